Background: an optimization exercise with open tools, aiming at a short achievable clock period and few clock cycles. Do not read the settings as production practice. RTL that was checked went through simulation tests only; none was proved equivalent to the original. Runs are listed by start time; runs that overlapped did not see each other's results, and the first one shown may already differ from the original design. Some runs may be left out. An edit can pass the tests and still lose a function that they never use. The RTL of run 2 was laid out without a check of its function.

**flow/design.v**
```verilog
`timescale 1ns / 1ps
module ALU(A,B,OP,R,V,Z,N,C);
	parameter WORDSIZE = 32;
	parameter OPSIZE = 4;
	parameter IMMSIZE = 20;
	parameter UI = WORDSIZE - IMMSIZE;
	parameter ADD = 1;
	parameter SUB = 2;
	parameter SLL = 3;
	parameter SRL = 4;
	parameter SRA = 5;
	parameter SLU = 6;	 
	parameter SLT = 7;	 
	parameter OR = 8;
	parameter AND = 9;
	parameter XOR = 10;
	parameter SIU = 11;  
	parameter AIU = 12;  
	parameter JLX = 13;  
	input [WORDSIZE-1:0] A,B;
	input [OPSIZE-1:0]	OP;
	output reg signed [WORDSIZE-1:0]	R;
	output V,N,Z;
	output reg C;
	wire signed [WORDSIZE-1:0] AA, BB;
	wire signA, signB, signR;
	assign AA = A;
	assign BB = B;
	assign signA = A[WORDSIZE-1];
	assign signB = B[WORDSIZE-1];
	assign signR = R[WORDSIZE-1];
	always @(*)
	begin
		case (OP)
			ADD: {C,R} = A + B;
			SUB: {C,R} = A - B;
			SLL: {C,R} = A << B;
			SRL: {C,R} = A >> B;
			SRA: {C,R} = A >>> B;
			SLU: {C,R} = A < B;
			SLT: {C,R} = AA < BB;
			OR : {C,R} = A | B;
			AND: {C,R} = A & B;
			XOR: {C,R} = A ^ B;
			SIU: {C,R} = B << UI;
			AIU: {C,R} = A + (B << UI);
			JLX: {C,R} = A + 4;
			default: {C,R} = 0;
		endcase
	end
	assign V = (OP == ADD) & (signA == signB) & (signR != signA);
	assign N = R[WORDSIZE-1];
	assign Z = !(|R);  
endmodule
`timescale 1ns / 1ps
module BranchLogic(IMM,RS1,PC,HOLD,D,Z,RST,OPCODE,INCR,MSL);
	parameter ZER = 1;
	parameter NZR = 2;
	parameter DAT = 3;
	parameter NDT = 4;
	parameter JLI = 5;
	parameter JLR = 6;
	input [31:0] IMM, PC, D, RS1;
   input [2:0] OPCODE;
   input Z, RST, HOLD;
   output reg [31:0] INCR;
	output MSL;  
	reg ADD_IMMEDIATE;
	wire DATA_NULL, ADD_REGISTER;
	assign DATA_NULL = |D;
	assign ADD_REGISTER = (OPCODE == JLR);
	assign MSL = |INCR[1:0];  
	always @(*)
	begin
		case(OPCODE)
			ZER: ADD_IMMEDIATE = Z;
			NZR: ADD_IMMEDIATE = !Z;
			DAT: ADD_IMMEDIATE = DATA_NULL;
			NDT: ADD_IMMEDIATE = !DATA_NULL;
			JLI: ADD_IMMEDIATE = 1'b1;
			JLR: ADD_IMMEDIATE = 1'b0;
			default: ADD_IMMEDIATE = 1'b0;
		endcase
		if (HOLD) begin
			INCR = PC;
		end else if (ADD_IMMEDIATE) begin
			INCR = PC + IMM;
		end else if (ADD_REGISTER) begin
			INCR = IMM + RS1 + 4;  
		end else begin
			INCR = PC + 4;
		end
	end	
endmodule
`timescale 1ns / 1ps
module BusMux2(
    input [31:0] IN1,
    input [31:0] IN2,
    input SEL,
    output reg [31:0] R
    );
	always @(*)
	begin
		if (SEL) begin
			R = IN1;
		end else begin
			R = IN2;
		end
	end
endmodule
`timescale 1ns / 1ps
module BusMux3(
    input [31:0] IN1,
    input [31:0] IN2,
	 input [31:0] IN3,
    input [1:0] SEL,
    output reg [31:0] R
    );
	always @(*)
	begin
		case (SEL)
			0: R = IN1;
			1: R = IN2;
			2: R = IN3;
			default: R = IN1;
		endcase
	end
endmodule
`timescale 1ns / 1ps
module PC(INCR, CLK, RST, PC);
	input [31:0] INCR;
   input CLK, RST;
   output reg [31:0] PC;
	always @(posedge CLK)
	begin
		if (RST) begin
			PC <= 0;
		end else	begin
			PC <= INCR;
		end
	end
endmodule
`timescale 1ns / 1ps
module RegFile(AW,AR,BR,WE,CLK,D,RST,A,B);
	input WE, CLK, RST;
	reg AWW;
	input [4:0] AW, AR, BR;
	input [31:0] D;
	output [31:0] A, B;
	reg [31:0] memory [31:0];
	integer i;
	always @(posedge CLK)
	begin
		memory[0] <= 0;
		if (RST) begin
			for (i=1;i<=31;i=i+1) begin
				memory[i] <= 0;
			end
		end else if (WE & (AW != 0)) begin
			memory[AW] <= D;
		end		
	end
	assign A = memory[AR];
	assign B = memory[BR];
endmodule
`timescale 1ns / 1ps
module InstrDecode(INSTR,FUNCT7,FUNCT3,OPCODE,IMM,RS1,RS2_SHAMT,RD);
	parameter LUI = 7'b0110111;
	parameter AUIPC = 7'b0010111;
	parameter JAL = 7'b1101111;
	parameter JALR = 7'b1100111;
	parameter BTYPE = 7'b1100011;
	parameter LOADS = 7'b0000011;
	parameter STORES = 7'b0100011;
	parameter ARITHM_I = 7'b0010011;
	parameter ARITHM_R = 7'b0110011;
	input [31:0] INSTR;
	output [6:0] FUNCT7;
	output [3:0] FUNCT3;
	output [6:0] OPCODE;
	output reg signed [31:0] IMM;
	output [4:0] RS1;
	output [4:0] RS2_SHAMT;
	output [4:0] RD;
	wire signed [11:0] IMM_I;
	wire signed [11:0] IMM_S;
	wire signed [12:0] IMM_B;
	wire signed [19:0] IMM_U;
	wire signed [20:0] IMM_J;
	assign OPCODE = INSTR[6:0];
	assign FUNCT7 = INSTR[31:25];
	assign FUNCT3 = INSTR[14:12];
	assign RD = INSTR[11:7];
	assign RS1 = INSTR[19:15];
	assign RS2_SHAMT = INSTR[24:20];
	assign IMM_I = INSTR[31:20];
	assign IMM_S = {INSTR[31:25],INSTR[11:7]};
	assign IMM_B = {INSTR[31],INSTR[7],INSTR[30:25],INSTR[11:8],1'b0};
	assign IMM_U = INSTR[31:12];
	assign IMM_J = {INSTR[31],INSTR[19:12],INSTR[20],INSTR[30:21],1'b0};  
	always @(*)
	begin
		case(OPCODE)
			LUI, AUIPC	: IMM = IMM_U;
			JAL 			: IMM = IMM_J;
			BTYPE			: IMM = IMM_B;
			STORES		: IMM = IMM_S;
			JALR, LOADS, ARITHM_I : IMM = IMM_I;
			default: IMM = 0;
		endcase
	end
endmodule
`timescale 1ns / 1ps
module InstrCache(PC,CLK,RST,IADDR,IDATA,INSTR);
	input [31:0] PC;
	input CLK, RST;
	output [31:0] IADDR;
	input [31:0] IDATA;
	output reg [31:0] INSTR;
	assign IADDR = PC;
	always @(posedge CLK)
	begin
		if (RST)
			INSTR <= {{12{1'b0}},{5{1'b0}},{3{1'b0}},{5{1'b0}},7'b0010011};
		else
			INSTR <= IDATA;
	end
endmodule
`timescale 1ns / 1ps
module Controller(FUNCT7,FUNCT3,OPCODE,RDY,RDY_IO,RST,CLK,HOLD,SELA,SELB,WE,CWE,RREQ,SIGNED,LIM,CMUXSEL,OP,OP_B);
	input [6:0] FUNCT7, OPCODE;
	input [3:0] FUNCT3;
	input RDY, RDY_IO, RST, CLK;
	output reg [2:0] LIM;
	output reg [1:0] CMUXSEL;
	output SELA, SELB, WE, SIGNED;
	output reg HOLD, RREQ, CWE;
	output reg [3:0] OP;
	output reg [2:0] OP_B;
	reg [2:0] state;
	reg restart;
	parameter LUI = 7'b0110111;
	parameter AUIPC = 7'b0010111;
	parameter JAL = 7'b1101111;
	parameter JALR = 7'b1100111;
	parameter BTYPE = 7'b1100011;
	parameter LOADS = 7'b0000011;
	parameter STORES = 7'b0100011;
	parameter ARITHM_I = 7'b0010011;
	parameter ARITHM_R = 7'b0110011;
	parameter ZER = 1;
	parameter NZR = 2;
	parameter DAT = 3;
	parameter NDT = 4;
	parameter JLI = 5;
	parameter JLR = 6;
	parameter ADD = 1;
	parameter SUB = 2;
	parameter SLL = 3;
	parameter SRL = 4;
	parameter SRA = 5;
	parameter SLU = 6;	 
	parameter SLT = 7;	 
	parameter OR = 8;
	parameter AND = 9;
	parameter XOR = 10;
	parameter SIU = 11;  
	parameter AIU = 12;  
	parameter JLX = 13;
	parameter FUNCT3_ADD_SUB = 3'b000;
	parameter FUNCT3_SLL = 3'b001;
	parameter FUNCT3_SLT = 3'b010;
	parameter FUNCT3_SLU = 3'b011;
	parameter FUNCT3_XOR = 3'b100;
	parameter FUNCT3_SRX = 3'b101;
	parameter FUNCT3_OR = 3'b110;
	parameter FUNCT3_AND = 3'b111;
	parameter FUNCT7_DEF = 7'b0000000;
	parameter FUNCT7_MOD = 7'b0100000;
	parameter BEQ = FUNCT3_ADD_SUB;
	parameter BNE = FUNCT3_SLL;
	parameter BLT = FUNCT3_XOR;
	parameter BGE = FUNCT3_SRX;
	parameter BLTU = FUNCT3_OR;
	parameter BGEU = FUNCT3_AND;
	parameter LB = FUNCT3_ADD_SUB;
	parameter LH = FUNCT3_SLL;
	parameter LW = FUNCT3_SLT;
	parameter LBU = FUNCT3_XOR;
	parameter LHU = FUNCT3_SRX;
	parameter SB = FUNCT3_ADD_SUB;
	parameter SH = FUNCT3_SLL;
	parameter SW = FUNCT3_SLT;
	parameter START = 1;
	parameter R_UNSET = 2;
	parameter W_UNSET = 3;
	parameter WAIT = 4;
	parameter CMUX_ALU = 0;
	parameter CMUX_CACHE = 1;
	parameter CMUX_IOCTL = 2;
	assign SELA = !((OPCODE == LUI) | (OPCODE == AUIPC) | (OPCODE == JALR) | (OPCODE == JAL));
	assign SELB = (OPCODE == BTYPE) | (OPCODE == ARITHM_R);
	assign WE = !((OPCODE == STORES) | (OPCODE == BTYPE)); 
	assign SIGNED = !((FUNCT3 == LBU) | (FUNCT3 == LHU) | (OPCODE == STORES)); 
	always @(negedge CLK)
	begin
		if (RST) begin
			state <= START;
			CMUXSEL <= CMUX_ALU;
			HOLD <= 0;
			RREQ <= 0;
			CWE <= 0;
		end else begin
			case (state)
				START: begin
						HOLD <= 0;
						RREQ <= 0;
						CWE <= 0;
						CMUXSEL <= CMUX_ALU;
						if (OPCODE == LOADS) begin
							HOLD <= 1;
							RREQ <= 1;
							state <= R_UNSET;
						end else if (OPCODE == STORES) begin
							HOLD <= 1;
							CWE <= 1;
							state <= W_UNSET;
						end
					end
				R_UNSET: begin
						RREQ <= 0;
						state <= WAIT;
					end
				W_UNSET: begin
						CWE <= 0;
						state <= WAIT;
					end
				WAIT: begin
						if (RDY | RDY_IO) begin
							CMUXSEL <= RDY ? CMUX_CACHE : CMUX_IOCTL;
							HOLD <= 0;
							state <= START;
						end
					end
				default: state <= START;			
			endcase
		end
	end
	always @(*)
	begin
		case (FUNCT3)
			LB,LBU,SB: LIM = 0;
			LH,LHU,SH: LIM = 1;
			default: LIM = 3;
		endcase
		if (OPCODE == BTYPE) begin
			case (FUNCT3)
				BEQ: OP_B = ZER;
				BNE: OP_B = NZR;
				BLT, BLTU: OP_B = DAT;
				BGE, BGEU: OP_B = NDT;
				default: OP_B = 0;
			endcase
		end else if (OPCODE == JAL) begin
			OP_B = JLI;
		end else if (OPCODE == JALR) begin
			OP_B = JLR;
		end else begin
			OP_B = 0;
		end
		if ((OPCODE == AUIPC)) begin
			OP = AIU;
		end else if ((OPCODE ==  JAL) | (OPCODE == JALR)) begin
			OP = JLX;
		end else if ((OPCODE == STORES) | (OPCODE == LOADS)) begin
			OP = ADD;
		end else if (OPCODE == LUI) begin
			OP = SIU;
		end else if (OPCODE == BTYPE) begin
			case (FUNCT3)
				BEQ, BNE: OP = SUB;
				BLT, BGE: OP = SLT;
				BLTU,BGEU:OP = SLU;
				default: OP = 0;
			endcase
		end else begin
			OP_B = 0;
			case(FUNCT3)
				FUNCT3_ADD_SUB: if ((OPCODE == ARITHM_R) & (FUNCT7 == FUNCT7_MOD)) begin
					OP = SUB;
				end else begin
					OP = ADD;
				end
				FUNCT3_SLL: OP = SLL;
				FUNCT3_SLT: OP = SLT;
				FUNCT3_SLU: OP = SLU;
				FUNCT3_XOR: OP = XOR;
				FUNCT3_SRX: if (FUNCT7 == FUNCT7_MOD) begin
					OP = SRA;
				end else begin
					OP = SRL;
				end
				FUNCT3_OR: OP = OR;
				FUNCT3_AND: OP = AND;
				default: OP = 0;
			endcase
		end
	end  
endmodule
`timescale 1ns / 1ps
module CacheController(WE,ADDR,DIN,FOUND,MD,MDO,RREQ,RST,CLK,MADDR,MWE,MRDY,CDOUT,CDIN,CWE,DOUT,RDY,LIM,SIGNED);
	parameter START = 1;
	parameter WAIT = 3;
	parameter CHECK_CACHE = 4;
	parameter WAIT_MREAD = 5;
	parameter CACHE_UPDATE = 6;
	parameter WAIT_MWRITE = 7;
	parameter MREAD_BUF = 8;
	parameter W_MASK_B = {{24{1'b0}},{8{1'b1}}};
	parameter W_MASK_H = {{16{1'b0}},{16{1'b1}}};
	parameter W_MASK_W = {32{1'b1}};
	input [31:0] ADDR, DIN, CDOUT;
	input [2:0] LIM;
	input [7:0] MD;   
	output [7:0] MDO;  
	output reg[31:0] MADDR, DOUT;
	output reg[31+3+1:0] CDIN;
	input WE, CLK, FOUND, RREQ, MRDY, RST, SIGNED;
	output reg MWE, CWE, RDY;
	reg [31:0] mask;  
	reg [3:0] state;
	reg [7:0] mdin [3:0];
	reg [7:0] rbuf [3:0];
	reg [2:0] incr;
	wire [31:0] flattened;
	wire io_flag;
	assign MDO = mdin[incr];
	assign flattened = {rbuf[3],rbuf[2],rbuf[1],rbuf[0]};
	assign io_flag = ADDR[31];
	always @(*)
	begin
		case(LIM)
			0: mask = W_MASK_B;
			1: mask = W_MASK_H;
			default: mask = W_MASK_W;
		endcase
	end
	always @(posedge CLK)
	begin
		if (RST) begin
			state <= START;
			MWE <= 0;
		end else begin
			case (state)
				START: begin
						RDY <= 1;
						CWE <= 0;
						MWE <= 0;
						incr <= 0;
						state <= WAIT;
					end
				WAIT: begin
						RDY <= 0;
						CDIN <= {SIGNED,LIM,(DIN & mask)};
						MADDR <= ADDR;
						if (WE & !io_flag) begin
							MWE <= 1;
							{mdin[3],mdin[2],mdin[1],mdin[0]} <= DIN;
							state <= WAIT_MWRITE;
						end else if (RREQ & !io_flag) begin
							{rbuf[3],rbuf[2],rbuf[1],rbuf[0]} <= {32{1'b0}};
							state <= CHECK_CACHE;
						end
					end
				CHECK_CACHE: begin
						if (FOUND) begin
							DOUT <= CDOUT;
							state <= START;
						end else begin
							state <= WAIT_MREAD;
						end
					end
				WAIT_MREAD: begin
						if (MRDY) begin
							state <= MREAD_BUF;
						end
					end
				MREAD_BUF: begin
						MADDR <= MADDR + 1;
						incr <= incr + 1;
						rbuf[incr] <= MD;
						if (incr >= LIM) begin						
							state <= CACHE_UPDATE;
						end else begin
							state <= WAIT_MREAD;
						end
					end
				CACHE_UPDATE: begin
						case (LIM)
							0: {CDIN,DOUT} <= {SIGNED,LIM,{2{{24{(SIGNED & flattened[7])}},flattened[7:0]}}};
							1: {CDIN,DOUT} <= {SIGNED,LIM,{2{{16{(SIGNED & flattened[15])}},flattened[15:0]}}};
							default: {CDIN,DOUT} <= {SIGNED,LIM,{2{flattened}}};
						endcase
						state <= START;
					end
				WAIT_MWRITE: begin
						if (MRDY) begin
							if (incr >= LIM) begin
								state <= START;
							end else begin
								MADDR <= MADDR + 1;
								incr <= incr + 1;
							end
						end
					end
				default: state <= START;
			endcase
		end  
	end  
endmodule
`timescale 1ns / 1ps
module CacheTop(ADDR,DIN,WE,RREQ,LIM,SIGNED,RST,CLK,DOUT,RDY,MADDR,MDI,MDO,MWE);
	input [31:0] ADDR, DIN;
	input [2:0] LIM;  
	input WE, CLK, RREQ, RST, SIGNED;
	output [31:0] DOUT;
	output RDY;
	output [31:0] MADDR;
	input [7:0] MDI;
	output [7:0] MDO;
	output MWE;
	wire [31:0] CDOUT;
	wire [31+3+1:0] CDIN;
	wire FOUND, CWE, MRDY;
   CacheController controller (
    .WE(WE), 
    .ADDR(ADDR), 
    .DIN(DIN), 
    .FOUND(FOUND), 
    .MD(MDI), 
    .MDO(MDO), 
	 .RREQ(RREQ),
    .RST(RST), 
    .CLK(CLK), 
    .MADDR(MADDR), 
    .MWE(MWE), 
    .MRDY(MRDY), 
    .CDOUT(CDOUT), 
    .CDIN(CDIN), 
    .CWE(CWE), 
    .DOUT(DOUT), 
    .RDY(RDY),
	 .LIM(LIM),
	 .SIGNED(SIGNED)
    );
	assign CDOUT = 0;
	assign FOUND = 0;
	assign MRDY = 1'b1;
endmodule
`timescale 1ns / 1ps
module riscv_cpu(clk, 
           rst, 
           imem_addr, 
           imem_data, 
           mem_addr, 
           mem_wdata, 
           mem_we, 
           mem_rdata);
    input clk;
    input rst;
   output [31:0] imem_addr;
    input [31:0] imem_data;
   output [31:0] mem_addr;
   output [7:0] mem_wdata;
   output mem_we;
    input [7:0] mem_rdata;
   wire [31:0] A;
   wire [31:0] B;
   wire C;
   wire N;
   wire V;
   wire MSL;
   wire [31:0] XLXN_9;
   wire [3:0] XLXN_12;
   wire [6:0] XLXN_25;
   wire [3:0] XLXN_26;
   wire [6:0] XLXN_27;
   wire [31:0] XLXN_42;
   wire XLXN_64;
   wire XLXN_65;
   wire [31:0] XLXN_108;
   wire [31:0] XLXN_118;
   wire [31:0] XLXN_232;
   wire [31:0] XLXN_233;
   wire [31:0] XLXN_243;
   wire [31:0] XLXN_245;
   wire [4:0] XLXN_257;
   wire [4:0] XLXN_258;
   wire [4:0] XLXN_259;
   wire XLXN_261;
   wire [31:0] XLXN_263;
   wire [2:0] XLXN_266;
   wire XLXN_269;
   wire XLXN_271;
   wire [2:0] XLXN_272;
   wire [31:0] XLXN_319;
   wire XLXN_320;
   wire XLXN_321;
   wire [1:0] XLXN_326;
   wire XLXN_327;
   wire XLXN_328;
   wire Z;
   wire DCLK;
   wire RST;
   assign DCLK = clk;
   assign RST = rst;
   assign XLXN_319 = 32'd0;
   assign XLXN_327 = 1'b0;
   InstrDecode  XLXI_2 (.INSTR(XLXN_108[31:0]), 
                       .FUNCT3(XLXN_26[3:0]), 
                       .FUNCT7(XLXN_25[6:0]), 
                       .IMM(XLXN_118[31:0]), 
                       .OPCODE(XLXN_27[6:0]), 
                       .RD(XLXN_257[4:0]), 
                       .RS1(XLXN_259[4:0]), 
                       .RS2_SHAMT(XLXN_258[4:0]));
   RegFile  XLXI_5 (.AR(XLXN_259[4:0]), 
                   .AW(XLXN_257[4:0]), 
                   .BR(XLXN_258[4:0]), 
                   .CLK(DCLK), 
                   .D(XLXN_263[31:0]), 
                   .RST(RST), 
                   .WE(XLXN_261), 
                   .A(A[31:0]), 
                   .B(B[31:0]));
   ALU  XLXI_10 (.A(XLXN_9[31:0]), 
                .B(XLXN_42[31:0]), 
                .OP(XLXN_12[3:0]), 
                .C(C), 
                .N(N), 
                .R(XLXN_232[31:0]), 
                .V(V), 
                .Z(Z));
   BusMux2  XLXI_17 (.IN1(B[31:0]), 
                    .IN2(XLXN_118[31:0]), 
                    .SEL(XLXN_64), 
                    .R(XLXN_42[31:0]));
   BusMux2  XLXI_18 (.IN1(A[31:0]), 
                    .IN2(XLXN_245[31:0]), 
                    .SEL(XLXN_65), 
                    .R(XLXN_9[31:0]));
   PC  XLXI_19 (.CLK(DCLK), 
               .INCR(XLXN_243[31:0]), 
               .RST(RST), 
               .PC(XLXN_245[31:0]));
   BranchLogic  XLXI_20 (.D(XLXN_263[31:0]), 
                        .HOLD(XLXN_269), 
                        .IMM(XLXN_118[31:0]), 
                        .OPCODE(XLXN_266[2:0]), 
                        .PC(XLXN_245[31:0]), 
                        .RST(RST), 
                        .RS1(A[31:0]), 
                        .Z(Z), 
                        .INCR(XLXN_243[31:0]), 
                        .MSL(MSL));
   InstrCache  XLXI_21 (.CLK(DCLK), 
                       .RST(RST), 
                       .PC(XLXN_243[31:0]), 
                       .IADDR(imem_addr[31:0]), 
                       .IDATA(imem_data[31:0]), 
                       .INSTR(XLXN_108[31:0]));
   CacheTop  XLXI_22 (.ADDR(XLXN_232[31:0]), 
                     .CLK(DCLK), 
                     .DIN(B[31:0]), 
                     .LIM(XLXN_272[2:0]), 
                     .RREQ(XLXN_321), 
                     .RST(RST), 
                     .SIGNED(XLXN_271), 
                     .WE(XLXN_320), 
                     .DOUT(XLXN_233[31:0]), 
                     .RDY(XLXN_328), 
                     .MADDR(mem_addr[31:0]), 
                     .MDI(mem_rdata[7:0]), 
                     .MDO(mem_wdata[7:0]), 
                     .MWE(mem_we));
   BusMux3  XLXI_56 (.IN1(XLXN_232[31:0]), 
                    .IN2(XLXN_233[31:0]), 
                    .IN3(XLXN_319[31:0]), 
                    .SEL(XLXN_326[1:0]), 
                    .R(XLXN_263[31:0]));
   Controller  XLXI_57 (.CLK(DCLK), 
                       .FUNCT3(XLXN_26[3:0]), 
                       .FUNCT7(XLXN_25[6:0]), 
                       .OPCODE(XLXN_27[6:0]), 
                       .RDY(XLXN_328), 
                       .RDY_IO(XLXN_327), 
                       .RST(RST), 
                       .CMUXSEL(XLXN_326[1:0]), 
                       .CWE(XLXN_320), 
                       .HOLD(XLXN_269), 
                       .LIM(XLXN_272[2:0]), 
                       .OP(XLXN_12[3:0]), 
                       .OP_B(XLXN_266[2:0]), 
                       .RREQ(XLXN_321), 
                       .SELA(XLXN_65), 
                       .SELB(XLXN_64), 
                       .SIGNED(XLXN_271), 
                       .WE(XLXN_261));
endmodule
```
**flow/run.sh**
```bash
#!/bin/bash
# synth_recipe.tcl (not shown) runs the flow's synth.tcl, then flattens the netlist and writes it again
# the make line also repeats each setting of config.mk as NAME=value (left out here)
make -C /OpenROAD-flow-scripts/flow DESIGN_CONFIG=/design/flow/config.mk WORK_HOME=/design/flow/orfs CLKGATE_MAP_FILE= SYNTH_SCRIPT=/design/flow/synth_recipe.tcl finish
```
**flow/config.mk**
```make
export PLATFORM = sky130hd
export DESIGN_NAME = riscv_cpu
export DESIGN_NICKNAME = riscv_cpu
export VERILOG_FILES = /design/flow/design.v
export SDC_FILE = /design/flow/constraint.sdc
export NUM_CORES = 4
export LEC_CHECK = 0
export CAP_MARGIN = 20
export CORE_MARGIN = 2
export CORE_UTILIZATION = 30
export PLACE_DENSITY = 0.5
export SLEW_MARGIN = 20
```
**flow/constraint.sdc**
```tcl
create_clock -name core_clock -period 22.0 [get_ports {clk}]
set_input_delay 4.4000 -clock core_clock [delete_from_list [all_inputs] [get_ports {clk}]]
set_output_delay 4.4000 -clock core_clock [all_outputs]
set_load 0.01 [all_outputs]
```
==> results of run 1 <==
-- critical path: stages (launching register included) --
cell and delay, ns:
sky130_fd_sc_hd__dfxtp_1 0.63, sky130_fd_sc_hd__inv_2 0.42, sky130_fd_sc_hd__buf_16 0.29, sky130_fd_sc_hd__o21bai_2 0.16, sky130_fd_sc_hd__buf_4 0.40, sky130_fd_sc_hd__and4b_1 0.29, sky130_fd_sc_hd__nand4_1 0.12, sky130_fd_sc_hd__nor4_1 0.36
sky130_fd_sc_hd__nand4_1 0.64, sky130_fd_sc_hd__o211a_4 0.59, sky130_fd_sc_hd__nor2_8 0.42, sky130_fd_sc_hd__a2111oi_1 0.13, sky130_fd_sc_hd__buf_4 0.17, sky130_fd_sc_hd__a211oi_1 0.33, sky130_fd_sc_hd__clkdlybuf4s50_1 0.62
-- cells in the mapped netlist, types with 68 or more instances --
| cell type | instances |
|---|---|
| sky130_fd_sc_hd__a21o_1 | 68 |
| sky130_fd_sc_hd__a21oi_1 | 308 |
| sky130_fd_sc_hd__a22oi_1 | 273 |
| sky130_fd_sc_hd__buf_2 | 70 |
| sky130_fd_sc_hd__clkbuf_1 | 406 |
| sky130_fd_sc_hd__dfxtp_1 | 108 |
| sky130_fd_sc_hd__edfxtp_1 | 1124 |
| sky130_fd_sc_hd__ha_1 | 214 |
| sky130_fd_sc_hd__inv_1 | 154 |
| sky130_fd_sc_hd__mux2i_1 | 673 |
| sky130_fd_sc_hd__mux4_2 | 271 |
| sky130_fd_sc_hd__nand2_1 | 382 |
| sky130_fd_sc_hd__nand3_1 | 184 |
| sky130_fd_sc_hd__nor2_1 | 1296 |
| sky130_fd_sc_hd__nor3_1 | 103 |
| sky130_fd_sc_hd__o21ai_0 | 183 |
| sky130_fd_sc_hd__xnor2_1 | 103 |
-- sequential cells by signal, indices dropped and copies added, names as in the netlist, 3 cells and up --
| name | count |
|---|---|
| XLXI_57.state | 3 |
| XLXI_19.PC | 32 |
| XLXI_22.controller.MADDR | 32 |
| XLXI_5.memory | 1024 |
| XLXI_21.INSTR | 32 |
| XLXI_22.controller.incr | 3 |
| XLXI_22.controller.mdin | 32 |
| XLXI_22.controller.DOUT | 32 |
| XLXI_22.controller.state | 4 |
| XLXI_22.controller.rbuf | 32 |
-- cells by family (layout without fill, tap and decap cells) --
group,after synthesis,count (layout),synth area share
buf+inv,775,847,0.04484
simple gates,2425,2426,0.1400
fa+ha+maj,221,221,0.03587
xor+xnor,155,155,0.01741
compound gates,1450,1450,0.1289
flops,1232,1232,0.4605
mux,997,997,0.1725
other cells,1,43,0.00004808
-- through the flow --
step	std cells	area, um2	setup slack [ns]	hold slack (ns)	util
2_1_floorplan	7287	78110	3.080	0.4003	-
3_3_place_gp	10480	83450	0.9044	0.4025	0.3222
3_5_place_dp	10480	83510	0.9106	0.4215	0.3224
4_1_cts	10760	88160	0.07306	0.4348	0.3404
5_1_grt	10770	88270	0.08266	0.4404	0.3408
6_report	10770	88280	0.1910	0.4295	0.3409
-- cell type report --
| type | count | area, um2 |
|---|---|---|
| multi-input cells | 5281 | 39390 |
| fillers | 25880 | 170700 |
| repair buffers | 397 | 3358 |
| inverters | 175 | 658.1 |
| flip-flops and latches | 1232 | 35940 |
| well taps | 3402 | 4257 |
| clock buffers | 191 | 3905 |
| clock inverters | 84 | 749.5 |
| diodes | 11 | 27.53 |
-- worst max-delay path by stage --
| stage | start | end | slack [ns] | depth (start not counted) |
|---|---|---|---|---|
| finish | XLXI_57.CMUXSEL[0] | imem_addr[21] | 0.19 | 14 |
| global route | XLXI_57.CMUXSEL[0] | imem_addr[21] | 0.08 | 14 |
| CTS | XLXI_57.CMUXSEL[0] | imem_addr[21] | 0.07 | 13 |
| detailed placement | XLXI_57.CMUXSEL[0] | imem_addr[21] | 0.91 | 13 |
| global placement | XLXI_57.CMUXSEL[0] | imem_addr[21] | 0.90 | 14 |
| floorplan | XLXI_57.CMUXSEL[0] | imem_addr[16] | 3.08 | 13 |
-- routing by layer --
layer | GRT usage | wire length, um
met4 | 0.1707 | 26930
met3 | 0.07352 | 39180
met5 | 0 | 175
met1 | 0.3390 | 141100
met2 | 0.4338 | 168600
==> qor.yml, run 1 <==
synth.area.top_cells: "sky130_fd_sc_hd__edfxtp_1, sky130_fd_sc_hd__mux2i_1, sky130_fd_sc_hd__mux4_2"
ant_nets: 0
drive_gt1_frac: 0.1395
avgSynthCellArea_um2: 10.75
cts_stage_hold_buffer_count: 0
launch_point_of_the_worst_hold_path: "XLXI_22.controller.rbuf[0][4]"
finalHoldViolCount: 0
max_cap_violations: 0
sort_of_element_at_the_end_of_the_critical_path: "output port"
clkLatencyLatePin_ns: 0.85
path_clk_slew_ns: 0.06
post_synth_instance_area_um2: 77990
routed_via_density: 6.049
floorplan.io_pins: 115
grt_pass1_wl_um: 514600
wl_per_cell_um: 34.90
grt_setup_unrepaired: "false"
cp_max_fo: 32
critical_path.startpoint_type: "register"
io_port_bufs: 114
finalWirelength_um: 375900
yosysSeqAreaShare: 0.4605
pre_antenna_drt_iters: 6
syn-instance-count: 7256
fp.dieW_um: 513.9
ys_dominant_reg_cell: "sky130_fd_sc_hd__edfxtp_1"
layout_commonest_cell: "sky130_fd_sc_hd__nor2_1"
clkSinkCount: 1232
cts_setup_buffers: 0
skew_ns: 0.06630
timing.critical_path.required_ns: 17.60
first_global_vias: 63270
slew-limit-headroom: 0.1687
worst_slew_pin_slew_ns: 1.238
dr_total_vias: 65170
yosys_register_bits: 1232
timing.setup.tns_ns: 0
cell_type_with_the_highest_aggregate_area_in_the_netlist: "sky130_fd_sc_hd__edfxtp_1"
synth_top_area_share: 0.4328
report.final.setup_viol: 0
synthToLayoutAreaGrowth_pct: 13.20
critPathKind: "register to output port"
crit_arrival_ns: 17.41
cts.root.buffer_cell: "sky130_fd_sc_hd__clkbuf_16"
initial_cell_density_of_the_core: 0.3011
grtUsageTotal: 0.2769
antenna_found_initial: 27
resize_count_post_cts: 0
drcViolationCount: 0
grt_start_max_net_pins: 111
mostFrequentLayoutCells: "sky130_fd_sc_hd__nor2_1, sky130_fd_sc_hd__edfxtp_1, sky130_fd_sc_hd__mux2i_1"
cts_tree: "done"
min_delay_path_depth: 0
reg2reg_from: "XLXI_57.CMUXSEL[0]"
yosysWarnings: 11
edff_count_synth: 1124
run_status: "timing/DRC/antenna clean"
min_path_type: "register to register"
async_reset_ff_frac: 0
ys_types: 116
globalRouteOverflowTotal: 0
timing.rr.end: "XLXI_19.PC[21]"
rrSetupSlack_ns: 5.87
numCtsBuffers: 146
cts_htree_levels: 4
final_max_slew_viol_count: 0
hpwl_um: 262300
buffer_depth_of_the_longest_clock_path: 3
die-height_um: 513.9
layout.nets: 7501
die-area_um2: 264100
reg2regPathDepth: 13
coreArea_um2: 259000
num_rows: 187
detailedRoute.firstIterationViolations: 8989
hold-path-endpoint: "XLXI_22.controller.DOUT[4]"
globalplace.congestion: 1.001
Testbench counts, summed over its fixed seeds: cycles 99,251.
Power of run 1 is not shown: the default activity estimate is doubtful for this run.
==> run 2, diff against run 1 <==
==> flow/design.v (replaced) <==
`timescale 1ns / 1ps
module riscv_cpu(clk, rst, imem_addr, imem_data, mem_addr, mem_wdata, mem_we, mem_rdata);
   input clk;
   input rst;
   output [31:0] imem_addr;
   input [31:0] imem_data;
   output [31:0] mem_addr;
   output [7:0] mem_wdata;
   output mem_we;
   input [7:0] mem_rdata;
   localparam QD = 4;    
   localparam QW = 2;    
   reg [31:0] pc_f;
   reg [31:0] ir;
   reg [31:0] pc_e;
   reg v_e;
   assign imem_addr = pc_f;
   wire [6:0] opc = ir[6:0];
   wire [2:0] f3 = ir[14:12];
   wire [6:0] f7 = ir[31:25];
   wire [4:0] rd = ir[11:7];
   wire [4:0] rs1 = ir[19:15];
   wire [4:0] rs2 = ir[24:20];
   wire is_lui   = (opc == 7'b0110111);
   wire is_auipc = (opc == 7'b0010111);
   wire is_jal   = (opc == 7'b1101111);
   wire is_jalr  = (opc == 7'b1100111);
   wire is_br    = (opc == 7'b1100011);
   wire is_ld    = (opc == 7'b0000011);
   wire is_st    = (opc == 7'b0100011);
   wire is_opi   = (opc == 7'b0010011);
   wire is_op    = (opc == 7'b0110011);
   wire [31:0] imm_i = {{20{ir[31]}}, ir[31:20]};
   wire [31:0] imm_s = {{20{ir[31]}}, ir[31:25], ir[11:7]};
   wire [31:0] imm_b = {{19{ir[31]}}, ir[31], ir[7], ir[30:25], ir[11:8], 1'b0};
   wire [31:0] imm_u = {ir[31:12], 12'b0};
   wire [31:0] imm_j = {{11{ir[31]}}, ir[31], ir[19:12], ir[20], ir[30:21], 1'b0};
   wire uses_rs1 = !(is_lui | is_auipc | is_jal);
   wire uses_rs2 = is_op | is_br | is_st;
   wire wr_alu   = is_lui | is_auipc | is_jal | is_jalr | is_opi | is_op;
   wire wr_rd    = (wr_alu | is_ld) & (rd != 5'd0);
   wire is_mem   = is_ld | is_st;
   wire [1023:0] rff;
   wire        we1, we2;
   wire [4:0]  wa1, wa2;
   wire [31:0] wd1, wd2;
   assign rff[31:0] = 32'd0;
   genvar g;
   generate
      for (g = 1; g < 32; g = g + 1) begin : R
         reg [31:0] q;
         always @(posedge clk) begin
            if (rst)
               q <= 32'd0;
            else if (we1 && wa1 == g)
               q <= wd1;
            else if (we2 && wa2 == g)
               q <= wd2;
         end
         assign rff[g*32 +: 32] = q;
      end
   endgenerate
   wire [31:0] a = rff[rs1*32 +: 32];
   wire [31:0] b = rff[rs2*32 +: 32];
   reg [31:1] busy;
   wire [31:0] busy0 = {busy, 1'b0};
   reg [QW:0] q_cnt;
   wire q_full = (q_cnt == QD);
   wire stall = v_e & ((uses_rs1 & busy0[rs1]) | (uses_rs2 & busy0[rs2]) |
                       (wr_rd & busy0[rd]) | (is_mem & q_full));
   wire go = v_e & !stall;
   wire [31:0] opb = is_op ? b : imm_i;
   wire sub = is_op & (f7 == 7'b0100000);
   wire [31:0] sum = sub ? (a - opb) : (a + opb);
   wire lt  = ($signed(a) < $signed(opb));
   wire ltu = (a < opb);
   wire big = |opb[31:5];
   wire [31:0] shl = big ? 32'd0 : (a << opb[4:0]);
   wire [31:0] shr = big ? 32'd0 : (a >> opb[4:0]);
   reg [31:0] alu;
   always @(*) begin
      case (f3)
         3'b000: alu = sum;
         3'b001: alu = shl;
         3'b010: alu = {31'd0, lt};
         3'b011: alu = {31'd0, ltu};
         3'b100: alu = a ^ opb;
         3'b101: alu = shr;
         3'b110: alu = a | opb;
         default: alu = a & opb;
      endcase
   end
   wire [31:0] pc4 = pc_e + 32'd4;
   reg [31:0] res;
   always @(*) begin
      if (is_lui)
         res = imm_u;
      else if (is_auipc)
         res = pc_e + imm_u;
      else if (is_jal | is_jalr)
         res = pc4;
      else
         res = alu;
   end
   assign we1 = go & wr_alu & (rd != 5'd0);
   assign wa1 = rd;
   assign wd1 = res;
   wire beq  = (a == b);
   wire blt  = ($signed(a) < $signed(b));
   wire bltu = (a < b);
   reg cond;
   always @(*) begin
      case (f3)
         3'b000: cond = beq;
         3'b001: cond = !beq;
         3'b100: cond = blt;
         3'b101: cond = !blt;
         3'b110: cond = bltu;
         3'b111: cond = !bltu;
         default: cond = 1'b0;
      endcase
   end
   wire taken = go & (is_jal | is_jalr | (is_br & cond));
   wire [31:0] jalr_off = imm_i + 32'd4;
   wire [31:0] target = is_jalr ? (a + jalr_off) : (pc_e + (is_jal ? imm_j : imm_b));
   always @(posedge clk) begin
      if (rst) begin
         pc_f <= 32'd4;
         v_e <= 1'b0;
      end else if (!stall) begin
         ir <= imem_data;
         pc_e <= pc_f;
         v_e <= !taken;
         pc_f <= taken ? target : (pc_f + 32'd4);
      end
   end
   wire [1:0] m_cnt = (f3[1:0] == 2'b00) ? 2'd0 : (f3[1:0] == 2'b01) ? 2'd1 : 2'd3;
   wire m_sg = !((f3 == 3'b100) | (f3 == 3'b101));
   wire [31:0] m_addr = a + (is_st ? imm_s : imm_i);
   wire mem_go = go & is_mem;
   reg        q_st   [0:QD-1];
   reg [1:0]  q_cn   [0:QD-1];
   reg        q_sg   [0:QD-1];
   reg [4:0]  q_rd   [0:QD-1];
   reg [31:0] q_ad   [0:QD-1];
   reg [31:0] q_da   [0:QD-1];
   reg [QW-1:0] q_hd, q_tl;
   reg        eb;         
   reg        e_st;
   reg [1:0]  e_cnt;      
   reg [1:0]  e_sz;
   reg [1:0]  e_idx;
   reg        e_sg;
   reg [4:0]  e_rd;
   reg [31:0] maddr;
   reg [31:0] wsh;
   reg        mwe;
   assign mem_addr = maddr;
   assign mem_wdata = wsh[7:0];
   assign mem_we = mwe;
   wire e_free = !eb | (e_cnt == 2'd0);
   wire take_q = e_free & (q_cnt != 0);
   wire take_d = e_free & (q_cnt == 0) & mem_go;
   wire push = mem_go & !take_d;
   always @(posedge clk) begin
      if (push) begin
         q_st[q_tl] <= is_st;
         q_cn[q_tl] <= m_cnt;
         q_sg[q_tl] <= m_sg;
         q_rd[q_tl] <= rd;
         q_ad[q_tl] <= m_addr;
         q_da[q_tl] <= b;
      end
   end
   always @(posedge clk) begin
      if (rst) begin
         q_cnt <= 0;
         q_hd <= 0;
         q_tl <= 0;
      end else begin
         if (push) q_tl <= q_tl + 1'b1;
         if (take_q) q_hd <= q_hd + 1'b1;
         q_cnt <= q_cnt + push - take_q;
      end
   end
   always @(posedge clk) begin
      if (rst) begin
         eb <= 1'b0;
         mwe <= 1'b0;
      end else if (take_q) begin
         eb <= 1'b1;
         e_st <= q_st[q_hd];
         mwe <= q_st[q_hd];
         e_cnt <= q_cn[q_hd];
         e_sz <= q_cn[q_hd];
         e_idx <= 2'd0;
         e_sg <= q_sg[q_hd];
         e_rd <= q_rd[q_hd];
         maddr <= q_ad[q_hd];
         wsh <= q_da[q_hd];
      end else if (take_d) begin
         eb <= 1'b1;
         e_st <= is_st;
         mwe <= is_st;
         e_cnt <= m_cnt;
         e_sz <= m_cnt;
         e_idx <= 2'd0;
         e_sg <= m_sg;
         e_rd <= rd;
         maddr <= m_addr;
         wsh <= b;
      end else if (eb & (e_cnt != 2'd0)) begin
         e_cnt <= e_cnt - 1'b1;
         e_idx <= e_idx + 1'b1;
         maddr <= maddr + 32'd1;
         wsh <= {8'd0, wsh[31:8]};
      end else begin
         eb <= 1'b0;
         mwe <= 1'b0;
      end
   end
   reg       rcv_v, rcv_last, rcv_sg;
   reg [1:0] rcv_idx, rcv_sz;
   reg [4:0] rcv_rd;
   reg [7:0] lb0, lb1, lb2, lb3;
   reg       wb_v, wb_sg;
   reg [1:0] wb_sz;
   reg [4:0] wb_rd;
   always @(posedge clk) begin
      if (rst) begin
         rcv_v <= 1'b0;
         wb_v <= 1'b0;
      end else begin
         rcv_v <= eb & !e_st;
         rcv_last <= (e_cnt == 2'd0);
         rcv_idx <= e_idx;
         rcv_sz <= e_sz;
         rcv_sg <= e_sg;
         rcv_rd <= e_rd;
         wb_v <= rcv_v & rcv_last;
         wb_sz <= rcv_sz;
         wb_sg <= rcv_sg;
         wb_rd <= rcv_rd;
      end
      if (rcv_v) begin
         case (rcv_idx)
            2'd0: lb0 <= mem_rdata;
            2'd1: lb1 <= mem_rdata;
            2'd2: lb2 <= mem_rdata;
            default: lb3 <= mem_rdata;
         endcase
      end
   end
   assign we2 = wb_v & (wb_rd != 5'd0);
   assign wa2 = wb_rd;
   assign wd2 = (wb_sz == 2'd0) ? {{24{wb_sg & lb0[7]}}, lb0} :
                (wb_sz == 2'd1) ? {{16{wb_sg & lb1[7]}}, lb1, lb0} :
                {lb3, lb2, lb1, lb0};
   integer k;
   always @(posedge clk) begin
      if (rst)
         busy <= 31'd0;
      else begin
         for (k = 1; k < 32; k = k + 1) begin
            if (mem_go & is_ld & (rd == k))
               busy[k] <= 1'b1;
            else if (wb_v & (wb_rd == k))
               busy[k] <= 1'b0;
         end
      end
   end
endmodule
==> qor.yml, run 2 <==
run_status: "timing/DRC/antenna clean"
largest_register_ffs: 992
resize_count_post_cts: 0
detailedRoute.firstIterationViolations: 14210
biggestRegsByFlops: "R.q x992, q_ad x128, q_da x128"
hpwl_um: 354700
timing.critical_path.required_ns: 22.72
yosys.cell_count.top_type: "sky130_fd_sc_hd__nand2_1"
drive_gt1_frac: 0.1355
coreArea_um2: 333200
layout.nets: 11120
synth_area_in_compound_gates: 0.2358
synthToLayoutAreaGrowth_pct: 11.58
avgSynthCellArea_um2: 8.907
launch_point_of_the_worst_hold_path: "e_sz[0]"
num_rows: 212
synthAdderAreaFrac: 0.03205
dominant_combinational_cell_family_by_area_after_synthesis: "compound AO/OA/AOI/OAI gates"
report.final.setup_viol: 0
sort_of_element_at_the_end_of_the_critical_path: "register"
final_util: 0.3361
max_cap_violations: 0
grt_start_max_net_pins: 170
dp.cells: 15010
grt_setup_unrepaired: "false"
final_max_slew_viol_count: 0
pre_antenna_drt_iters: 6
multi_input_gate_area_in_the_final_layout_um2: 59220
path_common_cell: "sky130_fd_sc_hd__buf_4"
finalWirelength_um: 525300
min_path_type: "register to register"
buffer_depth_of_the_longest_clock_path: 4
cts_htree_levels: 4
synth.area.top_cells: "sky130_fd_sc_hd__dfxtp_1, sky130_fd_sc_hd__edfxtp_1, sky130_fd_sc_hd__mux4_2"
critical_path.startpoint_type: "register"
timing.rr.end: "R[25].q[30]"
floorplan.io_pins: 115
yosysWarnings: 1
synth_top_area_share: 0.2133
edff_count_synth: 484
synthSimpleGateAreaFrac: 0.1583
timing.final.crit_share: 0.4687
cts_tree: "done"
dr_total_vias: 98920
cts_stage_hold_buffer_count: 0
drcViolationCount: 0
min_delay_path_depth: 0
post_synth_instance_area_um2: 100300
syn-instance-count: 11270
clkLatencyLatePin_ns: 0.92
finalHoldViolCount: 0
path_clk_slew_ns: 0.07
critPathKind: "register to register"
cts_setup_buffers: 0
wl_per_cell_um: 34.18
timing.setup.tns_ns: 0
clock.fmax_mhz: 96.99
grtUsageTotal: 0.2965
post_layout_nonfiller_instances: 15370
routed_via_density: 6.436
crit_arrival_ns: 11.03
register_area_um2: 35940
ant_nets: 0
critical_path.top_delay_family: "buffers and inverters"
layout_commonest_cell: "sky130_fd_sc_hd__nand2_1"
clkSinkCount: 1553
timing.critical_path.cells: "buf_12, buf_12, buf_4, buf_4, mux4_2, a22oi_1, o31ai_1, nor2_2, inv_1, ha_1, nor2_1, a221o_1, a41oi_2, o21ai_0, o22ai_1, o21ai_0, a311oi_1, mux2i_1, nand4_1, nor3b_2, buf_4, o32ai_1"
die-height_um: 582.3
fillCellCount: 34050
globalRouteOverflowTotal: 0
yosys_register_bits: 1553
worst_slew_pin_slew_ns: 1.412
first_global_vias: 92320
placed_area_um2: 105700
cts.root.buffer_cell: "sky130_fd_sc_hd__clkbuf_16"
cell_type_with_the_highest_aggregate_area_in_the_netlist: "sky130_fd_sc_hd__dfxtp_1"
io_port_bufs: 114
timing.critical_path.slowest_cell_delay_ns: 0.79
fp.dieW_um: 582.3
async_reset_ff_frac: 0
synth_mux_area_frac: 0.1394
cpMaxStageDelayCell: "sky130_fd_sc_hd__buf_4"
hold-path-endpoint: "rcv_sz[0]"
reg2reg_from: "ir[15]"
slew-limit-headroom: 0.05559
skew_ns: 0.09914
min_period_ns: 10.31
synthTopCellsByCount: "sky130_fd_sc_hd__nand2_1, sky130_fd_sc_hd__nor2_1, sky130_fd_sc_hd__dfxtp_1, sky130_fd_sc_hd__clkbuf_1, sky130_fd_sc_hd__a21oi_1"
yosysSeqAreaShare: 0.3581
ys_types: 106
finalInstanceArea_um2: 112000
ys_dominant_reg_cell: "sky130_fd_sc_hd__dfxtp_1"
reg2regPathDepth: 22
die-area_um2: 339100
rrSetupSlack_ns: 11.69
initial_cell_density_of_the_core: 0.3012
synth_xor_area_frac: 0.01545
globalplace.congestion: 1.017
cp_max_fo: 77
largest_register: "R.q"
antenna_found_initial: 33
mostFrequentLayoutCells: "sky130_fd_sc_hd__nand2_1, sky130_fd_sc_hd__dfxtp_1, sky130_fd_sc_hd__nor2_1"
numCtsBuffers: 190
grt_pass1_wl_um: 726700
worstPathBufferInverterCount: 6
[run 2: cell types whose count changed after synthesis, sizes merged, moves of 153 or more]
cell     change
buf        +204
mux2i      -381
dfxtp      +961
clkbuf     +363
a211oi     +276
mux4       +160
o211ai     +268
edfxtp     -640
nand2     +1138
nor2       -214
o22ai      +153
o2111ai    +156
o21ai      +354
a21oi      +403
[run 2: worst max path at each step]
| stage | from | endpoint | slack [ns] | depth (start not counted) |
|---|---|---|---|---|
| floorplan | rst | e_cnt[0] | 13.24 | 6 |
| global placement | ir[15] | R[13].q[30] | 11.82 | 22 |
| detailed placement | ir[15] | R[13].q[30] | 12.23 | 22 |
| CTS | ir[15] | R[17].q[30] | 12.20 | 22 |
| global route | ir[15] | R[26].q[30] | 11.69 | 22 |
| finish | ir[15] | R[25].q[30] | 11.69 | 22 |
[run 2: routing by layer]
layer | vias to the layer above | global-route usage | wire (um)
met5 | - | 0 | 150
met4 | 22 | 0.1917 | 39290
met3 | 1565 | 0.07892 | 58560
met2 | 6719 | 0.4477 | 226700
met1 | 48980 | 0.3727 | 200600
li1 | 41630 | - | -
[run 2: layout make-up]
cell class                      instances  share of cell area
Sequential cell                      1553              0.3210
Tap cell                             4387             0.04903
Inverter                              192            0.006504
Clock inverter                         78            0.006951
Antenna cell                           18           0.0004023
Multi-Input combinational cell       8355              0.5289
Clock buffer                          258             0.04745
Timing Repair Buffer                  528             0.03972
[run 2: cell families (layout without fill, tap and decap cells)]
kind of cell               after synthesis  after routing
other                                    0             18
buffers and inverters                 1358           1056
xor gates and xnor gates               177            177
AOI/OAI and AO/OA                     3474           3474
DFF                                   1553           1553
muxes                                  844            844
adders and majority gates              254            254
and+or+nand+nor                       3606           3606
[run 2: through the flow]
step | hold WS, ns | worst slack (ns)
4_1_cts | 0.4064 | 12.20
6_report | 0.4093 | 11.69
5_1_grt | 0.3977 | 11.69
3_3_place_gp | 0.4108 | 11.82
2_1_floorplan | 0.3891 | 13.24
3_5_place_dp | 0.4059 | 12.23
Power of run 2 is not shown: the default activity estimate is doubtful for this run.
==> run 3, diff against run 2 <==
==> flow/design.v (replaced) <==
`timescale 1ns / 1ps
module riscv_cpu(clk, rst, imem_addr, imem_data, mem_addr, mem_wdata, mem_we, mem_rdata);
   input clk;
   input rst;
   output [31:0] imem_addr;
   input [31:0] imem_data;
   output [31:0] mem_addr;
   output [7:0] mem_wdata;
   output mem_we;
   input [7:0] mem_rdata;
   localparam QD = 4;    
   localparam QW = 2;    
   localparam NB = 4;    
   reg rst_q;
   always @(posedge clk) rst_q <= rst;
   integer j, m;
   reg [31:0] pc_f;
   reg [31:0] ia_q;      
   assign imem_addr = ia_q;
   reg        btb_v  [0:NB-1];
   reg [9:0]  btb_pc [0:NB-1];
   reg [9:0]  btb_tg [0:NB-1];
   reg [1:0]  btb_rr;
   reg [NB-1:0] hit;
   reg [31:0] ptg;
   always @(*) begin
      ptg = 32'd0;
      for (j = 0; j < NB; j = j + 1) begin
         hit[j] = btb_v[j] & (btb_pc[j] == pc_f[11:2]);
         ptg = ptg | ({32{hit[j]}} & {20'd0, btb_tg[j], 2'b00});
      end
   end
   wire pred = |hit;
   reg        v_d;
   reg [31:0] ir_d, pc_d;
   reg        pred_d;
   reg [31:0] ptg_d;
   reg [NB-1:0] hit_d;
   wire [6:0] opc_d = ir_d[6:0];
   wire [2:0] f3_d  = ir_d[14:12];
   wire [6:0] f7_d  = ir_d[31:25];
   wire [4:0] rd_d  = ir_d[11:7];
   wire [4:0] rs1_d = ir_d[19:15];
   wire [4:0] rs2_d = ir_d[24:20];
   wire d_lui   = (opc_d == 7'b0110111);
   wire d_auipc = (opc_d == 7'b0010111);
   wire d_jal   = (opc_d == 7'b1101111);
   wire d_jalr  = (opc_d == 7'b1100111);
   wire d_br    = (opc_d == 7'b1100011);
   wire d_ld    = (opc_d == 7'b0000011);
   wire d_st    = (opc_d == 7'b0100011);
   wire d_opi   = (opc_d == 7'b0010011);
   wire d_op    = (opc_d == 7'b0110011);
   wire [31:0] imm_i = {{20{ir_d[31]}}, ir_d[31:20]};
   wire [31:0] imm_s = {{20{ir_d[31]}}, ir_d[31:25], ir_d[11:7]};
   wire [31:0] imm_b = {{19{ir_d[31]}}, ir_d[31], ir_d[7], ir_d[30:25], ir_d[11:8], 1'b0};
   wire [31:0] imm_u = {ir_d[31:12], 12'b0};
   wire [31:0] imm_j = {{11{ir_d[31]}}, ir_d[31], ir_d[19:12], ir_d[20], ir_d[30:21], 1'b0};
   reg [31:0] s1oh, s2oh, rdoh;
   reg        d_use1, d_use2, d_wralu, d_wrld, d_spred;
   wire [6:0] opc_f = imem_data[6:0];
   wire f_lui   = (opc_f == 7'b0110111);
   wire f_auipc = (opc_f == 7'b0010111);
   wire f_jal   = (opc_f == 7'b1101111);
   wire f_jalr  = (opc_f == 7'b1100111);
   wire f_br    = (opc_f == 7'b1100011);
   wire f_ld    = (opc_f == 7'b0000011);
   wire f_st    = (opc_f == 7'b0100011);
   wire f_opi   = (opc_f == 7'b0010011);
   wire f_op    = (opc_f == 7'b0110011);
   wire f_rdnz  = (imem_data[11:7] != 5'd0);
   wire f_spred = f_jal | (f_br & ((imem_data[14:12] == 3'b001) | imem_data[31]));
   reg        v_e;
   reg [31:0] A, B, OPB, OPBS;   
   reg        sub_e;
   reg [7:0]  f3oh_e;
   reg        cres_e;            
   reg [31:0] cres_v;
   reg        wralu_e, ld_e, st_e, br_e, jal_e, jalr_e;
   reg [2:0]  f3_e;
   reg [31:0] rdoh_e;
   reg [4:0]  rd_e;
   reg [31:0] mimm_e, jimm_e;    
   reg [31:0] rel_e, pc4_e;      
   reg        nxt_e;             
   reg [1:0]  mcnt_e;
   reg        msg_e;
   reg        pred_e;            
   reg        bp_e;              
   reg [31:0] ptg_e;
   reg        addi_e;            
   reg [31:0] nimm_e;            
   reg [31:0] jchk_e;            
   reg [NB-1:0] hit_e;
   wire [1023:0] rff;
   wire        we1, we2;
   wire [31:0] wd1, wd2;
   reg  [31:0] wb_oh;
   assign rff[31:0] = 32'd0;
   genvar g;
   generate
      for (g = 1; g < 32; g = g + 1) begin : R
         reg [31:0] q;
         always @(posedge clk) begin
            if (rst_q)
               q <= 32'd0;
            else if (we1 && rdoh_e[g])
               q <= wd1;
            else if (we2 && wb_oh[g])
               q <= wd2;
         end
         assign rff[g*32 +: 32] = q;
      end
   endgenerate
   reg [31:0] ra, rb;
   always @(*) begin
      ra = 32'd0;
      rb = 32'd0;
      for (m = 1; m < 32; m = m + 1) begin
         ra = ra | ({32{s1oh[m]}} & rff[m*32 +: 32]);
         rb = rb | ({32{s2oh[m]}} & rff[m*32 +: 32]);
      end
   end
   wire [31:0] sum = A + OPBS + {31'd0, sub_e};
   wire lt  = ({~A[31], A[30:0]} < {~OPB[31], OPB[30:0]});
   wire ltu = (A < OPB);
   wire eq  = (A == OPB);
   wire big_e = |OPB[31:5];
   wire [31:0] shl = big_e ? 32'd0 : (A << OPB[4:0]);
   wire [31:0] shr = big_e ? 32'd0 : (A >> OPB[4:0]);
   wire [31:0] alu = ({32{f3oh_e[0]}} & sum) |
                     ({32{f3oh_e[1]}} & shl) |
                     ({32{f3oh_e[2]}} & {31'd0, lt}) |
                     ({32{f3oh_e[3]}} & {31'd0, ltu}) |
                     ({32{f3oh_e[4]}} & (A ^ OPB)) |
                     ({32{f3oh_e[5]}} & shr) |
                     ({32{f3oh_e[6]}} & (A | OPB)) |
                     ({32{f3oh_e[7]}} & (A & OPB));
   wire [31:0] res = cres_e ? cres_v : alu;
   reg [31:1] busy;
   wire [31:0] busy0 = {busy, 1'b0};
   reg [QW:0] q_cnt;
   wire q_full = (q_cnt == QD);
   wire stall_e = v_e & (ld_e | st_e) & q_full;
   wire go = v_e & !stall_e;
   assign we1 = go & wralu_e;
   assign wd1 = res;
   reg cond;
   always @(*) begin
      case (f3_e)
         3'b000: cond = eq;
         3'b001: cond = !eq;
         3'b100: cond = lt;
         3'b101: cond = !lt;
         3'b110: cond = ltu;
         3'b111: cond = !ltu;
         default: cond = 1'b0;
      endcase
   end
   wire rel_taken = jal_e | (br_e & cond);           
   wire pred_ok = pred_e & ((rel_taken & (rel_e == ptg_e)) | (jalr_e & (A == jchk_e)));
   wire redirect = go & (pred_e ? !pred_ok : (jalr_e | (rel_taken & !nxt_e)));
   wire [31:0] jalr_tg = A + jimm_e;
   wire [31:0] fix_pc = jalr_e ? jalr_tg : rel_taken ? rel_e : pc4_e;
   wire ins = go & !bp_e & (jalr_e | (rel_taken & !nxt_e));
   wire del = go & bp_e & !pred_ok;
   wire [31:0] pend = (busy0 & ~wb_oh) | ((v_e & ld_e) ? rdoh_e : 32'd0);
   wire haz_d = v_d & ((d_use1 & |(pend & s1oh)) | (d_use2 & |(pend & s2oh)) |
                       ((d_wralu | d_wrld) & |(pend & rdoh)));
   wire stall_d = stall_e | haz_d;
   wire fe1 = v_e & wralu_e & |(rdoh_e & s1oh);    
   wire fe2 = v_e & wralu_e & |(rdoh_e & s2oh);
   wire fw1 = |(wb_oh & s1oh);               
   wire fw2 = |(wb_oh & s2oh);
   wire [31:0] a_d = fe1 ? res : fw1 ? wd2 : ra;
   wire [31:0] b_d = fe2 ? res : fw2 ? wd2 : rb;
   wire d_sub = d_op & (f7_d == 7'b0100000) & (f3_d == 3'b000);
   wire d_opb_reg = d_op | d_br;
   wire [31:0] opb_d = d_opb_reg ? b_d : imm_i;
   wire [31:0] rel_d = pc_d + (d_jal ? imm_j : imm_b);
   wire nxt_d = d_jal ? (imm_j == 32'd4) : (imm_b == 32'd4);
   wire dpred = !pred_d & d_spred & !nxt_d;
   wire zfuse = s2oh[0] & fe1 & addi_e & (f3_d[2:1] == 2'b00);
   wire dres = d_br & ((!fe1 & !fw1 & !fe2 & !fw2) | zfuse);
   wire eq_d  = zfuse ? (A == nimm_e) : (ra == rb);
   wire lt_d  = ({~ra[31], ra[30:0]} < {~rb[31], rb[30:0]});
   wire ltu_d = (ra < rb);
   reg cond_d;
   always @(*) begin
      case (f3_d)
         3'b000: cond_d = eq_d;
         3'b001: cond_d = !eq_d;
         3'b100: cond_d = lt_d;
         3'b101: cond_d = !lt_d;
         3'b110: cond_d = ltu_d;
         3'b111: cond_d = !ltu_d;
         default: cond_d = 1'b0;
      endcase
   end
   wire tk_d = cond_d & !nxt_d;
   wire ptg_ok_d = (ptg_d == rel_d);
   wire dr_t  = v_d & !stall_d & (dres ? (tk_d & !(pred_d & ptg_ok_d)) : dpred);
   wire dr_nt = v_d & !stall_d & dres & !tk_d & pred_d;
   wire dred = dr_t | dr_nt;
   wire [31:0] pc4_d = pc_d + 32'd4;
   wire [31:0] next_pc = redirect ? fix_pc : dr_t ? rel_d : dr_nt ? pc4_d : stall_d ? pc_f :
                         pred ? ptg : (pc_f + 32'd4);
   wire [31:0] next_ia = redirect ? fix_pc : dr_t ? rel_d : dr_nt ? pc4_d : stall_d ? pc_f :
                         pred ? ptg : (ia_q + 32'd4);
   always @(posedge clk) begin
      if (rst_q) begin
         pc_f <= 32'd4;
         ia_q <= 32'd4;
         v_d <= 1'b0;
         v_e <= 1'b0;
      end else begin
         pc_f <= next_pc;
         ia_q <= next_ia;
         if (!stall_d) begin
            ir_d <= imem_data;
            s1oh <= 32'd1 << imem_data[19:15];
            s2oh <= 32'd1 << imem_data[24:20];
            rdoh <= 32'd1 << imem_data[11:7];
            d_use1 <= !(f_lui | f_auipc | f_jal);
            d_use2 <= f_op | f_br | f_st;
            d_wralu <= (f_lui | f_auipc | f_jal | f_jalr | f_opi | f_op) & f_rdnz;
            d_wrld <= f_ld & f_rdnz;
            d_spred <= f_spred;
            pc_d <= pc_f;
            pred_d <= pred;
            ptg_d <= ptg;
            hit_d <= hit;
         end
         if (redirect)
            v_d <= 1'b0;
         else if (!stall_d)
            v_d <= !dred;
         if (!stall_e) begin
            v_e <= v_d & !haz_d & !redirect;
            A <= a_d;
            B <= b_d;
            OPB <= opb_d;
            OPBS <= d_sub ? ~opb_d : opb_d;
            sub_e <= d_sub;
            f3oh_e <= 8'd1 << f3_d;
            cres_e <= d_lui | d_auipc | d_jal | d_jalr;
            cres_v <= d_lui ? imm_u : d_auipc ? (pc_d + imm_u) : (pc_d + 32'd4);
            wralu_e <= d_wralu;
            ld_e <= d_ld;
            st_e <= d_st;
            br_e <= d_br;
            jal_e <= d_jal;
            jalr_e <= d_jalr;
            f3_e <= f3_d;
            rdoh_e <= (d_wralu | d_wrld) ? rdoh : 32'd0;
            rd_e <= rd_d;
            mimm_e <= d_st ? imm_s : imm_i;
            jimm_e <= imm_i + 32'd4;
            rel_e <= rel_d;
            pc4_e <= pc4_d;
            addi_e <= d_opi & (f3_d == 3'b000);
            nimm_e <= 32'd0 - imm_i;
            nxt_e <= nxt_d;
            mcnt_e <= (f3_d[1:0] == 2'b00) ? 2'd0 : (f3_d[1:0] == 2'b01) ? 2'd1 : 2'd3;
            msg_e <= !((f3_d == 3'b100) | (f3_d == 3'b101));
            pred_e <= dres ? tk_d : (pred_d | dpred);
            bp_e <= pred_d;
            ptg_e <= (pred_d & !dres) ? ptg_d : rel_d;
            jchk_e <= ptg_d - imm_i - 32'd4;
            hit_e <= hit_d;
         end
      end
   end
   reg        ins_q, del_q;
   reg [31:0] ins_pc, ins_tg;
   reg [NB-1:0] del_oh;
   reg [31:0] pc_e;
   always @(posedge clk) begin
      if (!stall_e) pc_e <= pc_d;
   end
   always @(posedge clk) begin
      if (rst_q) begin
         ins_q <= 1'b0;
         del_q <= 1'b0;
      end else begin
         ins_q <= ins;
         del_q <= del;
      end
      ins_pc <= pc_e;
      ins_tg <= jalr_e ? jalr_tg : rel_e;
      del_oh <= hit_e;
   end
   always @(posedge clk) begin
      if (rst_q) begin
         for (j = 0; j < NB; j = j + 1) btb_v[j] <= 1'b0;
         btb_rr <= 2'd0;
      end else if (ins_q) begin
         btb_v[btb_rr] <= 1'b1;
         btb_pc[btb_rr] <= ins_pc[11:2];
         btb_tg[btb_rr] <= ins_tg[11:2];
         btb_rr <= btb_rr + 1'b1;
      end else if (del_q) begin
         for (j = 0; j < NB; j = j + 1)
            if (del_oh[j]) btb_v[j] <= 1'b0;
      end
   end
   wire [31:0] m_addr = A + mimm_e;
   wire mem_go = go & (ld_e | st_e);
   reg        q_st   [0:QD-1];
   reg [1:0]  q_cn   [0:QD-1];
   reg        q_sg   [0:QD-1];
   reg [4:0]  q_rd   [0:QD-1];
   reg [31:0] q_ad   [0:QD-1];
   reg [31:0] q_da   [0:QD-1];
   reg [QW-1:0] q_hd, q_tl;
   reg        eb;         
   reg        e_st;
   reg [1:0]  e_cnt;      
   reg [1:0]  e_sz;
   reg [1:0]  e_idx;
   reg        e_sg;
   reg [4:0]  e_rd;
   reg [31:0] maddr;
   reg [31:0] wsh;
   reg        mwe;
   reg [31:0] ma_o;
   reg [7:0]  wd_o;
   assign mem_addr = ma_o;
   assign mem_wdata = wd_o;
   assign mem_we = mwe;
   wire e_free = !eb | (e_cnt == 2'd0);
   wire take_q = e_free & (q_cnt != 0);
   wire take_d = e_free & (q_cnt == 0) & mem_go;
   wire push = mem_go & !take_d;
   always @(posedge clk) begin
      if (push) begin
         q_st[q_tl] <= st_e;
         q_cn[q_tl] <= mcnt_e;
         q_sg[q_tl] <= msg_e;
         q_rd[q_tl] <= rd_e;
         q_ad[q_tl] <= m_addr;
         q_da[q_tl] <= B;
      end
   end
   always @(posedge clk) begin
      if (rst_q) begin
         q_cnt <= 0;
         q_hd <= 0;
         q_tl <= 0;
      end else begin
         if (push) q_tl <= q_tl + 1'b1;
         if (take_q) q_hd <= q_hd + 1'b1;
         q_cnt <= q_cnt + push - take_q;
      end
   end
   wire e_next = eb & (e_cnt != 2'd0);
   wire [31:0] maddr_n = rst_q ? maddr : take_q ? q_ad[q_hd] : take_d ? m_addr :
                         e_next ? (ma_o + 32'd1) : maddr;
   wire [7:0] wd_n = rst_q ? wsh[7:0] : take_q ? q_da[q_hd][7:0] : take_d ? B[7:0] :
                     e_next ? wsh[15:8] : wsh[7:0];
   always @(posedge clk) begin
      ma_o <= maddr_n;
      wd_o <= wd_n;
   end
   always @(posedge clk) begin
      if (rst_q) begin
         eb <= 1'b0;
         mwe <= 1'b0;
      end else if (take_q) begin
         eb <= 1'b1;
         e_st <= q_st[q_hd];
         mwe <= q_st[q_hd];
         e_cnt <= q_cn[q_hd];
         e_sz <= q_cn[q_hd];
         e_idx <= 2'd0;
         e_sg <= q_sg[q_hd];
         e_rd <= q_rd[q_hd];
         maddr <= q_ad[q_hd];
         wsh <= q_da[q_hd];
      end else if (take_d) begin
         eb <= 1'b1;
         e_st <= st_e;
         mwe <= st_e;
         e_cnt <= mcnt_e;
         e_sz <= mcnt_e;
         e_idx <= 2'd0;
         e_sg <= msg_e;
         e_rd <= rd_e;
         maddr <= m_addr;
         wsh <= B;
      end else if (eb & (e_cnt != 2'd0)) begin
         e_cnt <= e_cnt - 1'b1;
         e_idx <= e_idx + 1'b1;
         maddr <= maddr + 32'd1;
         wsh <= {8'd0, wsh[31:8]};
      end else begin
         eb <= 1'b0;
         mwe <= 1'b0;
      end
      if (rst) mwe <= 1'b0;
   end
   reg       rcv_v;
   reg [1:0] rcv_idx;
   reg [7:0] lb0, lb1, lb2;
   reg       wb_v, wb_sg;
   reg [1:0] wb_sz;
   always @(posedge clk) begin
      if (rst_q) begin
         rcv_v <= 1'b0;
         wb_v <= 1'b0;
         wb_oh <= 32'd0;
      end else begin
         rcv_v <= eb & !e_st;
         rcv_idx <= e_idx;
         wb_v <= eb & !e_st & (e_cnt == 2'd0);
         wb_oh <= (eb & !e_st & (e_cnt == 2'd0) & (e_rd != 5'd0)) ? (32'd1 << e_rd) : 32'd0;
         wb_sz <= e_sz;
         wb_sg <= e_sg;
      end
      if (rcv_v) begin
         case (rcv_idx)
            2'd0: lb0 <= mem_rdata;
            2'd1: lb1 <= mem_rdata;
            default: lb2 <= mem_rdata;
         endcase
      end
   end
   assign we2 = wb_v;
   assign wd2 = (wb_sz == 2'd0) ? {{24{wb_sg & mem_rdata[7]}}, mem_rdata} :
                (wb_sz == 2'd1) ? {{16{wb_sg & mem_rdata[7]}}, mem_rdata, lb0} :
                {mem_rdata, lb2, lb1, lb0};
   integer k;
   always @(posedge clk) begin
      if (rst_q)
         busy <= 31'd0;
      else begin
         for (k = 1; k < 32; k = k + 1) begin
            if (mem_go & ld_e & rdoh_e[k])
               busy[k] <= 1'b1;
            else if (wb_oh[k])
               busy[k] <= 1'b0;
         end
      end
   end
endmodule
==> flow/flow/run.sh (new file) <==
#!/bin/bash
# Layout flow: the standard flow (standard synthesis, floorplan, place,
# CTS, route), with the setup repair of the floorplan, CTS and global-route
# steps aimed at a slack margin, so that the critical paths are sized and
# buffered well below the clock period instead of only up to it.
# Every tool's output stays in the ORFS logs; make's output is in standard.log.
cp standard.sh standard_sh.log
export SETUP_SLACK_MARGIN=${MARGIN:-16.3}
export TNS_END_PERCENT=${TNS:-100}
bash standard.sh > standard.log 2>&1
==> flow/standard.sh (new file) <==
#!/bin/bash
# synth_recipe.tcl (not shown) runs the flow's synth.tcl, then flattens the netlist and writes it again
# the make line also repeats each setting of config.mk as NAME=value (left out here)
make -C /OpenROAD-flow-scripts/flow DESIGN_CONFIG=/design/flow/config.mk WORK_HOME=/design/flow/orfs CLKGATE_MAP_FILE= SYNTH_SCRIPT=/design/flow/synth_recipe.tcl "${@:-finish}"
--- a/flow/config.mk
+++ b/flow/config.mk
@@ -8,5 +8,5 @@
 export CAP_MARGIN = 20
 export CORE_MARGIN = 2
-export CORE_UTILIZATION = 30
-export PLACE_DENSITY = 0.5
+export CORE_UTILIZATION = 40
+export PLACE_DENSITY = 0.48
 export SLEW_MARGIN = 20
removed: flow/run.sh
==> qor.yml, run 3 <==
run_status: "timing/DRC/antenna clean"
die-area_um2: 314000
worstPathBufferInverterCount: 1
synthToLayoutAreaGrowth_pct: 15.90
path_clk_slew_ns: 0.06
grt_setup_unrepaired: "true"
worst_slew_pin_slew_ns: 1.352
drive_gt1_frac: 0.1222
yosysSeqAreaShare: 0.4495
grt_pass1_wl_um: 937400
timing.setup.tns_ns: 0
sort_of_element_at_the_end_of_the_critical_path: "output port"
floorplan.io_pins: 115
launch_point_of_the_worst_hold_path: "hit_e[3]"
die-height_um: 560.4
cell_type_with_the_highest_aggregate_area_in_the_netlist: "sky130_fd_sc_hd__edfxtp_1"
biggestRegsByFlops: "R.q x992, q_ad x128, q_da x128"
layout_commonest_cell: "sky130_fd_sc_hd__nor2_1"
synth_top_area_share: 0.2544
io_port_bufs: 114
initial_cell_density_of_the_core: 0.4016
slew-limit-headroom: 0.09845
critical_path.top_delay_family: "flip-flops"
synthTopCellsByCount: "sky130_fd_sc_hd__nor2_1, sky130_fd_sc_hd__nand2_1, sky130_fd_sc_hd__dfxtp_1, sky130_fd_sc_hd__clkbuf_1, sky130_fd_sc_hd__a21oi_1"
min_period_ns: 5.843
crit_arrival_ns: 1.44
routed_via_density: 6.893
dr_total_vias: 124900
report.final.setup_viol: 0
coreArea_um2: 308300
clkLatencyLatePin_ns: 0.97
cts_stage_hold_buffer_count: 0
hpwl_um: 417100
final_max_slew_viol_count: 0
hold_slack_ns: 0.3385
num_rows: 204
numCtsBuffers: 275
fillCellCount: 29520
cts_tree: "done"
worst_slack_after_detailed_placement_ns: 14.42
timing.final.crit_share: 0.2656
cts_htree_levels: 5
fp.dieW_um: 560.4
clkSinkCount: 2256
max_cap_violations: 0
avgSynthCellArea_um2: 8.852
multi_input_gate_area_in_the_final_layout_um2: 64140
ant_nets: 0
yosys_register_bits: 2256
skew_ns: 0.09849
grtUsageTotal: 0.4230
syn-instance-count: 13990
timing.critical_path.required_ns: 17.60
timing.critical_path.cells: "buf_6"
cpMaxStageDelayCell: "sky130_fd_sc_hd__dfxtp_4"
wl_per_cell_um: 38.57
crit_path_start: "ia_q[19]"
buffer_depth_of_the_longest_clock_path: 4
timing.critical_path.slowest_cell_delay_ns: 0.38
largest_register_ffs: 992
grt_start_max_net_pins: 187
final_util: 0.4655
ys_types: 90
cp_max_fo: 4
post_synth_instance_area_um2: 123800
finalHoldViolCount: 0
edff_count_synth: 1049
first_global_vias: 113000
reg2reg_from: "s2oh[18]"
clock.fmax_mhz: 171.2
pre_antenna_drt_iters: 11
ys_dominant_reg_cell: "sky130_fd_sc_hd__dfxtp_1"
finalWirelength_um: 698800
async_reset_ff_frac: 0
layout.nets: 14100
critPathKind: "register to output port"
drcViolationCount: 0
cts.root.buffer_cell: "sky130_fd_sc_hd__clkbuf_16"
min_path_type: "register to register"
antenna_found_initial: 49
register_area_um2: 55880
critical_path.startpoint_type: "register"
finalWorstSetupSlack_ns: 16.16
largest_register: "R.q"
globalplace.congestion: 0.9816
globalRouteOverflowTotal: 0
detailedRoute.firstIterationViolations: 21860
mostFrequentLayoutCells: "sky130_fd_sc_hd__nor2_1, sky130_fd_sc_hd__nand2_1, sky130_fd_sc_hd__dfxtp_1"
yosys.cell_count.top_type: "sky130_fd_sc_hd__nor2_1"
synth.area.top_cells: "sky130_fd_sc_hd__edfxtp_1, sky130_fd_sc_hd__dfxtp_1, sky130_fd_sc_hd__nor2_1"
yosysWarnings: 1
## run 3: cell count changes in the layout (fill, tap and decap cells not counted), sizes merged, moves of 307 or more
cell,delta
nor2,+1137
a211oi,+323
mux4,-312
a22oi,+384
edfxtp,+565
a21oi,+401
nand2,-307
## run 3: cell families (layout without fill, tap and decap cells)
kind of cell	count (synthesis)	count (layout)	synth area share
multiplexers	313	313	0.03778
AND/OR/NAND/NOR	4594	4594	0.1602
AO/OA/AOI/OAI	4495	4498	0.2411
flip-flops	2256	2256	0.4495
adder cells (fa/ha/maj)	321	321	0.03292
other	1	45	0.00003028
buffers and inverters	1589	1552	0.04842
XOR/XNOR	421	421	0.03000
## run 3: what timing repair did
item,in CTS,in global routing
resized for setup,740,226
buffers inserted,85,91
pin swaps,20,50
cloned,11,13
setup endpoints to repair,812,320
## run 3: cell type report
class / count / share of cell area
clock inverters: 121 / 0.01049
multi-input cells: 10150 / 0.4469
repair buffers: 747 / 0.05497
clock buffers: 376 / 0.05348
flip-flops and latches: 2256 / 0.3893
diodes: 44 / 0.0007672
well taps: 4120 / 0.03592
inverters: 307 / 0.008099
repair inverters: 1 / 0.00005231
## run 3: per-stage QoR
stage,area (um2),std cells
2_1_floorplan,124100,13990
3_5_place_dp,129900,17380
6_report,143500,18120
3_3_place_gp,129800,17380
4_1_cts,141300,17970
5_1_grt,143400,18080
## run 3: final timing paths
check | endpoint | slack, ns | depth (start not counted)
worst max register to register | ia_q[12] | 16.16 | 22
worst min-delay path | del_oh[3] | 0.34 | 0
worst min register to register | del_oh[3] | 0.34 | 0
worst max-delay path | imem_addr[19] | 16.16 | 1
## run 3: per-layer routing
metal	share of wire	routed length, um	global-route usage	vias to the layer above
met5	0.0012	822	0.004217	-
met2	0.42	292100	0.6186	9989
met4	0.086	59840	0.2903	31
met3	0.13	89000	0.1489	3175
met1	0.37	257100	0.5205	60670
li1	-	-	-	51030
Testbench counts for the RTL of run 3, summed over its fixed seeds: cycles 47,245.
Power of run 3 is not shown: the default activity estimate is doubtful for this run.
==> run 4, diff against run 3 <==
==> flow/design.v (replaced) <==
`timescale 1ns / 1ps
module riscv_cpu(clk, rst, imem_addr, imem_data, mem_addr, mem_wdata, mem_we, mem_rdata);
   input clk;
   input rst;
   output [31:0] imem_addr;
   input [31:0] imem_data;
   output [31:0] mem_addr;
   output [7:0] mem_wdata;
   output mem_we;
   input [7:0] mem_rdata;
   localparam QD = 4;    
   localparam QW = 2;    
   reg [31:0] pc_f;
   reg [31:0] ir;
   reg [31:0] pc_e;
   reg v_e;
   assign imem_addr = pc_f;
   wire [6:0] opc = ir[6:0];
   wire [2:0] f3 = ir[14:12];
   wire [6:0] f7 = ir[31:25];
   wire [4:0] rd = ir[11:7];
   wire [4:0] rs1 = ir[19:15];
   wire [4:0] rs2 = ir[24:20];
   wire is_lui   = (opc == 7'b0110111);
   wire is_auipc = (opc == 7'b0010111);
   wire is_jal   = (opc == 7'b1101111);
   wire is_jalr  = (opc == 7'b1100111);
   wire is_br    = (opc == 7'b1100011);
   wire is_ld    = (opc == 7'b0000011);
   wire is_st    = (opc == 7'b0100011);
   wire is_opi   = (opc == 7'b0010011);
   wire is_op    = (opc == 7'b0110011);
   wire [31:0] imm_i = {{20{ir[31]}}, ir[31:20]};
   wire [31:0] imm_s = {{20{ir[31]}}, ir[31:25], ir[11:7]};
   wire [31:0] imm_b = {{19{ir[31]}}, ir[31], ir[7], ir[30:25], ir[11:8], 1'b0};
   wire [31:0] imm_u = {ir[31:12], 12'b0};
   wire [31:0] imm_j = {{11{ir[31]}}, ir[31], ir[19:12], ir[20], ir[30:21], 1'b0};
   wire uses_rs1 = !(is_lui | is_auipc | is_jal);
   wire uses_rs2 = is_op | is_br | is_st;
   wire wr_alu   = is_lui | is_auipc | is_jal | is_jalr | is_opi | is_op;
   wire wr_rd    = (wr_alu | is_ld) & (rd != 5'd0);
   wire is_mem   = is_ld | is_st;
   wire [1023:0] rff;
   wire        we1, we2;
   wire [4:0]  wa1, wa2;
   wire [31:0] wd1, wd2;
   assign rff[31:0] = 32'd0;
   genvar g;
   generate
      for (g = 1; g < 32; g = g + 1) begin : R
         reg [31:0] q;
         always @(posedge clk) begin
            if (rst)
               q <= 32'd0;
            else if (we1 && wa1 == g)
               q <= wd1;
            else if (we2 && wa2 == g)
               q <= wd2;
         end
         assign rff[g*32 +: 32] = q;
      end
   endgenerate
   wire [31:0] a = rff[rs1*32 +: 32];
   wire [31:0] b = rff[rs2*32 +: 32];
   reg [31:1] busy;
   wire [31:0] busy0 = {busy, 1'b0};
   reg [QW:0] q_cnt;
   wire q_full = (q_cnt == QD);
   wire stall = v_e & ((uses_rs1 & busy0[rs1]) | (uses_rs2 & busy0[rs2]) |
                       (wr_rd & busy0[rd]) | (is_mem & q_full));
   wire go = v_e & !stall;
   wire [31:0] opb = is_op ? b : imm_i;
   wire sub = is_op & (f7 == 7'b0100000);
   wire [31:0] sum = sub ? (a - opb) : (a + opb);
   wire lt  = ({~a[31], a[30:0]} < {~opb[31], opb[30:0]});
   wire ltu = (a < opb);
   wire big = |opb[31:5];
   wire [31:0] shl = big ? 32'd0 : (a << opb[4:0]);
   wire [31:0] shr = big ? 32'd0 : (a >> opb[4:0]);
   reg [31:0] alu;
   always @(*) begin
      case (f3)
         3'b000: alu = sum;
         3'b001: alu = shl;
         3'b010: alu = {31'd0, lt};
         3'b011: alu = {31'd0, ltu};
         3'b100: alu = a ^ opb;
         3'b101: alu = shr;
         3'b110: alu = a | opb;
         default: alu = a & opb;
      endcase
   end
   wire [31:0] pc4 = pc_e + 32'd4;
   reg [31:0] res;
   always @(*) begin
      if (is_lui)
         res = imm_u;
      else if (is_auipc)
         res = pc_e + imm_u;
      else if (is_jal | is_jalr)
         res = pc4;
      else
         res = alu;
   end
   assign we1 = go & wr_alu & (rd != 5'd0);
   assign wa1 = rd;
   assign wd1 = res;
   wire beq  = (a == b);
   wire blt  = ({~a[31], a[30:0]} < {~b[31], b[30:0]});
   wire bltu = (a < b);
   reg cond;
   always @(*) begin
      case (f3)
         3'b000: cond = beq;
         3'b001: cond = !beq;
         3'b100: cond = blt;
         3'b101: cond = !blt;
         3'b110: cond = bltu;
         3'b111: cond = !bltu;
         default: cond = 1'b0;
      endcase
   end
   wire taken = go & (is_jal | is_jalr | (is_br & cond));
   wire [31:0] jalr_off = imm_i + 32'd4;
   wire [31:0] target = is_jalr ? (a + jalr_off) : (pc_e + (is_jal ? imm_j : imm_b));
   always @(posedge clk) begin
      if (rst) begin
         pc_f <= 32'd4;
         v_e <= 1'b0;
      end else if (!stall) begin
         ir <= imem_data;
         pc_e <= pc_f;
         v_e <= !taken;
         pc_f <= taken ? target : (pc_f + 32'd4);
      end
   end
   wire [1:0] m_cnt = (f3[1:0] == 2'b00) ? 2'd0 : (f3[1:0] == 2'b01) ? 2'd1 : 2'd3;
   wire m_sg = !((f3 == 3'b100) | (f3 == 3'b101));
   wire [31:0] m_addr = a + (is_st ? imm_s : imm_i);
   wire mem_go = go & is_mem;
   reg        q_st   [0:QD-1];
   reg [1:0]  q_cn   [0:QD-1];
   reg        q_sg   [0:QD-1];
   reg [4:0]  q_rd   [0:QD-1];
   reg [31:0] q_ad   [0:QD-1];
   reg [31:0] q_da   [0:QD-1];
   reg [QW-1:0] q_hd, q_tl;
   reg        eb;         
   reg        e_st;
   reg [1:0]  e_cnt;      
   reg [1:0]  e_sz;
   reg [1:0]  e_idx;
   reg        e_sg;
   reg [4:0]  e_rd;
   reg [31:0] maddr;
   reg [31:0] wsh;
   reg        mwe;
   assign mem_addr = maddr;
   assign mem_wdata = wsh[7:0];
   assign mem_we = mwe;
   wire e_free = !eb | (e_cnt == 2'd0);
   wire take_q = e_free & (q_cnt != 0);
   wire take_d = e_free & (q_cnt == 0) & mem_go;
   wire push = mem_go & !take_d;
   always @(posedge clk) begin
      if (push) begin
         q_st[q_tl] <= is_st;
         q_cn[q_tl] <= m_cnt;
         q_sg[q_tl] <= m_sg;
         q_rd[q_tl] <= rd;
         q_ad[q_tl] <= m_addr;
         q_da[q_tl] <= b;
      end
   end
   always @(posedge clk) begin
      if (rst) begin
         q_cnt <= 0;
         q_hd <= 0;
         q_tl <= 0;
      end else begin
         if (push) q_tl <= q_tl + 1'b1;
         if (take_q) q_hd <= q_hd + 1'b1;
         q_cnt <= q_cnt + push - take_q;
      end
   end
   always @(posedge clk) begin
      if (rst) begin
         eb <= 1'b0;
         mwe <= 1'b0;
      end else if (take_q) begin
         eb <= 1'b1;
         e_st <= q_st[q_hd];
         mwe <= q_st[q_hd];
         e_cnt <= q_cn[q_hd];
         e_sz <= q_cn[q_hd];
         e_idx <= 2'd0;
         e_sg <= q_sg[q_hd];
         e_rd <= q_rd[q_hd];
         maddr <= q_ad[q_hd];
         wsh <= q_da[q_hd];
      end else if (take_d) begin
         eb <= 1'b1;
         e_st <= is_st;
         mwe <= is_st;
         e_cnt <= m_cnt;
         e_sz <= m_cnt;
         e_idx <= 2'd0;
         e_sg <= m_sg;
         e_rd <= rd;
         maddr <= m_addr;
         wsh <= b;
      end else if (eb & (e_cnt != 2'd0)) begin
         e_cnt <= e_cnt - 1'b1;
         e_idx <= e_idx + 1'b1;
         maddr <= maddr + 32'd1;
         wsh <= {8'd0, wsh[31:8]};
      end else begin
         eb <= 1'b0;
         mwe <= 1'b0;
      end
   end
   reg       rcv_v, rcv_last, rcv_sg;
   reg [1:0] rcv_idx, rcv_sz;
   reg [4:0] rcv_rd;
   reg [7:0] lb0, lb1, lb2, lb3;
   reg       wb_v, wb_sg;
   reg [1:0] wb_sz;
   reg [4:0] wb_rd;
   always @(posedge clk) begin
      if (rst) begin
         rcv_v <= 1'b0;
         wb_v <= 1'b0;
      end else begin
         rcv_v <= eb & !e_st;
         rcv_last <= (e_cnt == 2'd0);
         rcv_idx <= e_idx;
         rcv_sz <= e_sz;
         rcv_sg <= e_sg;
         rcv_rd <= e_rd;
         wb_v <= rcv_v & rcv_last;
         wb_sz <= rcv_sz;
         wb_sg <= rcv_sg;
         wb_rd <= rcv_rd;
      end
      if (rcv_v) begin
         case (rcv_idx)
            2'd0: lb0 <= mem_rdata;
            2'd1: lb1 <= mem_rdata;
            2'd2: lb2 <= mem_rdata;
            default: lb3 <= mem_rdata;
         endcase
      end
   end
   assign we2 = wb_v & (wb_rd != 5'd0);
   assign wa2 = wb_rd;
   assign wd2 = (wb_sz == 2'd0) ? {{24{wb_sg & lb0[7]}}, lb0} :
                (wb_sz == 2'd1) ? {{16{wb_sg & lb1[7]}}, lb1, lb0} :
                {lb3, lb2, lb1, lb0};
   integer k;
   always @(posedge clk) begin
      if (rst)
         busy <= 31'd0;
      else begin
         for (k = 1; k < 32; k = k + 1) begin
            if (mem_go & is_ld & (rd == k))
               busy[k] <= 1'b1;
            else if (wb_v & (wb_rd == k))
               busy[k] <= 1'b0;
         end
      end
   end
endmodule
==> flow/run.sh (new file) <==
#!/bin/bash
# synth_recipe.tcl (not shown) runs the flow's synth.tcl, then flattens the netlist and writes it again
# the make line also repeats each setting of config.mk as NAME=value (left out here)
make -C /OpenROAD-flow-scripts/flow DESIGN_CONFIG=/design/flow/config.mk WORK_HOME=/design/flow/orfs CLKGATE_MAP_FILE= SYNTH_SCRIPT=/design/flow/synth_recipe.tcl finish
--- a/flow/config.mk
+++ b/flow/config.mk
@@ -8,5 +8,5 @@
 export CAP_MARGIN = 20
 export CORE_MARGIN = 2
-export CORE_UTILIZATION = 40
-export PLACE_DENSITY = 0.48
+export CORE_UTILIZATION = 30
+export PLACE_DENSITY = 0.5
 export SLEW_MARGIN = 20
removed: flow/flow/run.sh
removed: flow/standard.sh
==> qor.yml, run 4 <==
reg2regPathDepth: 22
max_cap_violations: 0
yosysSeqAreaShare: 0.3573
floorplan.io_pins: 115
timing.critical_path.required_ns: 22.69
cts_tree: "done"
async_reset_ff_frac: 0
syn-instance-count: 11270
first_global_vias: 93870
worstSetupEndpoint: "R[13].q[29]"
drcViolationCount: 0
clkSinkCount: 1553
reg2reg_from: "ir[16]"
mostFrequentLayoutCells: "sky130_fd_sc_hd__nand2_1, sky130_fd_sc_hd__dfxtp_1, sky130_fd_sc_hd__nor2_1"
wl_per_cell_um: 34.30
hold_slack_ns: 0.4243
slew-limit-headroom: 0.1602
yosys.cell_count.top_type: "sky130_fd_sc_hd__nand2_1"
pre_antenna_drt_iters: 8
dr_total_vias: 99920
initial_cell_density_of_the_core: 0.3014
synth.area.top_cells: "sky130_fd_sc_hd__dfxtp_1, sky130_fd_sc_hd__edfxtp_1, sky130_fd_sc_hd__mux4_2"
timing.final.crit_share: 0.4495
io_port_bufs: 114
largest_register_ffs: 992
cp_max_fo: 41
globalplace.congestion: 1.023
cts_stage_hold_buffer_count: 0
coreArea_um2: 333700
hpwl_um: 348500
sort_of_element_at_the_end_of_the_critical_path: "register"
routed_via_density: 6.478
crit_arrival_ns: 10.58
critical_path.startpoint_type: "register"
buffer_depth_of_the_longest_clock_path: 4
min_period_ns: 9.890
synthToLayoutAreaGrowth_pct: 12.38
run_status: "timing/DRC/antenna clean"
timing.setup.tns_ns: 0
cts_htree_levels: 4
num_rows: 212
globalRouteOverflowTotal: 0
cts.root.buffer_cell: "sky130_fd_sc_hd__clkbuf_16"
die-area_um2: 339900
timing.rr.end: "R[13].q[29]"
ant_nets: 0
resize_count_post_cts: 0
worst_slew_pin_slew_ns: 1.260
synthTopCellsByCount: "sky130_fd_sc_hd__nand2_1, sky130_fd_sc_hd__nor2_1, sky130_fd_sc_hd__dfxtp_1, sky130_fd_sc_hd__a21oi_1, sky130_fd_sc_hd__clkbuf_1"
ys_dominant_reg_cell: "sky130_fd_sc_hd__dfxtp_1"
rrSetupSlack_ns: 12.11
clock.fmax_mhz: 101.1
largest_register: "R.q"
numCtsBuffers: 192
grt_setup_unrepaired: "false"
yosysWarnings: 1
edff_count_synth: 484
avgSynthCellArea_um2: 8.923
clkLatencyLatePin_ns: 0.92
detailedRoute.firstIterationViolations: 13530
die-height_um: 583.0
finalHoldViolCount: 0
min_path_type: "register to register"
crit_path_start: "ir[16]"
biggestRegsByFlops: "R.q x992, q_ad x128, q_da x128"
grt_pass1_wl_um: 732700
grtUsageTotal: 0.2980
cell_type_with_the_highest_aggregate_area_in_the_netlist: "sky130_fd_sc_hd__dfxtp_1"
post_synth_instance_area_um2: 100600
report.final.setup_viol: 0
skew_ns: 0.08977
yosys_register_bits: 1553
layout_commonest_cell: "sky130_fd_sc_hd__nand2_1"
drive_gt1_frac: 0.1373
final_max_slew_viol_count: 0
critPathKind: "register to register"
antenna_found_initial: 28
cts_setup_buffers: 0
synth_top_area_share: 0.2128
layout.nets: 11160
fp.dieW_um: 583.0
grt_start_max_net_pins: 185
ys_types: 105
finalWirelength_um: 529000
path_clk_slew_ns: 0.06
-- run 4: layout make-up --
class / count / area (um2)
Tap cell: 4387 / 5489
Clock inverter: 66 / 777.0
Fill cell: 34010 / 220700
Sequential cell: 1553 / 35940
Multi-Input combinational cell: 8374 / 60000
Antenna cell: 29 / 72.57
Inverter: 199 / 757.0
Clock buffer: 281 / 5533
Timing Repair Buffer: 536 / 4457
-- run 4: per-layer routing --
metal,vias to the layer above,wire length [um],GRT usage
met3,1802,59850,0.07784
met1,49570,202900,0.3762
met2,6775,225000,0.4461
li1,41750,-,-
met4,20,40950,0.1989
met5,-,333,0
-- run 4: per-stage QoR --
stage	area, um2	worst slack [ns]	cells	utilization
floorplan	100600	13.26	11270	-
global placement	106500	12.53	15050	0.3192
detailed placement	106500	12.74	15050	0.3193
CTS	112900	12.70	15390	0.3382
global route	113000	12.29	15400	0.3385
finish	113000	12.11	15430	0.3387
-- run 4: how the worst min path moves through the flow --
stage	end	cells after the start	startpoint	slack [ns]
after global routing	rcv_sz[1]	0	e_sz[1]	0.44
final	rcv_sz[1]	0	e_sz[1]	0.42
after floorplan	rcv_v	1	e_st	0.39
after detailed placement	rcv_rd[1]	0	e_rd[1]	0.41
after global placement	wb_rd[0]	0	rcv_rd[0]	0.41
after CTS	rcv_sz[1]	0	e_sz[1]	0.43
-- run 4: cells by family after synthesis --
family,after synthesis,synth area share
flops,1553,0.3573
xor+xnor,187,0.01629
fa+ha+maj,261,0.03284
buf+inv,1344,0.05717
mux,899,0.1406
simple gates,3492,0.1537
compound gates,3535,0.2421
-- run 4: worst max-delay path, cell delays in order, from the launching register on --
cell,delay [ns]
sky130_fd_sc_hd__edfxtp_1,0.32
sky130_fd_sc_hd__buf_4,0.51
sky130_fd_sc_hd__buf_4,0.61
sky130_fd_sc_hd__buf_4,0.60
sky130_fd_sc_hd__buf_4,0.70
sky130_fd_sc_hd__mux4_2,0.42
sky130_fd_sc_hd__a22oi_1,0.70
sky130_fd_sc_hd__o21ai_0,0.31
sky130_fd_sc_hd__a211oi_1,0.49
sky130_fd_sc_hd__buf_4,0.31
sky130_fd_sc_hd__ha_1,0.38
sky130_fd_sc_hd__nor4b_1,0.60
sky130_fd_sc_hd__a21boi_0,0.25
sky130_fd_sc_hd__o211ai_1,0.18
sky130_fd_sc_hd__a211oi_1,0.68
sky130_fd_sc_hd__o21ai_0,0.37
sky130_fd_sc_hd__a2111oi_0,0.54
sky130_fd_sc_hd__o31ai_1,0.22
sky130_fd_sc_hd__o21ai_0,0.14
sky130_fd_sc_hd__xnor2_1,0.16
sky130_fd_sc_hd__a211oi_4,0.32
sky130_fd_sc_hd__buf_4,0.44
sky130_fd_sc_hd__o32ai_1,0.17
Testbench counts for the RTL of run 4, summed over its fixed seeds: cycles 49,607.
Power of run 4 is not shown: the default activity estimate is doubtful for this run.

port drivers added, routing unchanged:
The flow's constraints put no driver on any port. The routed layouts listed below were extracted and timed again, unchanged, in two steps. Step 1 assumes that a clkbuf_16 drives the clock port and a buf_2 every other input. Step 2 adds t to the input delays and takes it off the output delays; t is the mean of the earliest and latest rising clock arrival at the registers after step 1. Input paths then give back, and output paths get back, about the clock's delay inside the block. Three values: ideal, step 1, step 2; two values: the first two.
| run | t (ns) | setup slack, ns | hold slack, ns |
|---|---|---|---|
| run 2 | 0.972 | 11.690 / 11.690 / 11.690 | 0.409 / 0.409 / 0.409 |
| run 3 | 1.034 | 16.157 / 16.049 / 15.322 | 0.339 / 0.339 / 0.339 |
| run 4 | 0.984 | 12.110 / 12.110 / 12.110 | 0.424 / 0.424 / 0.424 |
After both steps every run listed still meets setup and hold. The setup slack of run 3, which loses most, moves by -0.108 ns with the drivers and by -0.835 ns with both steps.
